Background: an optimization exercise with open tools, aiming at small area. Do not read the settings as production practice. Where RTL was checked, it was by simulation tests only, not by an equivalence proof against the original. The runs stand in the order in which they began. Some may have run side by side, so a run need not build on the results above it, and the first need not be the original design. The series may have gaps, and a smaller design here may also do less where the tests do not look. The RTL of runs 2 to 5 was laid out without a check of its function.

[flow/design.v]
module b9600tx(clk, reset, sig);
	input clk,reset;
	output sig;
	reg [11:0] cnt;
	wire [11:0] cntp1;
	reg sigr;
	assign cntp1 = cnt +1;
	always @(posedge clk)
	begin
		if (reset)
		begin
			cnt <= 0;
			sigr <= 0;
		end
		else
		begin
			cnt <= cntp1;
			if(cnt == 'd2604)
				sigr <= 1;
			else
				sigr <= 0;
		end
	end
	assign sig = sigr;
endmodule
module b115200tx(clk, reset, sig);
	input clk,reset;
	output sig;
	reg [7:0] cnt;
	wire [7:0] cntp1;
	reg sigr;
	assign cntp1 = cnt +1;
	always @(posedge clk)
	begin
		if (reset)
		begin
			cnt <= 0;
			sigr <= 0;
		end
		else
		begin
			cnt <= cntp1;
			if(cnt == 'd217)
				sigr <= 1;
			else
				sigr <= 0;
		end
	end
	assign sig = sigr;
endmodule
module b9600rx(clk, reset, sig);
	input clk,reset;
	output sig;
	reg [11:0] cnt;
	wire [11:0] cntp1;
	reg sigr;
	assign cntp1 = cnt +1;
	always @(posedge clk)
	begin
		if (reset)
		begin
			cnt <= 0;
			sigr <= 0;
		end
		else
		begin
			cnt <= cntp1;
			if(cnt == 11'd372)
				sigr <= 1;
			else
				sigr <= 0;
		end
	end
	assign sig = sigr;
endmodule
module b115200rx(clk, reset, sig);
	input clk,reset;
	output sig;
	reg [5:0] cnt;
	wire [5:0] cntp1;
	reg sigr;
	assign cntp1 = cnt +1;
	always @(posedge clk)
	begin
		if (reset)
		begin
			cnt <= 0;
			sigr <= 0;
		end
		else
		begin
			cnt <= cntp1;
			if(cnt == 'd30)
				sigr <= 1;
			else
				sigr <= 0;
		end
	end
	assign sig = sigr;
endmodule
module timer50u (clk, reset, enable, out1);
	parameter size = 'd13;
	input clk, reset, enable;
	output out1;
	reg [size-1:0] count;
	wire [size-1:0] countp1;
	wire eflag;
	parameter equal = 13'd2500;
	assign countp1 = count + 1;
	always @(posedge clk)
	begin
		if (reset)
			count <= 'd0;
		else if (enable)
			count <= countp1;
	end
	assign eflag = (count > equal) & ~reset;
	assign out1 = eflag;
endmodule
module counter2ms(clk, rst, ena, out);
	input clk, rst, ena;
	output out;
	wire outIntra, aXor;
	wire [5:0] cntP1;
	reg [5:0] cnt;
	reg timerRst;
	timer50u intraTimer(.clk(clk), .reset(rst | timerRst), .enable(ena), .out1(outIntra));
	always @(posedge clk)
	begin
		if(rst)
		begin
			cnt <= 'd0;
			timerRst <= 'd0;
		end
		else if(outIntra & ena)
			begin 
				cnt <= cntP1;
				timerRst <= 'd1;
			end
		else 
			timerRst <= 'd0;
	end
	assign cntP1 = cnt + 'd1;
	assign aXor = (cnt > 6'd40) & ~rst;
	assign out = aXor;
endmodule
module counter40ms (clk, reset, en, out);
	input clk, reset, en;
	output out;
	wire outIntra, aXor;
	wire [5:0] cntP1;
	reg [5:0] cnt;
	reg timerRst;
	assign cntP1 = cnt +'d1;
	counter2ms intracnt (.clk(clk), .rst(reset | timerRst), .ena(en), .out (outIntra));
	always @ (posedge clk)
	begin
		if (reset)
		begin
			cnt <='d0;
			timerRst <='d0;
		end
		else if (en & outIntra)
		begin
			cnt <= cntP1;
			timerRst <= 'd1;
		end
		else
			timerRst <= 'd0;
	end
	assign aXor = (cnt > 6'd20) & ~reset;
	assign out = aXor;
endmodule
module Tx(clk, rst, write_en, data_in, data_out, busy, baud_rate, parity_switch, data_length);
	input clk, rst, write_en, baud_rate, parity_switch, data_length;
	input [7:0] data_in;
	output data_out;
	output busy;
	reg [7:0] data_in_reg;
	reg data, parity;
	reg [3:0] state;
	reg b_clk_l_r, b_clk_h_r, busyreg, b_clk_h_r_ez, b_clk_l_r_ez, mrst;
	wire [3:0] statep1;
	wire btl, bth;
	wire b_clk_l, b_clk_h;
	assign statep1 = state + 1;
	assign data_out = data;
	assign b_clk_l = ~b_clk_l_r;
	assign b_clk_h = ~b_clk_h_r;
	assign busy = busyreg;
	b9600tx baudlowtx (.clk(clk), .reset(rst | mrst | baud_rate | btl) , .sig(btl));
	b115200tx baudhtx (.clk(clk), .reset(rst | mrst | ~baud_rate | bth), .sig(bth));
	always @(posedge clk)
	begin
		if(rst)
		begin
			data <= 1;
			parity <= 0;
			state <= 4'd0;
			b_clk_l_r <= 1;
			b_clk_h_r <= 1;
			busyreg <=0;
			b_clk_h_r_ez <=1;
			b_clk_l_r_ez <=1;
			mrst <= 1;
		end
		else
		begin
			if(btl)
			begin
				b_clk_l_r <= b_clk_l;
			end
			if(bth)
			begin
				b_clk_h_r <= b_clk_h;
			end
			else
				b_clk_h_r <= b_clk_h_r +0;
			if (write_en)
			begin 
				data_in_reg <= data_in;
				data <= 0;
				state <= 2;
				busyreg <=1;
				mrst <= 0;
			end
			if (busyreg)
			begin
				if(b_clk_l_r & (b_clk_l_r != b_clk_l_r_ez))
				begin
					b_clk_l_r_ez <=b_clk_l_r;
					if(~baud_rate)
					begin
						case(state)
							2: begin
								data <= data_in_reg[0];
								parity <= data ^ parity;
								state <= statep1;
							end
							3: begin
								data <= data_in_reg[1];
								parity <= data ^ parity;
								state <= statep1;
							end
							4: begin
								data <= data_in_reg[2];
								parity <= data ^ parity;
								state <= statep1;
							end
							5: begin
								data <= data_in_reg[3];
								parity <= data ^ parity;
								state <= statep1;
							end
							6: begin
								data <= data_in_reg[4];
								parity <= data ^ parity;
								state <= statep1;
							end
							7: begin
								data <= data_in_reg[5];
								parity <= data ^ parity;
								state <= statep1;
							end
							8: begin
								data <= data_in_reg[6];
								parity <= data ^ parity;
								state <= statep1;
							end
							9: begin
								if(data_length) 
									begin
										data <= data_in_reg[7];
										parity <= data ^ parity;
										state <= statep1;
									end
								else if(parity_switch) 
									begin
										data <= parity;
										state <= statep1;
									end
								else
									begin
										data <= 1;  
										state <= 'd0;
									end
							end
							10: begin
								if(data_length & ~parity_switch)
									begin
										data <= 1;  
										state <= 'd0;
									end
								else if(data_length & parity_switch)
									begin
										data <= parity;
										state <= statep1;
									end
								else 
									begin
										data <= 1; 
										state <= 'd0;
									end
							end
							11: begin
								data <= 1;  
								state <= 'd0;
							end
							default: begin
								data <= 1; 
								state <= 'd0;
								busyreg <= 0;
								mrst <= 1;
								b_clk_h_r <= 1;
								b_clk_h_r_ez <=0;
							end
						endcase
					end
				end
				else if(b_clk_h_r & (b_clk_h_r != b_clk_h_r_ez))
				begin
					b_clk_h_r_ez <= b_clk_h_r;
					if (baud_rate)
					begin
						case(state)
							2: begin
								data <= data_in_reg[0];
								parity <= data ^ parity;
								state <= statep1;
							end
							3: begin
								data <= data_in_reg[1];
								parity <= data ^ parity;
								state <= statep1;
							end
							4: begin
								data <= data_in_reg[2];
								parity <= data ^ parity;
								state <= statep1;
							end
							5: begin
								data <= data_in_reg[3];
								parity <= data ^ parity;
								state <= statep1;
							end
							6: begin
								data <= data_in_reg[4];
								parity <= data ^ parity;
								state <= statep1;
							end
							7: begin
								data <= data_in_reg[5];
								parity <= data ^ parity;
								state <= statep1;
							end
							8: begin
								data <= data_in_reg[6];
								parity <= data ^ parity;
								state <= statep1;
							end
							9: begin
								if(data_length) 
									begin
										data <= data_in_reg[7];
										parity <= data ^ parity;
										state <= statep1;
									end
								else if(parity_switch) 
									begin
										data <= parity;
										state <= statep1;
									end
								else
									begin
										data <= 1;  
										state <= 'd0;
									end
							end
							10: begin
								if(data_length & ~parity_switch)
									begin
										data <= 1;  
										state <= 'd0;
									end
								else if(data_length & parity_switch)
									begin
										data <= parity;
										state <= statep1;
									end
								else 
									begin
										data <= 1; 
										state <= 'd0;
									end
							end
							11: begin
								data <= 1;  
								state <= 'd0;
							end
							default: begin
								data <= 1; 
								state <= 'd0;
								busyreg <= 0;
								mrst <= 1;
								b_clk_l_r <= 1;
								b_clk_l_r_ez <=0;
							end
						endcase
					end
				end
				else
				begin
					b_clk_l_r_ez <=b_clk_l_r;
					b_clk_h_r_ez <=b_clk_h_r;
				end
			end
		end
	end
endmodule
module Rx(reset, clk, readen, rx, baudr, ps, dlr, letter, valid, framee, paritye, overrune); 
	input reset, clk, readen, rx, dlr, ps, baudr;
	output [7:0] letter;
	output valid, framee, paritye, overrune;
	reg [6:0] pulses;
	reg [2:0] pcount;
	(* KEEP = "TRUE" *) reg [2:0] Bcalc;
	reg SB, Bvalid, bclkl, bclkh, SBe;
	reg [7:0] data;
	reg [2:0] Dcnt;
	reg [3:0] Bcnt;
	reg parity, validr;
	reg framereg, parityreg, overrunreg;
	wire bl,bh;
	wire [2:0]pcountp1;
	wire pxor;
	wire [2:0]Dcntp1;
	wire bclkln;
	wire [3:0] Bcntp1;
	reg bclkhez, bclklez, readenez;
	assign pcountp1 = pcount +1;
	assign pxor = parity;
	assign Dcntp1 = Dcnt +1;
	assign letter = data;
	assign bclkln = ~bclkl;
	assign bclkhn = ~bclkh;
	assign valid = validr;
	assign paritye = parityreg;
	assign framee = framereg;
	assign overrune = overrunreg;
	assign Bcntp1 = Bcnt +1;
	b9600rx baudlowrx (.clk(clk), .reset(reset | baudr | bl ), .sig(bl));
	b115200rx baudhighrx (.clk(clk), .reset(reset | ~baudr | bh), .sig(bh));
	always @(posedge clk)
	begin
		if (reset)
		begin
			Dcnt <='d0;
			pulses <=255;
			pcount <=0;
			Bcalc <=7;
			SB <=0;
			Bvalid <=0;
			bclkh <=0;
			bclkl <=0;
			parity <=0;
			framereg <=0;
			overrunreg <=0;
			parityreg <=0;
			validr <= 0;
			SBe <=0;
			Bcnt <=0;
		end
		else
		begin
			if (bl)
				bclkl <= bclkln;
			if (bh)
				bclkh <= bclkhn;
			if ((bclkl != bclklez) & bclkl == 1)
			begin
				bclklez <= bclkl;
				if (~baudr)
				begin
					case (pcount)
						0: begin
							pulses[0] <= rx;
							pcount <= pcountp1;
							Dcnt <= Dcntp1;
							Bcalc <=  pulses[1] + pulses[2] + pulses[3] + pulses[4] + pulses[5] + pulses[6] + rx;
						end
						1: begin
							pulses[1] <= rx;
							pcount <= pcountp1;
							Dcnt <= Dcntp1;
							Bcalc <= pulses[0]  + pulses[2] + pulses[3] + pulses[4] + pulses[5] + pulses[6] + rx;
						end
						2: begin
							pulses[2] <= rx;
							pcount <= pcountp1;
							Dcnt <= Dcntp1;
							Bcalc <= pulses[0] + pulses[1]  + pulses[3] + pulses[4] + pulses[5] + pulses[6] + rx;
						end
						3: begin
							pulses[3] <= rx;
							pcount <= pcountp1;
							Dcnt <= Dcntp1;
							Bcalc <= pulses[0] + pulses[1] + pulses[2] +  pulses[4] + pulses[5] + pulses[6] + rx;
						end
						4: begin
							pulses[4] <= rx;
							pcount <= pcountp1;
							Dcnt <= Dcntp1;
							Bcalc <= pulses[0] + pulses[1] + pulses[2] + pulses[3] +  pulses[5] + pulses[6] + rx;
						end
						5: begin
							pulses[5] <= rx;
							pcount <= pcountp1;
							Dcnt <= Dcntp1;
							Bcalc <= pulses[0] + pulses[1] + pulses[2] + pulses[3] + pulses[4] +  pulses[6] + rx;
						end
						default: begin
							pulses[6] <= rx;
							pcount <= 0;
							Dcnt <= Dcntp1;
							Bcalc <= pulses[0] + pulses[1] + pulses[2] + pulses[3] + pulses[4] + pulses[5] + rx; 
						end
					endcase
				end
			end
			else
				bclklez <= bclkl;
			if ((bclkh != bclkhez) & bclkh == 1)
			begin
				bclkhez <= bclkh;
				if (baudr)
				begin
					case (pcount)
						0: begin
							pulses[0] <= rx;
							pcount <= pcountp1;
							Dcnt <= Dcntp1;
							Bcalc <= pulses[1] + pulses[2] + pulses[3] + pulses[4] + pulses[5] + pulses[6] + rx;
						end
						1: begin
							pulses[1] <= rx;
							pcount <= pcountp1;
							Dcnt <= Dcntp1;
							Bcalc <= pulses[0] + pulses[2] + pulses[3] + pulses[4] + pulses[5] + pulses[6] + rx;
						end
						2: begin
							pulses[2] <= rx;
							pcount <= pcountp1;
							Dcnt <= Dcntp1;
							Bcalc <= pulses[0] + pulses[1] + pulses[3] + pulses[4] + pulses[5] + pulses[6] + rx;
						end
						3: begin
							pulses[3] <= rx;
							pcount <= pcountp1;
							Dcnt <= Dcntp1;
							Bcalc <= pulses[0] + pulses[1] + pulses[2] + pulses[4] + pulses[5] + pulses[6] + rx;
						end
						4: begin
							pulses[4] <= rx;
							pcount <= pcountp1;
							Dcnt <= Dcntp1;
							Bcalc <= pulses[0] + pulses[1] + pulses[2] + pulses[3] + pulses[5] + pulses[6] + rx;
						end
						5: begin
							pulses[5] <= rx;
							pcount <= pcountp1;
							Dcnt <= Dcntp1;
							Bcalc <= pulses[0] + pulses[1] + pulses[2] + pulses[3] + pulses[4] + pulses[6] + rx;
						end
						default: begin
							pulses[6] <= rx;
							pcount <= 0;
							Dcnt <= Dcntp1;
							Bcalc <= pulses[0] + pulses[1] + pulses[2] + pulses[3] + pulses[4] + pulses[5] + rx; 
						end
					endcase
				end
			end
			else
				bclkhez <= bclkh;
			if(~SB)
			begin 
				Bvalid <=0;
				SBe <= 0;
				if ((Bcalc <4))
				begin
					SB <= 1;
					parity <= 0;
					Bcnt <=15;
					if (SBe == 0)
					begin
						Dcnt <=4;
						SBe <= 1;
					end
					overrunreg <= validr;
				end
			end
			else if(Dcnt == 7)
				begin
					Bvalid <=1;
				end
			if (SB & Bvalid)
			begin
				Bvalid <= 0;
				case (Bcnt)
					0: begin
						data[0] <= Bcalc > 3;
						parity <= pxor ^ (Bcalc > 3);
						Dcnt <= Dcntp1;
						Bcnt <= Bcntp1;
					end
					1: begin
						data[1] <= Bcalc > 3;
						parity <= pxor ^ (Bcalc > 3);
						Dcnt <= Dcntp1;
						Bcnt <= Bcntp1;
					end
					2: begin
						data[2] <= Bcalc > 3;
						parity <= pxor ^ (Bcalc > 3);
						Dcnt <= Dcntp1;
						Bcnt <= Bcntp1;
					end
					3: begin
						data[3] <= Bcalc > 3;
						parity <= pxor ^ (Bcalc > 3);
						Dcnt <= Dcntp1;
						Bcnt <= Bcntp1;
					end
					4: begin
						data[4] <= Bcalc > 3;
						parity <= pxor ^ (Bcalc > 3);
						Dcnt <= Dcntp1;
						Bcnt <= Bcntp1;
					end
					5: begin
						data[5] <= Bcalc > 3;
						parity <= pxor ^ (Bcalc > 3);
						Dcnt <= Dcntp1;
						Bcnt <= Bcntp1;
					end
					6: begin
						data[6] <= Bcalc > 3;
						parity <= pxor ^ (Bcalc > 3);
						Dcnt <= Dcntp1;
						Bcnt <= Bcntp1;
					end
					7: begin
						if(dlr)
						begin
							data[7] <= Bcalc > 3;
							parity <= pxor ^ (Bcalc > 3);
							Dcnt <= Dcntp1;
							Bcnt <= Bcntp1;
						end
						else
						begin
							Dcnt <= Dcntp1;
							data[7] <= 0;
							if(ps)
								begin
									Bcnt <= Bcntp1;
									if (parity == (Bcalc > 3))
										parityreg <= 0;
									else
										parityreg <= 1;
								end
							else
							begin
								SB <= 0;
								parityreg <=0;
								Bcnt <= 15;
								if (Bcalc > 3)
								begin
									framereg <= 0;
									validr <= 1;
								end
								else
								begin
									framereg <= 1;
									validr <= 0;
								end
							end
						end
					end
					8: begin
						Dcnt <= Dcntp1;
						if(dlr)
						begin
							if(ps)
							begin
								Bcnt <= Bcntp1;
								if (parity == (Bcalc > 3))
									parityreg <= 0;
								else
									parityreg <= 1;
							end
							else
							begin
								parityreg <=0;
								Bcnt <= 15;
								SB <= 0;
								validr <= Bcalc >3;
								framereg <= ~(Bcalc >3);
							end
						end
						else
						begin
							SB <= 0;
							Bcnt <= 15;
							if (Bcalc > 3)
							begin
								framereg <= 0;
								validr <= 1;
							end
							else
							begin
								framereg <= 1;
								validr <= 0;
							end
						end
					end
					9: begin
						SB <= 0;
						Bcnt <= 15;
						if (Bcalc > 3)
						begin
							framereg <= 0;
							validr <= 1;
						end
						else
						begin
							framereg <= 1;
							validr <= 0;
						end
					end
					default:
					begin
						Bcnt <= 0;
						Dcnt <= Dcntp1;
					end
				endcase
			end
			if (readenez != readen & readen == 1)
				validr <= 0;
			else
				readenez <= readen;
		end	 
	end
endmodule
module LCDc(LCD, LCDe, busy, clk, reset, lettero, LSDew);
	input [7:0] LCD;
	input LCDe, clk, reset;
	output busy, LSDew;
	output [9:0] lettero;
	reg [9:0] LSD;
	reg [7:0] LSDez;
	reg [4:0] clkcn;
	reg [4:0] tavcn;
	wire [4:0] clkcnp1;
	reg [4:0]state;
	reg busyr;
	wire [4:0]tavcnp1;
	reg en40m,en2m,en50u,LSDe,cnf;
	wire cflag40m,cflag2m,cflag50u;
	assign clkcnp1 = clkcn +1;
	assign lettero = LSD;
	assign LSDew = LSDe;
	assign busy = busyr;
	assign tavcnp1 = tavcn +1;
	counter40ms time40ms (.clk(clk), .reset(reset | ~en40m),.en(en40m), .out(cflag40m));
	counter2ms time2ms (.clk(clk), .rst(reset | ~en2m),.ena(en2m), .out(cflag2m));
	timer50u time50us (.clk(clk), .reset(reset | ~en50u),.enable(en50u), .out1(cflag50u));
	always @(reset)
	begin
	end
	always @(posedge clk)
	begin
		if (reset)
		begin
			state <=0;
			state <=1;
			busyr <= 0;
			en2m <= 0;
			en40m <= 0;
			en50u <= 0;
			clkcn <= 0;
			LSDe <= 0;
			cnf <=1;
			tavcn <= 0;
			LSDez <= 0;
			LSD <= 0;
		end
		else
		begin
			case (state)
			6'b000001: begin
				busyr <=1;
				en40m <= 1;
				if (cflag40m)
				begin
					state <= 6'd2;
					cnf <= 0;
				end
				else if (~cnf & cflag40m)
					state <= 6'd2;
				else
					state <= 6'b000001;
			end
			6'd2: begin
				en40m <=0;
				LSD <= 10'b0000110000;  
				state <= 6'd3;
				cnf <= 1;
			end
			6'd3:begin
				en50u <= 1;
				if (cnf)
					clkcn <= clkcnp1;
				else
					clkcn <= clkcn;
				if (~|(clkcn ^ 4'd3))
					LSDe <= 1;
				else if (~|(clkcn ^ 4'd15)) begin
					LSDe <= 0;
					cnf <=0;
					end
				else
					LSDe <= LSDe;
				if (cflag50u)
				begin
					state <= 6'd4;
					clkcn <= 0;
				end
				else if (~cnf & cflag50u)
					state <= 6'd4;
				else
					state <= 6'd3;  
			end
			6'd4: begin
				en50u <=0;
				LSD <= 10'b0000110000;  
				state <= 6'd5;
				cnf <= 1;
			end
			6'd5:begin
				en50u <= 1;
				if (cnf)
					clkcn <= clkcnp1;
				else
					clkcn <= clkcn;
				if (~|(clkcn ^ 4'd3))
					LSDe <= 1;
				else if (~|(clkcn ^ 4'd15)) begin
					LSDe <= 0;
					cnf <=0;
					end
				else
					LSDe <= LSDe;
				if (cflag50u)
				begin
					state <= 6'd6;
					clkcn <= 0;
				end
				else if (~cnf & cflag50u)
					state <= 6'd6;
				else
					state <= 6'd5;
			end
			6'd6: begin
				en50u <=0;
				LSD <= 10'b000001111;
				state <= 6'd7;
				cnf <= 1;
			end
			6'd7: begin
				en50u <= 1;
				if (cnf)
					clkcn <= clkcnp1;
				else
					clkcn <= clkcn;
				if (~|(clkcn ^ 4'd3))
					LSDe <= 1;
				else if (~|(clkcn ^ 4'd15)) begin
					LSDe <= 0;
					cnf <=0;
					end
				else
					LSDe <= LSDe;
				if (cflag50u)
				begin
					state <= 6'd8;
					clkcn <= 0;
				end
				else if (~cnf & cflag50u)
					state <= 6'd8;
				else
					state <= 6'd7;
			end
			6'd8: begin
				en50u <=0;
				LSD <= 10'b1;  
				state <= 6'd9;
				cnf <= 1;
			end
			6'd9: begin
				en2m <= 1;
				if (cnf)
					clkcn <= clkcnp1;
				else
					clkcn <= clkcn;
				if (~|(clkcn ^ 4'd3))
					LSDe <= 1;
				else if (~|(clkcn ^ 4'd15)) begin
					LSDe <= 0;
					cnf <=0;
					end
				else
					LSDe <= LSDe;
				if (cflag2m)
				begin
					state <= 6'd10;
					state <= 6'd10;
					clkcn <= 0;
				end
				else if (~cnf & cflag2m)
					state <= 6'd10;
				else
					state <= 6'd9;
			end
			6'd10: begin
				en2m <=0;
				LSD <= 10'b0000000110;
				state <= 6'd11;
				cnf <= 1;
			end
			6'd11: begin
				en50u <= 1;
				if (cnf)
					clkcn <= clkcnp1;
				else
					clkcn <= clkcn;
				if (~|(clkcn ^ 4'd3))
					LSDe <= 1;
				else if (~|(clkcn ^ 4'd15)) begin
					LSDe <= 0;
					cnf <=0;
					end
				else
					LSDe <= LSDe;
				if (cflag50u)
				begin
					state <= 6'd12;
					clkcn <= 0;
				end
				else if (~cnf & cflag50u)
					state <= 6'd12;
				else
					state <= 6'd11;
			end
			6'd12: begin
				en50u <=0;
				en2m <=0;
				LSD <= 10'b0000001111;  
				state <= 6'd13;
				cnf <= 1;
			end
			6'd13: begin
				en50u <= 1;
				if (cnf)
					clkcn <= clkcnp1;
				else
					clkcn <= clkcn;
				if (~|(clkcn ^ 4'd3))
					LSDe <= 1;
				else if (~|(clkcn ^ 4'd15)) begin
					LSDe <= 0;
					cnf <=0;
					end
				else
					LSDe <= LSDe;
				if (cflag50u)
				begin
					state <= 6'd14;
					clkcn <= 0;
				end
				else if (~cnf & cflag50u)
					state <= 6'd14;
				else
					state <= 6'd13;
			end
			6'd14: begin
				en50u <=0;
				en2m <=0;
				LSD <= 10'b0000000110;  
				state <= 6'd15;
				cnf <= 1;
			end
			6'd15: begin
				en50u <= 1;
				if (cnf)
					clkcn <= clkcnp1;
				else
					clkcn <= clkcn;
				if (~|(clkcn ^ 4'd3))
					LSDe <= 1;
				else if (~|(clkcn ^ 4'd15)) begin
					LSDe <= 0;
					cnf <=0;
					end
				else
					LSDe <= LSDe;
				if (cflag50u)
				begin
					state <= 6'd16;
					clkcn <= 0;
				end
				else if (~cnf & cflag50u)
					state <= 6'd16;
				else
					state <= 6'd15;
			end
			6'd16: begin
				en50u <=0;
				en2m <=0;
				busyr <= 0;
				cnf <=1;
				LSD[7:0] <= LCD;
				LSDez[7:0] <= LCD;
				LSD[8] <= 0;
				LSD[9] <= 1;
				if (LCDe)
					if(LCD == 'hd)
						state <= 6'd18;
					else if(tavcn <16)
					begin
						state <= 6'd17;
						tavcn <= tavcnp1;
					end
					else
						state <= 6'd20;
				else
					state <= 6'd16;
				end
			6'd17: begin
				en50u <= 1;
				busyr <= 1;
				if (cnf)
					clkcn <= clkcnp1;
				else
					clkcn <= clkcn;
				if (~|(clkcn ^ 4'd3))
					LSDe <= 1;
				else if (~|(clkcn ^ 4'd15)) begin
					LSDe <= 0;
					cnf <=0;
					end
				else
					LSDe <= LSDe;
				if (cflag50u)
				begin
					state <= 6'd16;
					clkcn <= 0;
				end
				else if (~cnf & cflag50u)
					state <= 6'd16;
				else
					state <= 6'd17;
				end
			6'd18: begin
				en50u <=0;
				busyr <=1;
				tavcn <= 0;
				en2m <=0;
				LSD <= 10'b1;  
				state <= 6'd19;
				cnf <= 1;
			end
			6'd19: begin
				en2m <= 1;
				if (cnf)
					clkcn <= clkcnp1;
				else
					clkcn <= clkcn;
				if (~|(clkcn ^ 4'd3))
					LSDe <= 1;
				else if (~|(clkcn ^ 4'd15)) begin
					LSDe <= 0;
					cnf <=0;
					end
				else
					LSDe <= LSDe;
				if (cflag2m)
				begin
					state <= 6'd16;
					clkcn <= 0;
				end
				else if (~cnf & cflag2m)
					state <= 6'd16;
				else
					state <= 6'd19;
			end
			6'd20: begin
				en50u <= 1;
				busyr <= 1;
				LSD <= 'h18;
				if (cnf)
					clkcn <= clkcnp1;
				else
					clkcn <= clkcn;
				if (~|(clkcn ^ 4'd3))
					LSDe <= 1;
				else if (~|(clkcn ^ 4'd15)) begin
					LSDe <= 0;
					cnf <=0;
					end
				else
					LSDe <= LSDe;
				if (cflag50u)
				begin
					state <= 6'd21;
					clkcn <= 0;
				end
				else if (~cnf & cflag50u)
				begin
					state <= 6'd21;
				end
				else
					state <= 6'd20;
			end
			6'd21: begin
				en50u <=0;
				en2m <=0;
				LSD[7:0] <= LSDez; 
				LSD[8] <= 0;
				LSD[9] <= 1;
				state <= 6'd17;
				cnf <= 1;
			end
			default : 
				state <= 6'b000001;
			endcase
		end
	end
endmodule
module control(clk, reset, paritys, bauds, dls, rxo, txo, lcdo, lcdeo, led);
	output [2:0] led;
	input clk, reset, dls, bauds, paritys, rxo;
	output [9:0]lcdo;
	output txo, lcdeo;
	reg [7:0] tx;
	wire valid, busylcd, busywr;
	reg parityreg, framereg, overunreg, xon, writeready, readenreg, lcdenreg;
	reg [2:0] newflag;
	reg [2:0] fifocn;
	reg [2:0] lcdfifocn;
	reg [2:0] txfifocn;
	reg [7:0] fifo0;
	reg [7:0] fifo1;
	reg [7:0] fifo2;
	reg [7:0] fifo3;
	reg [7:0] fifo4;
	reg [7:0] fifo5;
	reg [7:0] fifo6;
	reg [7:0] fifo7;
	wire baudso, dlso, parityso, readen, lcden , writeen, writeenregw;
	wire [2:0] fifocnp1;
	wire [2:0] lcdfifocnp1;
	wire [2:0] txfifocnp1;
	wire [7:0] rx;
	reg [7:0] data;
	assign fifocnp1 = fifocn +1;
	assign lcdfifocnp1 = lcdfifocn +1;
	assign txfifocnp1 = txfifocn +1;
	assign led[2] = framereg;
	assign led[1] = parityreg;
	assign led[0] = overunreg;
	assign baudso = bauds;
	assign dlso = dls;
	assign parityso = paritys;
	assign readen = readenreg;
	assign lcden = lcdenreg;
	assign writeen = writeenregw;
	assign writeenregw = (xon & writeready & ~busywr);
	Rx receiver(.reset(reset), .clk(clk), .readen(readen), .rx(rxo), .baudr(baudso), .ps(parityso), .dlr(dlso), .letter(rx), .valid(valid), .framee(framee), .paritye(paritye), .overrune(overune));
	Tx sender(.clk(clk), .rst(reset), .write_en(writeen), .data_in(tx), .data_out(txo), .busy(busywr), .baud_rate(baudso), .parity_switch(parityso), .data_length(dlso));
	LCDc LSD(.LCD(data), .LCDe(lcden), .busy(busylcd), .clk(clk), .reset(reset), .lettero(lcdo), .LSDew(lcdeo));
	always @(posedge clk)
	begin
		if (~reset)
		begin
			if (paritye)
				parityreg <= 1;
			if (overune)
				overunreg <= 1;
			if (framee)
				framereg <=1;
			if (busylcd)
				lcdenreg <=0;
			if (busywr)	
				writeready <= 0;
			if ((lcdfifocn != fifocn) & ~busylcd & ~lcden)
			begin
				case (lcdfifocn)
					0: data <= fifo0;
					1: data <= fifo1;
					2: data <= fifo2;
					3: data <= fifo3;
					4: data <= fifo4;
					5: data <= fifo5;
					6: data <= fifo6;
					default: data <= fifo7;
				endcase
				lcdfifocn <= lcdfifocnp1;
				lcdenreg <= 1;
			end
			else
				lcdenreg <= 0;
			if ((txfifocn != fifocn) & ~busywr & ~writeready)
			begin
				case (txfifocn)
					0: tx <= fifo0;
					1: tx <= fifo1;
					2: tx <= fifo2;
					3: tx <= fifo3;
					4: tx <= fifo4;
					5: tx <= fifo5;
					6: tx <= fifo6;
					default: tx <= fifo7;
				endcase
				txfifocn <= txfifocnp1;
				writeready <= 1;
			end
			else
				writeready <= 0;
			if(valid & ~paritye)
			begin
				readenreg <= 1;
				if (rx == 'd19)
					xon <=0;
				else if(rx == 'd17)
					xon <= 1;
				else if (newflag == fifocn)
				begin
					case (fifocn)
						0: fifo0 <= rx;
						1: fifo1 <= rx;
						2: fifo2 <= rx;
						3: fifo3 <= rx;
						4: fifo4 <= rx;
						5: fifo5 <= rx;
						6: fifo6 <= rx;
						default: fifo7 <= rx;
					endcase
					fifocn <= fifocnp1;
				end
				else
					newflag <= fifocn;
			end
			else
			begin
				readenreg <=0;
			end
			end
		else
		begin
			framereg <= 0;
			parityreg <=0;
			overunreg <=0;
			xon <= 1;
			writeready <= 0;
			lcdenreg <= 0;
			fifo0 <= 0;
			fifo1 <= 0;
			fifo2 <= 0;
			fifo3 <= 0;
			fifo4 <= 0;
			fifo5 <= 0;
			fifo6 <= 0;
			fifo7 <= 0;
			fifocn <= 0;
			lcdfifocn <= 0;
			txfifocn <= 0;
			newflag <=0;
			data <= 0;
		end
	end
endmodule
[flow/constraint.sdc]
create_clock -name core_clock -period 20.0 [get_ports {clk}]
set_input_delay 4.0000 -clock core_clock [delete_from_list [all_inputs] [get_ports {clk}]]
set_output_delay 4.0000 -clock core_clock [all_outputs]
set_load 0.01 [all_outputs]
[flow/run.sh]
#!/bin/bash
# synth_recipe.tcl (not shown) runs the flow's synth.tcl, then flattens the netlist and writes it again
# the make line also repeats each setting of config.mk as NAME=value (left out here)
make -C /OpenROAD-flow-scripts/flow DESIGN_CONFIG=/design/flow/config.mk WORK_HOME=/design/flow/orfs CLKGATE_MAP_FILE= SYNTH_SCRIPT=/design/flow/synth_recipe.tcl finish
[flow/config.mk]
export PLATFORM = sky130hd
export DESIGN_NAME = control
export DESIGN_NICKNAME = control
export VERILOG_FILES = /design/flow/design.v
export SDC_FILE = /design/flow/constraint.sdc
export NUM_CORES = 4
export LEC_CHECK = 0
export CAP_MARGIN = 20
export CORE_MARGIN = 2
export CORE_UTILIZATION = 40
export SLEW_MARGIN = 20
==> impl_results.md, run 1 <==
- GRT Util Overall: 17.4%
- RR Startpoint: receiver.pulses[2]
- Initial antenna violation count: 0
- Max Cap Viol: 0
- FF-to-FF path depth: 13
- CTS Sinks: 298
- Slowest stage delay, CP: 0.52 ns
- Worst Path Buf+Inv: 4
- Fin area: 0.0167 mm2
- Worst Skew: 0.0144 ns
- Placed Area: 0.0155 mm2
- Slew @ Worst Pin: 0.966 ns
- Largest family of logic cells by synthesized area: simple AND/OR/NAND/NOR gates
- Clock buffer depth: 3
- H-tree depth: 2
- Share of cells above drive strength 1: 6.38%
- CP startpoint kind: primary input
- Largest net degree at the start of global routing: 74
- Commonest non-fill, non-tap cell in the layout: dfxtp_1
- Status: finished clean
- Worst-path clk slew: 0.06 ns
- Post-synthesis mux area share: 7.19%
- Vias: 11,400
- Setup-failing EPs final: 0
- Die Ht: 198 um
- Setup Crit Path Kind: primary input to flop
- Data required, critical path: 20.37 ns
- Final period utilization: 34.6%
- First-pass GRT wire length: 56.4 mm
- Min-delay src: tx[6]
- Synthesized area: 0.0151 mm2
- Number of diodes: 0
- Cells on Worst Hold Path: 0
- XOR/XNOR Fraction of Synth Area: 5.74%
- Number of synthesized flops with an enable pin: 28
- Post-Syn Nets: 1,737
- Post-DP HPWL: 22.5 mm
- Relative slew slack: 35.5%
- Top FF cell, synth: dfxtp_1
- Cell count after synthesis: 1,643
- CP arrival: 7.29 ns
- Final ANT Viol Nets: 0
- YS warnings: 15
- Routability cong.: 0.810
- Synth Area in Simple Gates: 18.8%
- Endpoints failing hold: 0
- Layout Nets: 1,714
- Worst R2R Setup Slack: 16.71 ns
- CP max-delay cell: fa_1
- Fin worst setup slack: 13.08 ns
- Starting Density: 40.4%
- Routed WL per cell: 15.4 um
- Cts bufs inserted: 34
- Top flop regs: LSD.time2ms.intraTimer.count: 13 flops, LSD.time40ms.intracnt.intraTimer.count: 13 flops, LSD.time50us.count: 13 flops
- Synth unique cells: 87
- Hold Path End: sender.data_in_reg[6]
- DRT Pass-1 Iters: 5
- Async SR Flop Fraction: 0%
- Final Non-Filler Cells: 2,156
- Die Footprint: 0.0393 mm2
- Worst-path fanout max: 12
- IO Pins: 21
- Clock insertion delay at the later pin of the skew report: 0.52 ns
- Worst Setup End Kind: flop
- CTS root buffer: clkbuf_16
- Setup TNS: 0 ns
- Post-CTS Resized: 0
- Max Clk Rate: 144 MHz
- Compound-Gate Fraction of Synth Area: 13.3%
- Global route total overflow: 0
- Crit path cell chain: clkdlybuf4s50_1 -> inv_1 -> fa_1 -> fa_1 -> inv_1 -> ha_1 -> inv_1 -> fa_1 -> xnor2_1 -> a22oi_1 -> o22ai_1 -> o31ai_1 -> o211ai_1
- Worst path top cell family by delay: adder cells
- Mean Syn Cell Area: 9.19 um2
- Port Buf Inserts: 19
- Post-CTS Setup Bufs: 0
- CTS tree: built
- Tmin final: 6.92 ns
- Vias in the first global route: 11,200
- Post-Place Setup Slack: 12.53 ns
- Register area share after synthesis: 41.4%
- Number of core rows: 71
- Die Wd: 198 um
- Layout area overhead: 10.6%
- Hold Crit Class: flop to flop
- Total wire length: 33.3 mm
- Fill cells: 3,593
- Final Max Tran Viols: 0
- Routed vias/inst: 5.29
- Core Area: 0.0374 mm2
- R2r endpoint: receiver.Bcalc[2]
- Initial DRC Count: 747
- Remaining DRCs: 0
- Unrepaired setup endpoints after global routing: no
- Hold buffer count at CTS: 0
- Adder-cell share of the synthesized area: 8.19%
- Synth Register Bits: 298
- Placed cell count: 2,095
- Most frequent cells in the layout: dfxtp_1 (270), nor2_1 (238), nand2_1 (100), a21oi_1 (97), inv_1 (95)
[area by class of cell]
| cell class | count | area, um2 | share of cell area (%) |
|---|---|---|---|
| Clock buffer | 47 | 993 | 5.95 |
| Clock inverter | 14 | 155 | 0.930 |
| Inverter | 97 | 364 | 2.18 |
| Multi-Input combinational cell | 1162 | 8040 | 48.2 |
| Sequential cell | 298 | 6250 | 37.4 |
| Tap cell | 511 | 639 | 3.83 |
| Timing Repair Buffer | 27 | 248 | 1.48 |
[kinds of logic after synthesis]
family | after synthesis
AND/OR/NAND/NOR | 573
flip-flops | 298
AO/OA/AOI/OAI | 295
buffers and inverters | 183
multiplexers | 106
XOR/XNOR | 99
adder cells (fa/ha/maj) | 88
other | 1
[synth_stat cells, types with 18 or more instances]
cell        n  area share, %
and3_1     22           0.91
nor2_1    238            5.9
o21ai_0    48            1.6
nand2b_1   20           0.83
ha_1       70            5.8
dfxtp_1   270             36
nand4_1    20           0.83
clkbuf_1   50            1.2
a21oi_1    97            3.2
mux2_2     19            1.4
a222oi_1   25            1.7
inv_1      95            2.4
fa_1       18            2.4
nand3_1    36            1.2
xnor2_1    51            3.0
mux2i_1    87            5.8
edfxtp_1   28            5.6
nand2_1   100            2.5
or3_1      18           0.75
xor2_1     48            2.8
nor3_1     34            1.1
[worst max path at each step]
stage	to	start	cells past startpoint	slack, ns
finish	receiver.Bcalc[2]	rxo	13	13.08
global route	receiver.Bcalc[2]	rxo	13	12.84
CTS	receiver.Bcalc[2]	rxo	13	13.06
detailed placement	receiver.Bcalc[2]	rxo	13	12.53
global placement	receiver.Bcalc[2]	rxo	13	12.60
floorplan	receiver.Bcalc[2]	rxo	12	13.37
[layer usage]
| metal | vias up | routed length, um | track usage, % |
|---|---|---|---|
| met5 | - | 0 | 0 |
| met4 | 0 | 717 | 5.74 |
| met3 | 56 | 1580 | 3.24 |
| met2 | 208 | 15300 | 28.6 |
| met1 | 5413 | 15700 | 22.9 |
| li1 | 5723 | - | - |
[through the flow]
stage	hold slack, ns	utilization, %
after CTS	0.434	44.6
after global placement	0.417	41.6
final	0.427	44.6
after global routing	0.437	44.6
after detailed placement	0.419	41.6
after floorplan	0.400	-
Power of run 1 is not shown: the default activity estimate is doubtful for this run.
==> run 2: changes to the inputs <==
==> flow/design.v (replaced) <==
module Tx(clk, rst, write_en, load, data_in, data_out, busy, baud_rate, parity_switch, data_length);
	input clk, rst, write_en, load, baud_rate, parity_switch, data_length;
	input [7:0] data_in;
	output data_out;
	output busy;
	reg [7:0] data_in_reg;
	reg data, parity, busyreg;
	reg [3:0] state;
	reg [12:0] cnt;
	wire zero = (cnt == 13'd2504);
	wire ev = busyreg & zero;
	assign data_out = data;
	assign busy = busyreg;
	always @(posedge clk)
		if (load)
			data_in_reg <= data_in;
	always @(posedge clk) begin
		if (write_en)
			cnt <= baud_rate ? 13'd127 : 13'd5119;
		else if (zero)
			cnt <= baud_rate ? 13'd254 : 13'd2046;
		else
			cnt <= {cnt[11:0], cnt[12] ^ cnt[9]};
	end
	always @(posedge clk) begin
		if (rst) begin
			data <= 1;
			parity <= 0;
			state <= 0;
			busyreg <= 0;
		end else if (write_en) begin
			data <= 0;
			state <= 2;
			busyreg <= 1;
		end else if (ev) begin
			case (state)
				2, 3, 4, 5, 6, 7, 8: begin
					data <= data_in_reg[state - 4'd2];
					parity <= data ^ parity;
					state <= state + 1'b1;
				end
				9: begin
					if (data_length) begin
						data <= data_in_reg[7];
						parity <= data ^ parity;
						state <= 10;
					end else if (parity_switch) begin
						data <= parity;
						state <= 10;
					end else begin
						data <= 1;
						state <= 0;
					end
				end
				10: begin
					if (data_length & parity_switch) begin
						data <= parity;
						state <= 11;
					end else begin
						data <= 1;
						state <= 0;
					end
				end
				11: begin
					data <= 1;
					state <= 0;
				end
				default: begin
					data <= 1;
					state <= 0;
					busyreg <= 0;
				end
			endcase
		end
	end
endmodule
module Rx(reset, clk, readen, rx, baudr, ps, dlr, letter, valid, framee, paritye, overrune);
	input reset, clk, readen, rx, dlr, ps, baudr;
	output [7:0] letter;
	output valid, framee, paritye, overrune;
	reg [9:0] bcnt;
	wire tick = (bcnt == 10'd234);
	reg [6:0] pulses;	 
	reg [2:0] Dcnt;
	reg [3:0] Bcnt;
	reg SB, Bvalid, SBe, parity, validr, framereg, parityreg, overrunreg;
	reg [7:0] data;
	wire [2:0] s0 = pulses[0] + pulses[1] + pulses[2];
	wire [2:0] s1 = pulses[3] + pulses[4] + pulses[5];
	wire [3:0] sum = s0 + s1 + pulses[6];
	wire maj = sum[3] | sum[2];
	wire [2:0] Dcntp1 = Dcnt + 1'b1;
	wire proc = SB & Bvalid;
	assign letter = data;
	assign valid = validr;
	assign paritye = parityreg;
	assign framee = framereg;
	assign overrune = overrunreg;
	always @(posedge clk) begin
		if (reset) begin
			bcnt <= baudr ? 10'd925 : 10'd521;
			pulses <= 7'h7f;
			Dcnt <= 0;
			SB <= 0;
			Bvalid <= 0;
			parity <= 0;
			framereg <= 0;
			overrunreg <= 0;
			parityreg <= 0;
			validr <= 0;
			SBe <= 0;
			Bcnt <= 0;
		end else begin
			if (tick)
				bcnt <= baudr ? 10'd653 : 10'd77;
			else
				bcnt <= {bcnt[8:0], bcnt[9] ^ bcnt[8]};
			if (tick) begin
				pulses <= {pulses[5:0], rx};
				Dcnt <= Dcntp1;
			end
			if (~SB) begin
				Bvalid <= 0;
				SBe <= 0;
				if (~maj) begin
					SB <= 1;
					parity <= 0;
					Bcnt <= 15;
					if (~SBe) begin
						Dcnt <= 4;
						SBe <= 1;
					end
					overrunreg <= validr;
				end
			end else if (Dcnt == 7)
				Bvalid <= 1;
			if (proc) begin
				Bvalid <= 0;
				case (Bcnt)
					0, 1, 2, 3, 4, 5, 6: begin
						data <= {maj, data[7:1]};
						parity <= parity ^ maj;
						Dcnt <= Dcntp1;
						Bcnt <= Bcnt + 1'b1;
					end
					7: begin
						Dcnt <= Dcntp1;
						if (dlr) begin
							data <= {maj, data[7:1]};
							parity <= parity ^ maj;
							Bcnt <= Bcnt + 1'b1;
						end else begin
							data <= {1'b0, data[7:1]};
							if (ps) begin
								Bcnt <= Bcnt + 1'b1;
								parityreg <= parity ^ maj;
							end else begin
								SB <= 0;
								parityreg <= 0;
								Bcnt <= 15;
								framereg <= ~maj;
								validr <= maj;
							end
						end
					end
					8: begin
						Dcnt <= Dcntp1;
						if (dlr & ps) begin
							Bcnt <= Bcnt + 1'b1;
							parityreg <= parity ^ maj;
						end else begin
							if (dlr)
								parityreg <= 0;
							SB <= 0;
							Bcnt <= 15;
							framereg <= ~maj;
							validr <= maj;
						end
					end
					9: begin
						SB <= 0;
						Bcnt <= 15;
						framereg <= ~maj;
						validr <= maj;
					end
					default: begin
						Bcnt <= 0;
						Dcnt <= Dcntp1;
					end
				endcase
			end
			if (readen)
				validr <= 0;
		end
	end
endmodule
module LCDc(LCD, LCDe, busy, clk, reset, lettero, LSDew);
	input [7:0] LCD;
	input LCDe, clk, reset;
	output busy, LSDew;
	output [9:0] lettero;
	localparam S1 = 5'd1, S16 = 5'd16, S17 = 5'd17, S18 = 5'd18, S19 = 5'd19,
		S21 = 5'd20, S20 = 5'd21;
	reg [4:0] state;
	reg [11:0] T;
	reg [9:0] LSD;
	reg [7:0] LSDez;
	reg [4:0] tavcn;
	reg busyr;
	wire timed = state[0];
	wire s40 = (state == S1);
	wire s2m = (state == 5'd9) | (state == S19);
	wire longw = s40 | s2m;
	wire c12 = &T;
	wire e40 = LSDez[4] & tavcn[3] & tavcn[2] & tavcn[1] & T[9] & T[6] & T[5];		 
	wire e2m = tavcn[4] & tavcn[3] & tavcn[0] & T[7] & T[6] & T[4] & T[3] & T[2] & T[1] & T[0];	 
	wire e50 = T[11] & T[8] & T[7] & T[6] & T[2] & T[1];			 
	wire done = s40 ? e40 : s2m ? e2m : e50;
	assign lettero = LSD;
	assign busy = busyr;
	assign LSDew = timed & ~s40 & (T[11:4] == 0) & (T[3] | T[2]) & ~(s2m & (|tavcn));
	wire tinc = (state == S16) & LCDe & (LCD != 8'h0d) & ~tavcn[4];
	always @(posedge clk) begin
		if (reset) begin
			state <= S1;
			T <= 0;
			busyr <= 0;
			tavcn <= 0;
			LSD <= 0;
			LSDez[4:0] <= 0;
		end else begin
			T <= timed ? T + 1'b1 : 12'd0;
			if ((state == S18) | (longw & done))
				tavcn <= 0;
			else if (tinc | (longw & c12))
				tavcn <= tavcn + 1'b1;
			if (s40 & c12 & (&tavcn))
				LSDez[4:0] <= LSDez[4:0] + 1'b1;
			busyr <= (state != S16);
			case (state)
				S16: begin
					LSD <= {2'b10, LCD};
					LSDez <= LCD;
					if (LCDe) begin
						if (LCD == 8'h0d)
							state <= S18;
						else if (~tavcn[4])
							state <= S17;
						else
							state <= S20;
					end
				end
				S17: if (done) state <= S16;
				S18: begin
					LSD <= 10'h001;
					state <= S19;
				end
				S19: if (done) state <= S16;
				S20: begin
					LSD <= 10'h018;
					if (done) state <= S21;
				end
				S21: begin
					LSD <= {2'b10, LSDez};
					state <= S17;
				end
				5'd2, 5'd4: begin LSD <= 10'h030; state <= state + 1'b1; end
				5'd6, 5'd12: begin LSD <= 10'h00f; state <= state + 1'b1; end
				5'd8: begin LSD <= 10'h001; state <= state + 1'b1; end
				5'd10, 5'd14: begin LSD <= 10'h006; state <= state + 1'b1; end
				5'd1, 5'd3, 5'd5, 5'd7, 5'd9, 5'd11, 5'd13, 5'd15:
					if (done) state <= state + 1'b1;
				default: state <= S1;
			endcase
		end
	end
endmodule
module control(clk, reset, paritys, bauds, dls, rxo, txo, lcdo, lcdeo, led);
	output [2:0] led;
	input clk, reset, dls, bauds, paritys, rxo;
	output [9:0] lcdo;
	output txo, lcdeo;
	wire valid, busylcd, busywr, framee, paritye, overrune;
	wire [7:0] rx;
	reg parityreg, framereg, overunreg, xon, writeready, readenreg, lcdenreg, pend;
	reg [2:0] fifocn, lcdfifocn, txfifocn;
	reg [7:0] fifo [0:7];
	reg [7:0] data;
	wire lcdrd = (lcdfifocn != fifocn) & ~busylcd & ~lcdenreg;
	wire txrd = (txfifocn != fifocn) & ~busywr & ~writeready;
	wire wen = xon & writeready & ~busywr;
	assign led = {framereg, parityreg, overunreg};
	Rx receiver(.reset(reset), .clk(clk), .readen(readenreg), .rx(rxo), .baudr(bauds), .ps(paritys), .dlr(dls),
		.letter(rx), .valid(valid), .framee(framee), .paritye(paritye), .overrune(overrune));
	Tx sender(.clk(clk), .rst(reset), .write_en(wen), .load(txrd), .data_in(fifo[txfifocn]), .data_out(txo), .busy(busywr),
		.baud_rate(bauds), .parity_switch(paritys), .data_length(dls));
	LCDc LSD(.LCD(data), .LCDe(lcdenreg), .busy(busylcd), .clk(clk), .reset(reset), .lettero(lcdo), .LSDew(lcdeo));
	always @(posedge clk) begin
		if (reset) begin
			framereg <= 0;
			parityreg <= 0;
			overunreg <= 0;
			xon <= 1;
			writeready <= 0;
			lcdenreg <= 0;
			fifocn <= 0;
			lcdfifocn <= 0;
			txfifocn <= 0;
			pend <= 0;
			data <= 0;
		end else begin
			if (paritye) parityreg <= 1;
			if (overrune) overunreg <= 1;
			if (framee) framereg <= 1;
			lcdenreg <= lcdrd;
			if (lcdrd) begin
				data <= fifo[lcdfifocn];
				lcdfifocn <= lcdfifocn + 1'b1;
			end
			writeready <= txrd;
			if (txrd)
				txfifocn <= txfifocn + 1'b1;
			if (valid & ~paritye) begin
				if (rx == 8'd19)
					xon <= 0;
				else if (rx == 8'd17)
					xon <= 1;
				else if (~pend) begin
					fifo[fifocn] <= rx;
					fifocn <= fifocn + 1'b1;
					pend <= 1;
				end else
					pend <= 0;
			end
		end
		readenreg <= valid & ~paritye;
	end
endmodule
--- a/flow/config.mk
+++ b/flow/config.mk
@@ -9,3 +9,4 @@
 export CORE_MARGIN = 2
 export CORE_UTILIZATION = 40
+export CTS_BUF_LIST = sky130_fd_sc_hd__clkbuf_4 sky130_fd_sc_hd__clkbuf_8
 export SLEW_MARGIN = 20
==> run 2 against run 1 <==
Compared with the run above:
- count of clock-buffer cells in the layout decreased by 30
- still clean on timing, DRC and antenna
- global-route usage decreased by 1.2 points
- setup slack improved by 0.34 ns
- synthesized cell count decreased by 50%
- die area decreased by 38%
- register-to-register slack improved by 0.18 ns
- critical endpoint is now lcdeo
- critical path type is now flop to output port
==> impl_results.md, run 2 <==
- Synth unique cells: 70 (-20%)
- Die Wd: 156 um (-21%)
- Fin area: 0.0101 mm2 (-39%)
- Cts bufs inserted: 17 (-50%)
- Vias: 6,005 (-47%)
- Unrepaired setup endpoints after global routing: no
- Starting Density: 40.9% (+0.55 points)
- Register area share after synthesis: 51.4% (+10 points)
- Port Buf Inserts: 19 (unchanged)
- Setup-failing EPs final: 0 (unchanged)
- Synth area leader: edfxtp_1
- IO Pins: 21 (unchanged)
- Post-Syn Nets: 860 (-50%)
- DRT Pass-1 Iters: 5 (unchanged)
- CP startpoint kind: flop
- Endpoints failing hold: 0 (unchanged)
- Share of cells above drive strength 1: 13.4% (+7.0 points)
- Routability cong.: 0.793 (-2.0%)
- Post-Place Setup Slack: 13.09 ns (+0.560 ns)
- Top FF cell, synth: dfxtp_1
- Final ANT Viol Nets: 0 (unchanged)
- Number of synthesized flops with an enable pin: 83 (+200%)
- GRT Util Overall: 16.2% (-1.2 points)
- Synth Register Bits: 197 (-34%)
- XOR/XNOR Fraction of Synth Area: 3.02% (-2.7 points)
- Async SR Flop Fraction: 0% (unchanged)
- Mean Syn Cell Area: 11.4 um2 (+24%)
- Clock buffer depth: 2 (-1)
- Synth Area in Simple Gates: 14.5% (-4.3 points)
- Setup TNS: 0 ns (unchanged)
- Relative slew slack: 29.7% (-5.7 points)
- Most frequent cell after synthesis: dfxtp_1
- Top flop regs: fifo: 64 flops, sender.cnt: 13 flops, LSD.T: 12 flops
- Tmin final: 6.59 ns (-0.337 ns)
- Global route total overflow: 0 (unchanged)
- Slew @ Worst Pin: 1.05 ns (+0.0851 ns)
- Worst-path clk slew: 0.12 ns (+0.06 ns)
- Setup Crit Path Kind: flop to output port
- Number of diodes: 0 (unchanged)
- Initial DRC Count: 505 (-32%)
- Adder-cell share of the synthesized area: 5.15% (-3.0 points)
- Status: finished clean
- CP arrival: 2.59 ns (-4.70 ns)
- Worst-path fanout max: 26 (+14)
- Die Ht: 156 um (-21%)
- Commonest non-fill, non-tap cell in the layout: dfxtp_1
- Most frequent cells in the layout: dfxtp_1 (114), nor2_1 (98), edfxtp_1 (83), nand2_1 (45), ha_1 (35)
- Dominant cells by area after synthesis: edfxtp_1 (27%), dfxtp_1 (25%), mux4_2 (8.2%), ha_1 (4.7%), nor2_1 (4.0%)
- Largest family of logic cells by synthesized area: simple AND/OR/NAND/NOR gates
- H-tree depth: 4 (+2)
- Post-DP HPWL: 13.0 mm (-42%)
- YS warnings: 4 (-11)
- Worst Skew: 0.0241 ns (+0.00968 ns)
- Data required, critical path: 16.00 ns (-4.37 ns)
- First-pass GRT wire length: 30.8 mm (-45%)
- Post-synthesis mux area share: 12.7% (+5.5 points)
- Core Area: 0.0227 mm2 (-39%)
- Synth top area share: 26.8% (-9.0 points)
- Hold Crit Class: flop to flop
- Post-layout util: 44.6% (about the same)
- Max Clk Rate: 152 MHz (+5.1%)
- Largest net degree at the start of global routing: 70 (-5.4%)
- Synthesized area: 0.00929 mm2 (-38%)
- Layout area overhead: 9.08%
- Compound-Gate Fraction of Synth Area: 9.81% (-3.5 points)
- Hold buffer count at CTS: 0 (unchanged)
- Total wire length: 18.7 mm (-44%)
- Clock insertion delay at the later pin of the skew report: 0.48 ns (-0.04 ns)
- CTS root buffer: clkbuf_8
- CTS tree: built
- Register with the most flip-flops: fifo
- Largest register FFs: 64
- Routed WL per cell: 16.8 um (+9.0%)
- Die Footprint: 0.0245 mm2 (-38%)
- Post-CTS Resized: 0 (unchanged)
- Post-CTS Setup Bufs: 0 (unchanged)
- Initial antenna violation count: 0 (unchanged)
- Commonest cells in the netlist: dfxtp_1 (114), nor2_1 (98), edfxtp_1 (83)
- Vias in the first global route: 5,714 (-49%)
- Layout Nets: 858 (-50%)
- Routed vias/inst: 5.40 (+2.0%)
- Worst Setup End Kind: output port
- Number of core rows: 55 (-23%)
- Max Cap Viol: 0 (unchanged)
- Fin worst setup slack: 13.41 ns (+0.337 ns)
- CTS Sinks: 197 (-34%)
- Cell count after synthesis: 817 (-50%)
- Placed Area: 0.00969 mm2 (-38%)
- Fill cells: 2,094 (-42%)
- Final period utilization: 32.9% (-1.7 points)
- Remaining DRCs: 0 (unchanged)
- Final Max Tran Viols: 0 (unchanged)
run 2: final timing paths:
check	from	endpoint	slack [ns]	cells past startpoint
min	readenreg	receiver.validr	0.45	1
max	LSD.state[2]	lcdeo	13.41	5
min reg2reg	readenreg	receiver.validr	0.45	1
max reg2reg	LSD.state[0]	LSD.tavcn[2]	16.89	9
run 2: layer usage:
layer	global-route usage (%)	wire length, um	vias up
li1	-	-	2989
met1	22.8	9170	2898
met4	4.72	297	0
met2	25.4	8720	103
met5	0	0	-
met3	3.30	541	15
run 2: kinds of logic (layout without fill, tap and decap cells):
group | after synthesis | after routing
flip-flops | 197 | 197
other | 1 | 1
AO/OA/AOI/OAI | 134 | 134
multiplexers | 74 | 74
AND/OR/NAND/NOR | 268 | 268
buffers and inverters | 74 | 85
adder cells (fa/ha/maj) | 37 | 37
XOR/XNOR | 32 | 32
run 2: layout make-up:
type	count	area, um2	area share, %
Sequential cell	197	4770	47.1
Multi-Input combinational cell	546	4230	41.8
Tap cell	285	357	3.52
Timing Repair Buffer	26	238	2.35
Clock buffer	17	234	2.31
Clock inverter	15	195	1.93
Inverter	27	101	1.00
run 2: worst max-delay path, stage by stage, from the launching register on:
cell and delay [ns]:
dfxtp_1 0.84, nor4b_2 0.17, nor4_1 0.21, o2111ai_1 0.14, a21oi_1 0.19, clkdlybuf4s50_1 0.57
run 2: stage by stage:
stage | hold slack, ns | instances
floorplan | 0.381 | 817
global placement | 0.422 | 1081
detailed placement | 0.432 | 1081
CTS | 0.453 | 1113
global route | 0.460 | 1113
finish | 0.452 | 1113
Power of run 2 is not shown: the default activity estimate is doubtful for this run.
==> run 3: changes to the inputs <==
--- a/flow/design.v
+++ b/flow/design.v
@@ -287,4 +287,16 @@
 	reg [7:0] fifo [0:7];
 	reg [7:0] data;
+	wire [7:0] lsel = 8'd1 << lcdfifocn;
+	wire [7:0] tsel = 8'd1 << txfifocn;
+	reg [7:0] lword, tword;
+	integer k;
+	always @* begin
+		lword = 0;
+		tword = 0;
+		for (k = 0; k < 8; k = k + 1) begin
+			lword = lword | ({8{lsel[k]}} & fifo[k]);
+			tword = tword | ({8{tsel[k]}} & fifo[k]);
+		end
+	end
 	wire lcdrd = (lcdfifocn != fifocn) & ~busylcd & ~lcdenreg;
 	wire txrd = (txfifocn != fifocn) & ~busywr & ~writeready;
@@ -293,5 +305,5 @@
 	Rx receiver(.reset(reset), .clk(clk), .readen(readenreg), .rx(rxo), .baudr(bauds), .ps(paritys), .dlr(dls),
 		.letter(rx), .valid(valid), .framee(framee), .paritye(paritye), .overrune(overrune));
-	Tx sender(.clk(clk), .rst(reset), .write_en(wen), .load(txrd), .data_in(fifo[txfifocn]), .data_out(txo), .busy(busywr),
+	Tx sender(.clk(clk), .rst(reset), .write_en(wen), .load(txrd), .data_in(tword), .data_out(txo), .busy(busywr),
 		.baud_rate(bauds), .parity_switch(paritys), .data_length(dls));
 	LCDc LSD(.LCD(data), .LCDe(lcdenreg), .busy(busylcd), .clk(clk), .reset(reset), .lettero(lcdo), .LSDew(lcdeo));
@@ -315,5 +327,5 @@
 			lcdenreg <= lcdrd;
 			if (lcdrd) begin
-				data <= fifo[lcdfifocn];
+				data <= lword;
 				lcdfifocn <= lcdfifocn + 1'b1;
 			end
--- a/flow/config.mk
+++ b/flow/config.mk
@@ -9,4 +9,5 @@
 export CORE_MARGIN = 2
 export CORE_UTILIZATION = 40
-export CTS_BUF_LIST = sky130_fd_sc_hd__clkbuf_4 sky130_fd_sc_hd__clkbuf_8
+export CTS_BUF_LIST = sky130_fd_sc_hd__clkbuf_8
+export CTS_CLUSTER_SIZE = 20
 export SLEW_MARGIN = 20
==> run 3 against run 2 <==
Compared with the run above:
- still clean
- final area down 1.8%
- non-clock buffer count down 2
- count of clock-buffer cells in the layout unchanged
- routed wire length up 10%
- sequential share of layout area up 0.87 points
- hold slack worse by 0.018 ns
- via count up 9.4%
- core utilization down 0.68 points
- synthesized cell count up 6.7%
- final cell count up 4.3%
==> impl_results.md, run 3 <==
- Slew @ Worst Pin: 1.00 ns (-0.0489 ns)
- Total wire length: 20.6 mm (+10%)
- YS warnings: 4 (unchanged)
- Number of core rows: 55 (unchanged)
- Mean Syn Cell Area: 10.6 um2 (-6.7%)
- Starting Density: 40.9% (-0.053 points)
- Hold buffer count at CTS: 0 (unchanged)
- IO Pins: 21 (unchanged)
- Synth top area share: 26.9% (+0.12 points)
- GRT Util Overall: 17.5% (+1.3 points)
- Worst Setup End Kind: output port
- Multi-input gate area: 0.00412 mm2 (-2.7%)
- Setup Crit Path Kind: flop to output port
- Number of synthesized flops with an enable pin: 83 (unchanged)
- Post-CTS Resized: 0 (unchanged)
- CTS root buffer: clkbuf_8
- Setup-failing EPs final: 0 (unchanged)
- Layout Nets: 916 (+6.8%)
- Top flop regs: fifo: 64 flops, sender.cnt: 13 flops, LSD.T: 12 flops
- First-pass GRT wire length: 33.4 mm (+8.4%)
- Number of diodes: 0 (unchanged)
- Synthesized area: 0.00925 mm2 (-0.43%)
- Relative slew slack: 32.6% (+2.9 points)
- DRT Pass-1 Iters: 9 (+4)
- Post-DP HPWL: 14.4 mm (+11%)
- Synth area leader: edfxtp_1
- Largest net degree at the start of global routing: 50 (-29%)
- Largest register FFs: 64 (unchanged)
- Commonest cells in the netlist: dfxtp_1 (114), nor2_1 (101), edfxtp_1 (83)
- Initial antenna violation count: 0 (unchanged)
- Worst Skew: 0.0160 ns (-0.00807 ns)
- Die Wd: 156 um (-0.21%)
- Final Max Tran Viols: 0 (unchanged)
- CP arrival: 2.58 ns (about the same)
- Port Buf Inserts: 19 (unchanged)
- CP startpoint kind: flop
- Hold Crit Class: flop to flop
- Setup TNS: 0 ns (unchanged)
- Die Ht: 156 um (-0.21%)
- Max Cap Viol: 0 (unchanged)
- Async SR Flop Fraction: 0% (unchanged)
- Top FF cell, synth: dfxtp_1
- Remaining DRCs: 0 (unchanged)
- Register area share after synthesis: 51.6% (+0.22 points)
- Tmin final: 6.58 ns (-0.00820 ns)
- Layout area overhead: 7.56%
- Commonest non-fill, non-tap cell in the layout: dfxtp_1
- Die Footprint: 0.0244 mm2 (-0.42%)
- Post-Route M1 WL: 9.86 mm (+7.6%)
- Wire length on met3: 1.06 mm (+96%)
- Register with the most flip-flops: fifo
- Cts bufs inserted: 17 (unchanged)
- Cell count after synthesis: 872 (+6.7%)
- Dominant cells by area after synthesis: edfxtp_1 (27%), dfxtp_1 (25%), ha_1 (6.1%), nor2_1 (4.1%), a222oi_1 (3.6%)
- Most frequent cell after synthesis: dfxtp_1
- Register area: 0.00477 mm2 (unchanged)
- Unrepaired setup endpoints after global routing: no
- Post-Syn Nets: 925 (+7.6%)
- Routed WL per cell: 17.8 um (+5.6%)
- Most frequent cells in the layout: dfxtp_1 (114), nor2_1 (101), edfxtp_1 (83), nand2_1 (49), ha_1 (45)
- H-tree depth: 4 (unchanged)
- Worst-path fanout max: 24 (-7.7%)
- Vias in the first global route: 6,124 (+7.2%)
- Max Clk Rate: 152 MHz (+0.12%)
- Share of cells above drive strength 1: 7.88% (-5.5 points)
- Endpoints failing hold: 0 (unchanged)
- Data required, critical path: 16.00 ns (about the same)
- Synth unique cells: 78 (+11%)
- Max layer used: met4
- Synth Register Bits: 197 (unchanged)
- Core Area: 0.0226 mm2 (-0.30%)
- Status: finished clean
- Final period utilization: 32.9% (-0.041 points)
- Routability cong.: 0.937 (+18%)
- Met2 wire length: 9.33 mm (+7.0%)
- Clock buffer depth: 2 (unchanged)
- Fill cells: 2,093 (-0.048%)
- Final ANT Viol Nets: 0 (unchanged)
- CTS tree: built
- Routed vias/inst: 5.66 (+4.9%)
- Worst-path clk slew: 0.10 ns (-0.02 ns)
- Initial DRC Count: 758 (+50%)
- CTS Sinks: 197 (unchanged)
- Global route total overflow: 0 (unchanged)
- Vias: 6,568 (+9.4%)
- Post-CTS Setup Bufs: 0 (unchanged)
- Clock insertion delay at the later pin of the skew report: 0.49 ns (about the same)
[run 3: cell count changes after synthesis, sizes merged, moves of 7 or more]
cell    before  now
mux2        11    3
ha          35   45
mux2i       29   19
xnor2       21   14
a21oi       30   41
a221o        1    9
or3          3   10
a222oi       1   33
nand2b      14    6
mux4        34    2
[run 3: final timing paths]
check        cells past startpoint        startpoint  slack, ns               to
min reg2reg                      1   receiver.Bvalid       0.43  receiver.Bvalid
max reg2reg                      5  receiver.data[4]      16.83       fifo[1][5]
min                              1   receiver.Bvalid       0.43  receiver.Bvalid
max                              5      LSD.state[2]      13.42            lcdeo
[run 3: layout make-up]
type	instances	area share, %
Clock inverter	15	1.19
Sequential cell	197	48.0
Multi-Input combinational cell	589	41.4
Timing Repair Buffer	24	2.21
Tap cell	285	3.58
Inverter	34	1.28
Clock buffer	17	2.35
[run 3: cell families (layout without fill, tap and decap cells)]
kind of cell,after synthesis,in the layout,synth area share (%)
AO/OA/AOI/OAI,211,211,16.8
XOR/XNOR,27,27,2.56
adder cells (fa/ha/maj),47,47,6.52
buffers and inverters,86,90,4.18
flip-flops,197,197,51.6
multiplexers,24,24,2.91
other,1,1,0.0405
AND/OR/NAND/NOR,279,279,15.3
[run 3: worst max-delay path, cell delays in order, from the launching register on]
cell,delay (ns)
dfxtp_1,0.87
nor4b_1,0.19
nor4_1,0.21
o2111ai_1,0.14
a21oi_1,0.15
clkdlybuf4s50_1,0.55
[run 3: metrics by stage]
step | hold slack, ns | std cells | util [%] | worst slack, ns | area, um2
after floorplan | 0.380 | 872 | - | 14.43 | 9250
after global placement | 0.422 | 1128 | 42.3 | 13.95 | 9570
after detailed placement | 0.415 | 1128 | 42.3 | 13.84 | 9570
after CTS | 0.438 | 1160 | 43.8 | 13.41 | 9930
after global routing | 0.455 | 1161 | 43.9 | 13.22 | 9950
final | 0.434 | 1161 | 43.9 | 13.42 | 9950
[run 3: metal layers]
metal  up-vias  GRT usage, %
li1       3233             -
met1      3115          24.8
met2       185          26.9
met3        35          3.97
met4         0          5.24
met5         -             0
Power of run 3 is not shown: the default activity estimate is doubtful for this run.
==> run 4: changes to the inputs <==
==> flow/design.v (replaced) <==
module Tx(clk, rst, write_en, load, data_in, data_out, busy, baud_rate, parity_switch, data_length);
	input clk, rst, write_en, load, baud_rate, parity_switch, data_length;
	input [7:0] data_in;
	output data_out;
	output busy;
	reg [7:0] data_in_reg;
	reg data, parity, busyreg;
	reg [3:0] state;
	reg [12:0] cnt;
	wire zero = (cnt == 13'd2504);
	wire ev = busyreg & zero;
	assign data_out = data;
	assign busy = busyreg;
	always @(posedge clk)
		if (load)
			data_in_reg <= data_in;
	always @(posedge clk) begin
		if (write_en)
			cnt <= baud_rate ? 13'd127 : 13'd5119;
		else if (zero)
			cnt <= baud_rate ? 13'd254 : 13'd2046;
		else
			cnt <= {cnt[11:0], cnt[12] ^ cnt[9]};
	end
	wire dbit = ~state[3] & ((state[2:0] != 3'd7) | data_length);
	wire s8 = state[3] & ~state[2] & ~state[0];
	wire s9 = state[3] & ~state[2] & state[0];
	wire last = state[3] & state[2];
	always @(posedge clk) begin
		if (write_en)
			state <= 0;
		else if (ev) begin
			if (dbit | (~state[3] & parity_switch) | (s8 & data_length & parity_switch))
				state <= state + 1'b1;
			else
				state <= 4'd12;
		end
	end
	always @(posedge clk) begin
		if (rst) begin
			data <= 1;
			parity <= 0;
			busyreg <= 0;
		end else if (write_en) begin
			data <= 0;
			busyreg <= 1;
		end else if (ev) begin
			if (dbit) begin
				data <= data_in_reg[state[2:0]];
				parity <= data ^ parity;
			end else if ((~state[3] & parity_switch) | (s8 & data_length & parity_switch))
				data <= parity;
			else
				data <= 1;
			if (last)
				busyreg <= 0;
		end
	end
endmodule
module Rx(reset, clk, readen, rx, baudr, ps, dlr, letter, valid, framee, paritye, overrune);
	input reset, clk, readen, rx, dlr, ps, baudr;
	output [7:0] letter;
	output valid, framee, paritye, overrune;
	reg [9:0] bcnt;
	wire tick = (bcnt == 10'd234);
	reg [6:0] pulses;	 
	reg [2:0] Dcnt;
	reg [3:0] Bcnt;
	reg SB, Bvalid, SBe, parity, validr, framereg, parityreg, overrunreg;
	reg [7:0] data;
	wire [2:0] s0 = pulses[0] + pulses[1] + pulses[2];
	wire [2:0] s1 = pulses[3] + pulses[4] + pulses[5];
	wire [3:0] sum = s0 + s1 + pulses[6];
	wire maj = sum[3] | sum[2];
	wire [2:0] Dcntp1 = {Dcnt[1:0], Dcnt[2] ^ (Dcnt[1] | ~Dcnt[0])};
	wire proc = SB & Bvalid;
	assign letter = data;
	assign valid = validr;
	assign paritye = parityreg;
	assign framee = framereg;
	assign overrune = overrunreg;
	reg [2:0] nDcnt;
	reg [3:0] nBcnt;
	reg b7, b8, b9, fin;
	reg nSB, nBvalid, nSBe, nparity, nvalidr, nframereg, nparityreg, noverrunreg, shift, shbit;
	always @* begin
		nDcnt = tick ? Dcntp1 : Dcnt;
		nBcnt = Bcnt;
		nSB = SB;
		nBvalid = Bvalid;
		nSBe = SBe;
		nparity = parity;
		nvalidr = validr;
		nframereg = framereg;
		nparityreg = parityreg;
		noverrunreg = overrunreg;
		shift = 0;
		shbit = maj;
		b7 = 0; b8 = 0; b9 = 0; fin = 0;
		if (~SB) begin
			nBvalid = 0;
			nSBe = 0;
			if (~maj) begin
				nSB = 1;
				nparity = 0;
				nBcnt = 15;
				if (~SBe) begin
					nDcnt = 3'b000;
					nSBe = 1;
				end
				noverrunreg = validr;
			end
		end else if (Dcnt == 3'b101)
			nBvalid = 1;
		if (proc) begin
			nBvalid = 0;
			b7 = ~Bcnt[3] & (&Bcnt[2:0]);
			b8 = Bcnt[3] & ~Bcnt[1] & ~Bcnt[0];
			b9 = Bcnt[3] & ~Bcnt[1] & Bcnt[0];
			fin = (b7 & ~dlr & ~ps) | (b8 & ~(dlr & ps)) | b9;
			nBcnt = fin ? 4'd15 : Bcnt + 1'b1;
			if (~b9)
				nDcnt = Dcntp1;
			shift = ~Bcnt[3];
			shbit = maj & ~(b7 & ~dlr);
			if ((~Bcnt[3] & ~b7) | (b7 & dlr))
				nparity = parity ^ maj;
			if ((b7 & ~dlr & ps) | (b8 & dlr & ps))
				nparityreg = parity ^ maj;
			if ((b7 & ~dlr & ~ps) | (b8 & dlr & ~ps))
				nparityreg = 0;
			if (fin) begin
				nSB = 0;
				nframereg = ~maj;
				nvalidr = maj;
			end
		end
		if (readen)
			nvalidr = 0;
	end
	always @(posedge clk) begin
		Dcnt <= nDcnt;
		Bcnt <= nBcnt;
		Bvalid <= nBvalid;
		SBe <= nSBe;
		parity <= nparity;
		if (shift)
			data <= {shbit, data[7:1]};
	end
	always @(posedge clk) begin
		if (reset) begin
			bcnt <= baudr ? 10'd925 : 10'd521;
			pulses <= 7'h7f;
			SB <= 0;
			framereg <= 0;
			overrunreg <= 0;
			parityreg <= 0;
			validr <= 0;
		end else begin
			if (tick) begin
				bcnt <= baudr ? 10'd653 : 10'd77;
				pulses <= {pulses[5:0], rx};
			end else
				bcnt <= {bcnt[8:0], bcnt[9] ^ bcnt[8]};
			SB <= nSB;
			framereg <= nframereg;
			overrunreg <= noverrunreg;
			parityreg <= nparityreg;
			validr <= nvalidr;
		end
	end
endmodule
module LCDc(LCD, LCDe, busy, clk, reset, lettero, LSDew, inc40, clr40);
	input [7:0] LCD;
	input LCDe, clk, reset;
	output busy, LSDew, inc40, clr40;
	output [9:0] lettero;
	localparam S1 = 5'd1, S16 = 5'd16, S17 = 5'd17, S18 = 5'd18, S19 = 5'd19,
		S21 = 5'd20, S20 = 5'd21;
	reg [4:0] state;
	reg [11:0] T;
	reg [9:0] LSD;
	reg [4:0] tavcn;
	reg busyr;
	wire timed = state[0];
	wire s40 = (state == S1);
	wire s2m = (state == 5'd9) | (state == S19);
	wire longw = s40 | s2m;
	wire c12 = &T;
	wire e40 = LCD[4] & tavcn[3] & tavcn[2] & tavcn[1] & T[9] & T[6] & T[5];		 
	wire e2m = tavcn[4] & tavcn[3] & tavcn[0] & T[7] & T[6] & T[4] & T[3] & T[2] & T[1] & T[0];	 
	wire e50 = T[11] & T[8] & T[7] & T[6] & T[2] & T[1];			 
	wire done = s40 ? e40 : s2m ? e2m : e50;
	wire ov = busyr & ((state == S20) | (state == S21));
	assign lettero = ov ? 10'h018 : LSD;
	assign inc40 = s40 & c12 & (&tavcn);
	assign clr40 = s40 & done;
	assign busy = busyr;
	assign LSDew = timed & ~s40 & (T[11:4] == 0) & (T[3] | T[2]) & ~(s2m & (|tavcn));
	wire tinc = (state == S16) & LCDe & (LCD != 8'h0d) & ~tavcn[4];
	always @(posedge clk) begin
		if (reset) begin
			state <= S1;
			T <= 0;
			busyr <= 0;
			tavcn <= 0;
			LSD <= 0;
		end else begin
			T <= timed ? T + 1'b1 : 12'd0;
			if ((state == S18) | (longw & done))
				tavcn <= 0;
			else if (tinc | (longw & c12))
				tavcn <= tavcn + 1'b1;
			busyr <= (state != S16);
			case (state)
				S16: begin
					LSD <= {2'b10, LCD};
					if (LCDe) begin
						if (LCD == 8'h0d)
							state <= S18;
						else if (~tavcn[4])
							state <= S17;
						else
							state <= S20;
					end
				end
				S17: if (done) state <= S16;
				S18: begin
					LSD <= 10'h001;
					state <= S19;
				end
				S19: if (done) state <= S16;
				S20: if (done) state <= S21;
				S21: state <= S17;
				5'd2, 5'd4: begin LSD <= 10'h030; state <= state + 1'b1; end
				5'd6, 5'd12: begin LSD <= 10'h00f; state <= state + 1'b1; end
				5'd8: begin LSD <= 10'h001; state <= state + 1'b1; end
				5'd10, 5'd14: begin LSD <= 10'h006; state <= state + 1'b1; end
				5'd1, 5'd3, 5'd5, 5'd7, 5'd9, 5'd11, 5'd13, 5'd15:
					if (done) state <= state + 1'b1;
				default: state <= S1;
			endcase
		end
	end
endmodule
module control(clk, reset, paritys, bauds, dls, rxo, txo, lcdo, lcdeo, led);
	output [2:0] led;
	input clk, reset, dls, bauds, paritys, rxo;
	output [9:0] lcdo;
	output txo, lcdeo;
	wire valid, busylcd, busywr, framee, paritye, overrune;
	wire [7:0] rx;
	reg parityreg, framereg, overunreg, xon, writeready, readenreg, lcdenreg, pend;
	reg [2:0] fifocn, lcdfifocn, txfifocn;
	function [2:0] pnext(input [2:0] p);
		pnext = {p[1:0], p[2] ^ (p[1] | ~p[0])};
	endfunction
	reg [7:0] fifo [0:7];
	reg [7:0] data;
	wire [7:0] lsel = 8'd1 << lcdfifocn;
	wire [7:0] tsel = 8'd1 << txfifocn;
	reg [7:0] lword, tword;
	integer k;
	always @* begin
		lword = 0;
		tword = 0;
		for (k = 0; k < 8; k = k + 1) begin
			lword = lword | ({8{lsel[k]}} & fifo[k]);
			tword = tword | ({8{tsel[k]}} & fifo[k]);
		end
	end
	wire lcdrd = (lcdfifocn != fifocn) & ~busylcd & ~lcdenreg;
	wire txrd = (txfifocn != fifocn) & ~busywr & ~writeready;
	wire wen = xon & writeready & ~busywr;
	assign led = {framereg, parityreg, overunreg};
	Rx receiver(.reset(reset), .clk(clk), .readen(readenreg), .rx(rxo), .baudr(bauds), .ps(paritys), .dlr(dls),
		.letter(rx), .valid(valid), .framee(framee), .paritye(paritye), .overrune(overrune));
	Tx sender(.clk(clk), .rst(reset), .write_en(wen), .load(txrd), .data_in(tword), .data_out(txo), .busy(busywr),
		.baud_rate(bauds), .parity_switch(paritys), .data_length(dls));
	wire inc40, clr40;
	LCDc LSD(.LCD(data), .LCDe(lcdenreg), .busy(busylcd), .clk(clk), .reset(reset), .lettero(lcdo), .LSDew(lcdeo),
		.inc40(inc40), .clr40(clr40));
	always @(posedge clk) begin
		if (reset) begin
			framereg <= 0;
			parityreg <= 0;
			overunreg <= 0;
			xon <= 1;
			writeready <= 0;
			fifocn <= 0;
			lcdfifocn <= 0;
			txfifocn <= 0;
			pend <= 0;
			data <= 0;
		end else begin
			if (paritye) parityreg <= 1;
			if (overrune) overunreg <= 1;
			if (framee) framereg <= 1;
			if (clr40)
				data <= 0;
			else if (inc40)
				data[4:0] <= data[4:0] + 1'b1;
			if (lcdrd) begin
				data <= lword;
				lcdfifocn <= pnext(lcdfifocn);
			end
			writeready <= txrd;
			if (txrd)
				txfifocn <= pnext(txfifocn);
			if (valid & ~paritye) begin
				if (rx == 8'd19)
					xon <= 0;
				else if (rx == 8'd17)
					xon <= 1;
				else if (~pend) begin
					fifo[fifocn] <= rx;
					fifocn <= pnext(fifocn);
					pend <= 1;
				end else
					pend <= 0;
			end
		end
		readenreg <= valid & ~paritye;
		lcdenreg <= lcdrd;
	end
endmodule
==> flow/flow/run.sh (new file) <==
#!/bin/bash
# Layout: the standard ORFS flow (standard.sh) with three changes:
#  - synthesis maps logic with an area-oriented ABC script (flow/abc.script);
#    registers are mapped before ABC, exactly as in the standard synthesis;
#  - clock tree synthesis uses small clock buffers and no dummy loads;
#  - port buffers use the smallest buffer cell.
# Each tool's output goes to flow.log in the work folder.
set -euo pipefail
here=$(pwd)
export OWN_ABC_SCRIPT="$here/flow/abc.script"
export CTS_ARGS="-sink_clustering_enable -repair_clock_nets -dont_use_dummy_load -sink_clustering_size 20 -sink_clustering_max_diameter 100 -buf_list {sky130_fd_sc_hd__clkbuf_8}"
export BUFFER_PORTS_ARGS="-buffer_cell sky130_fd_sc_hd__buf_1"
sed "s#SYNTH_SCRIPT=[^ ]*#SYNTH_SCRIPT=$here/flow/synth.tcl#" standard.sh > own_standard.sh
grep -q "SYNTH_SCRIPT=$here/flow/synth.tcl" own_standard.sh
bash own_standard.sh > flow.log 2>&1
==> flow/flow/abc.script (new file) <==
&get -n
&st
&deepsyn -T 20
&dch
&nf -a -p
&put
==> flow/flow/synth.tcl (new file) <==
# The standard synthesis script (synth_recipe.tcl), with one change: the
# ABC technology-mapping step runs the area-oriented script in abc.script.
proc synth {args} { yosys synth -nofsm -noshare {*}$args }
proc abc {args} {
  set i [lsearch $args -script]
  if {$i >= 0 && [info exists ::env(OWN_ABC_SCRIPT)]} {
    lset args [expr {$i + 1}] $::env(OWN_ABC_SCRIPT)
  }
  yosys abc {*}$args
}
source $::env(SCRIPTS_DIR)/synth.tcl
# left out here: clear keep_hierarchy, flatten, clean up, hide names made inside functions, write 1_2_yosys.v
==> flow/standard.sh (new file) <==
#!/bin/bash
# synth_recipe.tcl (not shown) runs the flow's synth.tcl, then flattens the netlist and writes it again
# the make line also repeats each setting of config.mk as NAME=value (left out here)
make -C /OpenROAD-flow-scripts/flow DESIGN_CONFIG=/design/flow/config.mk WORK_HOME=/design/flow/orfs CLKGATE_MAP_FILE= SYNTH_SCRIPT=/design/flow/synth_recipe.tcl "${@:-finish}"
--- a/flow/config.mk
+++ b/flow/config.mk
@@ -9,5 +9,3 @@
 export CORE_MARGIN = 2
 export CORE_UTILIZATION = 40
-export CTS_BUF_LIST = sky130_fd_sc_hd__clkbuf_8
-export CTS_CLUSTER_SIZE = 20
 export SLEW_MARGIN = 20
removed: flow/run.sh
==> run 4 against run 3 <==
Compared with the run above:
- hold slack worse by 0.039 ns
- core utilization rose by 0.51 points
- die area is 12% lower
- highest routed layer unchanged
- clock skew is 0.013 ns higher
- final area fell by 12%
- register-to-register slack improved by 0.15 ns
- still clean on timing, DRC and antenna
- synthesized cell count is 18% lower
- critical path depth is the same
- largest cell class unchanged
- global-route usage increased by 1.2 points
- sequential cell count fell by 8
==> impl_results.md, run 4 <==
- Status: finished clean
- Remaining DRCs: 0 (unchanged)
- Layout area overhead: 8.13%
- Synth Register Bits: 189 (-4.1%)
- CTS tree: built
- Worst Setup End Kind: output port
- Post-Syn Nets: 757 (-18%)
- DRT Pass-1 Iters: 7 (-2)
- Vias: 6,024 (-8.3%)
- Routability cong.: 0.911 (-2.7%)
- Register with the most flip-flops: fifo
- Layout Nets: 793 (-13%)
- Core Area: 0.0197 mm2 (-13%)
- Cts bufs inserted: 17 (unchanged)
- Max Clk Rate: 160 MHz (+5.6%)
- Max layer used: met4
- Clock buffer depth: 2 (unchanged)
- Post-DP HPWL: 14.1 mm (-1.9%)
- Max Cap Viol: 0 (unchanged)
- Most frequent cell after synthesis: dfxtp_1
- Worst R2R Setup Slack: 16.98 ns (+0.15 ns)
- Relative slew slack: 38.2% (+5.6 points)
- Post-synthesis mux area share: 0.666% (-2.2 points)
- Largest net degree at the start of global routing: 32 (-36%)
- Port Buf Inserts: 19 (unchanged)
- First-pass GRT wire length: 31.8 mm (-5.0%)
- Crit path launch: LSD.state[0]
- Commonest non-fill, non-tap cell in the layout: dfxtp_1
- Starting Density: 41.1% (+0.26 points)
- Final period utilization: 31.2% (-1.7 points)
- Synth top area share: 31.6% (+4.6 points)
- Number of core rows: 51 (-7.3%)
- Worst Skew: 0.0295 ns (+0.0135 ns)
- Hold buffer count at CTS: 0 (unchanged)
- Worst-path fanout max: 8 (-67%)
- Dominant cells by area after synthesis: edfxtp_1 (32%), dfxtp_1 (26%), ha_1 (4.6%), a222oi_1 (3.7%), nor2_1 (3.2%)
- WHS: 0.396 ns (-0.0388 ns)
- Synthesized area: 0.00808 mm2 (-13%)
- Hold Crit Class: flop to flop
- IO Pins: 21 (unchanged)
- Top FF cell, synth: dfxtp_1
- Routed vias/inst: 5.92 (+4.6%)
- Cells on Worst Hold Path: 1 (unchanged)
- Share of cells above drive strength 1: 3.45% (-4.4 points)
- R2r endpoint: LSD.tavcn[1]
- Cell count after synthesis: 719 (-18%)
- Global route total overflow: 0 (unchanged)
- Die Footprint: 0.0213 mm2 (-12%)
- Largest register FFs: 64 (unchanged)
- Post-layout util: 44.4% (+0.51 points)
- Clock insertion delay at the later pin of the skew report: 0.46 ns (-0.03 ns)
- GRT Util Overall: 18.8% (+1.2 points)
- Worst-path clk slew: 0.09 ns (about the same)
- Setup Crit Path Kind: flop to output port
- Initial DRC Count: 792 (+4.5%)
- CP arrival: 2.23 ns (-0.35 ns)
- H-tree depth: 4 (unchanged)
- Total wire length: 19.6 mm (-5.0%)
- Adder-cell share of the synthesized area: 5.14% (-1.4 points)
- Synth unique cells: 67 (-14%)
- Number of synthesized flops with an enable pin: 85 (+2.4%)
- Register area share after synthesis: 57.4% (+5.7 points)
- Met2 wire length: 9.30 mm (-0.34%)
- Wire length on met3: 1.33 mm (+25%)
- RR Startpoint: LSD.state[0]
- Most frequent cells in the layout: dfxtp_1 (104), edfxtp_1 (85), nor2_1 (69), nand2_1 (44), clkinv_1 (31)
- Top flop regs: fifo: 64 flops, sender.cnt: 13 flops, LSD.T: 12 flops
- Async SR Flop Fraction: 0% (unchanged)
- CTS root buffer: clkbuf_8
- Die Ht: 146 um (-6.4%)
- Worst setup path end: lcdeo
- Setup-failing EPs final: 0 (unchanged)
- CP startpoint kind: flop
- Post-CTS Setup Bufs: 0 (unchanged)
- Vias in the first global route: 5,776 (-5.7%)
- Mean Syn Cell Area: 11.2 um2 (+5.9%)
- FF-to-FF path depth: 6 (+1)
- Setup TNS: 0 ns (unchanged)
- Tmin final: 6.23 ns (-0.346 ns)
- XOR/XNOR Fraction of Synth Area: 0.434% (-2.1 points)
- CTS Sinks: 189 (-4.1%)
- Endpoints failing hold: 0 (unchanged)
- Routed WL per cell: 19.3 um (+8.4%)
- Slew @ Worst Pin: 0.920 ns (-0.0831 ns)
- Final Max Tran Viols: 0 (unchanged)
- Initial antenna violation count: 0 (unchanged)
- Post-CTS Resized: 0 (unchanged)
- Synth area leader: edfxtp_1
- YS warnings: 4 (unchanged)
- Synth Area in Simple Gates: 17.3% (+1.9 points)
- Compound-Gate Fraction of Synth Area: 17.3% (+0.43 points)
- Number of diodes: 0 (unchanged)
- Unrepaired setup endpoints after global routing: no
- Final ANT Viol Nets: 0 (unchanged)
- Die Wd: 146 um (-6.4%)
- Largest family of logic cells by synthesized area: compound AO/OA/AOI/OAI gates
- Commonest cells in the netlist: dfxtp_1 (104), edfxtp_1 (85), nor2_1 (69)
- Data required, critical path: 16.00 ns (about the same)
- Min-delay src: readenreg
- Post-Route M1 WL: 8.67 mm (-12%)
-- run 4: metrics by stage --
step	area, um2	std cells	setup slack (ns)
3_3_place_gp	8470	1001	13.93
6_report	8740	1018	13.77
4_1_cts	8720	1018	13.73
2_1_floorplan	8080	719	14.51
5_1_grt	8740	1018	13.61
3_5_place_dp	8490	1001	13.77
-- run 4: worst max-delay path, cell delays in order, from the launching register on --
cell and delay, ns:
dfxtp_1 0.48, ha_1 0.30, or3b_1 0.38, and2_0 0.25, o211a_1 0.26, buf_1 0.12
-- run 4: worst min path at each step --
stage	endpoint	slack [ns]
2_1_floorplan	receiver.validr	0.37
3_3_place_gp	receiver.validr	0.37
3_5_place_dp	receiver.validr	0.39
4_1_cts	receiver.validr	0.40
5_1_grt	receiver.validr	0.41
6_report	receiver.validr	0.40
-- run 4: final cells by class --
| cell class | instances | area (um2) |
|---|---|---|
| fill | 1820 | 10900 |
| sequential | 189 | 4630 |
| multi-input combinational | 495 | 3330 |
| tap | 265 | 332 |
| clock buffer | 17 | 234 |
| inverter | 31 | 116 |
| timing repair buffer | 21 | 86.3 |
-- run 4: routing by layer --
metal / up-vias / global-route usage, %
li1: 2844 / -
met1: 2906 / 24.8
met2: 239 / 30.8
met3: 35 / 4.81
met4: 0 / 4.90
met5: - / 0
-- run 4: cell families after synthesis --
family                   after synthesis
buffers and inverters                 35
other                                  1
XOR/XNOR                               4
multiplexers                           5
flip-flops                           189
AND/OR/NAND/NOR                      267
AO/OA/AOI/OAI                        186
adder cells (fa/ha/maj)               32
Power of run 4 is not shown: the default activity estimate is doubtful for this run.
==> run 5: changes to the inputs <==
--- a/flow/flow/run.sh
+++ b/flow/flow/run.sh
@@ -9,5 +9,5 @@
 here=$(pwd)
 export OWN_ABC_SCRIPT="$here/flow/abc.script"
-export CTS_ARGS="-sink_clustering_enable -repair_clock_nets -dont_use_dummy_load -sink_clustering_size 20 -sink_clustering_max_diameter 100 -buf_list {sky130_fd_sc_hd__clkbuf_8}"
+export CTS_ARGS="-sink_clustering_enable -repair_clock_nets -dont_use_dummy_load -sink_clustering_size 30 -sink_clustering_max_diameter 120 -buf_list {sky130_fd_sc_hd__clkbuf_16}"
 export BUFFER_PORTS_ARGS="-buffer_cell sky130_fd_sc_hd__buf_1"
 sed "s#SYNTH_SCRIPT=[^ ]*#SYNTH_SCRIPT=$here/flow/synth.tcl#" standard.sh > own_standard.sh
==> run 5 against run 4 <==
Compared with the run above:
- area after synthesis stayed put
- final area up 2.2%
- register-to-register slack barely moved
- final cell count stayed put
- first-iteration DRC count up 4.0%
- sequential share of layout area down 1.1 points
- critical endpoint unchanged
- highest routed layer unchanged
==> impl_results.md, run 5 <==
- Starting Density: 41.1% (unchanged)
- First-pass GRT wire length: 31.8 mm (+0.15%)
- Vias in the first global route: 5,820 (+0.76%)
- IO Pins: 21 (unchanged)
- Share of cells above drive strength 1: 3.45% (unchanged)
- Clock insertion delay at the later pin of the skew report: 0.43 ns (-0.03 ns)
- Port Buf Inserts: 19 (unchanged)
- H-tree depth: 4 (unchanged)
- Number of synthesized flops with an enable pin: 85 (unchanged)
- Synth top area share: 31.6% (unchanged)
- Worst-path fanout max: 8 (unchanged)
- Endpoints failing hold: 0 (unchanged)
- CP max-delay cell: dfxtp_1
- Max Clk Rate: 161 MHz (+0.52%)
- Worst path depth: 5 (unchanged)
- Routed vias/inst: 5.91 (-0.17%)
- Min-delay src: readenreg
- Routed WL per cell: 19.3 um (+0.13%)
- Layout Nets: 793 (unchanged)
- Status: finished clean
- Global route total overflow: 0 (unchanged)
- Synth area leader: edfxtp_1
- Initial DRC Count: 824 (+4.0%)
- RR Startpoint: LSD.state[0]
- Async SR Flop Fraction: 0% (unchanged)
- Top FF cell, synth: dfxtp_1
- Final ANT Viol Nets: 0 (unchanged)
- Post-Place Setup Slack: 13.77 ns (unchanged)
- YS warnings: 4 (unchanged)
- Number of core rows: 51 (unchanged)
- Worst path top cell family by delay: simple AND/OR/NAND/NOR gates
- Die Wd: 146 um (unchanged)
- Routability cong.: 0.911 (unchanged)
- Synth unique cells: 67 (unchanged)
- Fin area: 0.00893 mm2 (+2.2%)
- Remaining DRCs: 0 (unchanged)
- Layout area overhead: 10.5%
- Data required, critical path: 16.00 ns (about the same)
- GRT Util Overall: 18.9% (+0.14 points)
- Clock buffer depth: 2 (unchanged)
- Crit path launch: LSD.state[0]
- Worst-path clk slew: 0.07 ns (-0.02 ns)
- Vias: 6,014 (-0.17%)
- Worst Setup End Kind: output port
- Setup TNS: 0 ns (unchanged)
- Register area share after synthesis: 57.4% (unchanged)
- Setup Crit Path Kind: flop to output port
- Core Area: 0.0197 mm2 (unchanged)
- Dominant cells by area after synthesis: edfxtp_1 (32%), dfxtp_1 (26%), ha_1 (4.6%), a222oi_1 (3.7%), nor2_1 (3.2%)
- Synth Register Bits: 189 (unchanged)
- Commonest cells in the netlist: dfxtp_1 (104), edfxtp_1 (85), nor2_1 (69)
- CTS tree: built
- Cts bufs inserted: 17 (unchanged)
- Hold Crit Class: flop to flop
- Max Cap Viol: 0 (unchanged)
- Initial antenna violation count: 0 (unchanged)
- Setup-failing EPs final: 0 (unchanged)
- DRT Pass-1 Iters: 9 (+2)
- Largest net degree at the start of global routing: 32 (unchanged)
- Top flop regs: fifo: 64 flops, sender.cnt: 13 flops, LSD.T: 12 flops
- Commonest non-fill, non-tap cell in the layout: dfxtp_1
- Slew @ Worst Pin: 0.949 ns (+0.0297 ns)
- Post-CTS Resized: 0 (unchanged)
- Most frequent cell after synthesis: dfxtp_1
- CP startpoint kind: flop
- Placed Area: 0.00849 mm2 (unchanged)
- Number of diodes: 0 (unchanged)
- CTS root buffer: clkbuf_16
- Cells on Worst Hold Path: 1 (unchanged)
- Hold buffer count at CTS: 0 (unchanged)
- Post-Syn Nets: 757 (unchanged)
- Slowest stage delay, CP: 0.48 ns (about the same)
- Final period utilization: 31.0% (-0.16 points)
- Total wire length: 19.6 mm (+0.13%)
- Die Ht: 146 um (unchanged)
- Die Footprint: 0.0213 mm2 (unchanged)
- Cell count after synthesis: 719 (unchanged)
- Largest family of logic cells by synthesized area: compound AO/OA/AOI/OAI gates
- Unrepaired setup endpoints after global routing: no
- Relative slew slack: 36.2% (-2.0 points)
- Crit path cell chain: ha_1 -> or3b_1 -> and2_0 -> o211a_1 -> buf_1
- Most frequent cells in the layout: dfxtp_1 (104), edfxtp_1 (85), nor2_1 (69), nand2_1 (44), clkinv_1 (31)
- Worst Skew: 0.0195 ns (-0.00999 ns)
- Tmin final: 6.20 ns (-0.0324 ns)
- Mean Syn Cell Area: 11.2 um2 (unchanged)
- Register with the most flip-flops: fifo
- Post-synthesis mux area share: 0.666% (unchanged)
- Adder-cell share of the synthesized area: 5.14% (unchanged)
- Synthesized area: 0.00808 mm2 (unchanged)
- Synth Area in Simple Gates: 17.3% (unchanged)
- FF-to-FF path depth: 6 (unchanged)
- Fin worst setup slack: 13.80 ns (+0.0324 ns)
- Post-CTS Setup Bufs: 0 (unchanged)
- CTS Sinks: 189 (unchanged)
- CP arrival: 2.20 ns (-0.03 ns)
- Post-DP HPWL: 14.1 mm (unchanged)
- Worst Path Buf+Inv: 1 (unchanged)
- Largest register FFs: 64 (unchanged)
- Final Max Tran Viols: 0 (unchanged)
- Compound-Gate Fraction of Synth Area: 17.3% (unchanged)
- XOR/XNOR Fraction of Synth Area: 0.434% (unchanged)
==> run 5: logic make-up after synthesis <==
kind of cell | Yosys count
mux | 5
flops | 189
simple gates | 267
buf+inv | 35
other cells | 1
fa+ha+maj | 32
compound gates | 186
xor+xnor | 4
==> run 5: path summary, 6_finish.rpt <==
check | to | slack (ns)
max | lcdeo | 13.80
min | receiver.validr | 0.39
max reg2reg | LSD.state[0] | 16.97
min reg2reg | receiver.validr | 0.39
==> run 5: area by class of cell <==
type,instances,area [um2]
Fill cell,1795,10700
Tap cell,265,332
Sequential cell,189,4630
Clock buffer,17,425
Inverter,31,116
Timing Repair Buffer,21,86.3
Multi-Input combinational cell,495,3330
==> run 5: per-layer routing <==
layer | vias to the layer above | global-route usage [%] | routed length (um)
li1 | 2846 | - | -
met1 | 2920 | 24.9 | 8790
met2 | 218 | 30.7 | 9370
met3 | 30 | 5.00 | 1200
met4 | 0 | 5.78 | 270
met5 | - | 0 | 0
==> run 5: per-stage QoR <==
| stage | hold WS, ns | std cells | util, % |
|---|---|---|---|
| 2_1_floorplan | 0.368 | 719 | - |
| 3_3_place_gp | 0.375 | 1001 | 43.1 |
| 3_5_place_dp | 0.387 | 1001 | 43.2 |
| 4_1_cts | 0.394 | 1018 | 45.3 |
| 5_1_grt | 0.405 | 1018 | 45.4 |
| 6_report | 0.393 | 1018 | 45.4 |
Power of run 5 is not shown: the default activity estimate is doubtful for this run.
==> run 6: changes to the inputs <==
--- a/flow/design.v
+++ b/flow/design.v
@@ -23,16 +23,20 @@
 			cnt <= {cnt[11:0], cnt[12] ^ cnt[9]};
 	end
-	wire dbit = ~state[3] & ((state[2:0] != 3'd7) | data_length);
-	wire s8 = state[3] & ~state[2] & ~state[0];
-	wire s9 = state[3] & ~state[2] & state[0];
-	wire last = state[3] & state[2];
+	wire [2:0] snext = {state[1:0], state[2] ^ (state[1] | ~state[0])};
+	wire [7:0] pr = {data_in_reg[5], data_in_reg[6], data_in_reg[3], data_in_reg[7],
+		data_in_reg[4], data_in_reg[2], data_in_reg[1], data_in_reg[0]};
+	wire k7 = ~state[3] & state[2] & ~state[1] & ~state[0];
+	wire dbit = ~state[3] & (~k7 | data_length);
+	wire s8 = state[3] & ~state[1] & ~state[0];
+	wire last = state[3] & state[1];
+	wire adv = dbit | (~state[3] & parity_switch) | (s8 & data_length & parity_switch);
 	always @(posedge clk) begin
 		if (write_en)
 			state <= 0;
 		else if (ev) begin
-			if (dbit | (~state[3] & parity_switch) | (s8 & data_length & parity_switch))
-				state <= state + 1'b1;
+			if (adv)
+				state <= {state[3] | k7, snext};
 			else
-				state <= 4'd12;
+				state <= 4'b1010;
 		end
 	end
@@ -47,7 +51,7 @@
 		end else if (ev) begin
 			if (dbit) begin
-				data <= data_in_reg[state[2:0]];
+				data <= pr[state[2:0]];
 				parity <= data ^ parity;
-			end else if ((~state[3] & parity_switch) | (s8 & data_length & parity_switch))
+			end else if (adv)
 				data <= parity;
 			else
@@ -258,23 +262,21 @@
 	reg [7:0] fifo [0:7];
 	reg [7:0] data;
-	wire [7:0] lsel = 8'd1 << lcdfifocn;
-	wire [7:0] tsel = 8'd1 << txfifocn;
-	reg [7:0] lword, tword;
+	wire lcdrd = (lcdfifocn != fifocn) & ~busylcd & ~lcdenreg;
+	wire txrd = (txfifocn != fifocn) & ~busywr & ~writeready;
+	reg txlate;
+	wire tload = (txrd & ~lcdrd) | txlate;
+	wire [7:0] rsel = 8'd1 << (lcdrd ? lcdfifocn : txfifocn);
+	reg [7:0] rword;
 	integer k;
 	always @* begin
-		lword = 0;
-		tword = 0;
-		for (k = 0; k < 8; k = k + 1) begin
-			lword = lword | ({8{lsel[k]}} & fifo[k]);
-			tword = tword | ({8{tsel[k]}} & fifo[k]);
-		end
+		rword = 0;
+		for (k = 0; k < 8; k = k + 1)
+			rword = rword | ({8{rsel[k]}} & fifo[k]);
 	end
-	wire lcdrd = (lcdfifocn != fifocn) & ~busylcd & ~lcdenreg;
-	wire txrd = (txfifocn != fifocn) & ~busywr & ~writeready;
 	wire wen = xon & writeready & ~busywr;
 	assign led = {framereg, parityreg, overunreg};
 	Rx receiver(.reset(reset), .clk(clk), .readen(readenreg), .rx(rxo), .baudr(bauds), .ps(paritys), .dlr(dls),
 		.letter(rx), .valid(valid), .framee(framee), .paritye(paritye), .overrune(overrune));
-	Tx sender(.clk(clk), .rst(reset), .write_en(wen), .load(txrd), .data_in(tword), .data_out(txo), .busy(busywr),
+	Tx sender(.clk(clk), .rst(reset), .write_en(wen), .load(tload), .data_in(rword), .data_out(txo), .busy(busywr),
 		.baud_rate(bauds), .parity_switch(paritys), .data_length(dls));
 	wire inc40, clr40;
@@ -291,4 +293,5 @@
 			lcdfifocn <= 0;
 			txfifocn <= 0;
+			txlate <= 0;
 			pend <= 0;
 			data <= 0;
@@ -302,9 +305,10 @@
 				data[4:0] <= data[4:0] + 1'b1;
 			if (lcdrd) begin
-				data <= lword;
+				data <= rword;
 				lcdfifocn <= pnext(lcdfifocn);
 			end
 			writeready <= txrd;
-			if (txrd)
+			txlate <= txrd & lcdrd;
+			if (tload)
 				txfifocn <= pnext(txfifocn);
 			if (valid & ~paritye) begin
==> flow/flow/run.sh (replaced) <==
#!/bin/bash
# Layout: the standard ORFS flow (standard.sh) with three changes:
#  - synthesis maps logic with several area-oriented ABC scripts
#    (flow/abc_*.script) and keeps the smallest result (flow/synth.tcl);
#    registers are mapped before ABC, exactly as in the standard synthesis;
#  - clock tree synthesis uses clkbuf_8 buffers and no dummy loads;
#  - port buffers use the smallest buffer cell.
# All tool output goes to flow.log in the work folder.
set -euo pipefail
here=$(pwd)
export OWN_ABC_SCRIPTS="$(ls "$here"/flow/abc_*.script | tr '\n' ' ')"
export CTS_ARGS="-sink_clustering_enable -sink_clustering_levels 1 -sink_clustering_size 24 -sink_clustering_max_diameter 80 -repair_clock_nets -dont_use_dummy_load -buf_list {sky130_fd_sc_hd__clkbuf_8}"
export BUFFER_PORTS_ARGS="-buffer_cell sky130_fd_sc_hd__buf_1"
sed "s#SYNTH_SCRIPT=[^ ]*#SYNTH_SCRIPT=$here/flow/synth.tcl#" standard.sh > own_standard.sh
grep -q "SYNTH_SCRIPT=$here/flow/synth.tcl" own_standard.sh
bash own_standard.sh > flow.log 2>&1
==> flow/flow/abc_ds1.script (new file) <==
&get -n
&st
&deepsyn -T 20 -S 1
&dch
&nf -a -p
&put
==> flow/flow/abc_ds2.script (new file) <==
&get -n
&st
&deepsyn -T 20 -S 2
&dch
&nf -a -p
&put
==> flow/flow/abc_ds3.script (new file) <==
&get -n
&st
&deepsyn -T 20 -S 3
&dch
&nf -a -p
&put
==> flow/flow/abc_ds4.script (new file) <==
&get -n
&st
&deepsyn -T 20 -S 4
&dch
&nf -a -p
&put
==> flow/flow/abc_ds5.script (new file) <==
&get -n
&st
&deepsyn -T 20 -S 5
&dch
&nf -a -p
&put
==> flow/flow/abc_ds6.script (new file) <==
&get -n
&st
&deepsyn -T 20 -S 6
&dch
&nf -a -p
&put
==> flow/flow/abc_nf.script (new file) <==
&get -n
&st
&dch
&nf -a -p
&st
&dch
&nf -a -p
&put
==> flow/flow/synth.tcl (replaced) <==
# The standard synthesis script (synth_recipe.tcl), with one change: the
# ABC technology-mapping step is run with several area-oriented ABC scripts
# (flow/abc_*.script) on the same netlist, and the smallest result is kept.
# Registers are mapped before ABC, exactly as in the standard synthesis.
proc synth {args} { yosys synth -nofsm -noshare {*}$args }
proc abc {args} {
  set i [lsearch $args -script]
  set l [lsearch $args -liberty]
  if {$i < 0 || $l < 0 || ![info exists ::env(OWN_ABC_SCRIPTS)]} {
    yosys abc {*}$args
    return
  }
  set lib [lindex $args [expr {$l + 1}]]
  set tmp $::env(RESULTS_DIR)/own_abc_stat.txt
  set best -1
  yosys design -save own_pre_abc
  foreach script $::env(OWN_ABC_SCRIPTS) {
    yosys design -load own_pre_abc
    lset args [expr {$i + 1}] $script
    if {[catch {yosys abc {*}$args} err]} {
      puts "own abc: $script failed: $err"
      continue
    }
    yosys tee -q -o $tmp stat -liberty $lib
    set f [open $tmp r]
    set txt [read $f]
    close $f
    if {![regexp {Chip area for module [^:]*: ([0-9.]+)} $txt -> area]} { continue }
    puts "own abc: $script area $area"
    if {$best < 0 || $area < $best} {
      set best $area
      yosys design -save own_best_abc
    }
  }
  if {$best < 0} {
    yosys design -load own_pre_abc
    yosys abc {*}$args
  } else {
    puts "own abc: kept area $best"
    yosys design -load own_best_abc
  }
}
source $::env(SCRIPTS_DIR)/synth.tcl
# left out here: clear keep_hierarchy, flatten, clean up, hide names made inside functions, write 1_2_yosys.v
removed: flow/flow/abc.script
==> run 6 against run 5 <==
Compared with the run above:
- critical path depth is the same
- final cell count fell by 1.9%
- routed wire length is 14% lower
- sequential cell count is 1 higher
- clock skew up 0.019 ns
- hold slack better by 0.012 ns
- first-iteration DRC count is 52% lower
- setup slack worse by 0.020 ns
- global-route usage shrank 2.1 points
- final area shrank 5.0%
- synthesized cell count down 2.8%
- critical endpoint is now lcdo[3]
==> impl_results.md, run 6 <==
- Synth Register Bits: 190 (+0.53%)
- Layout Nets: 769 (-3.0%)
- Core Area: 0.0193 mm2 (-1.6%)
- Number of synthesized flops with an enable pin: 85 (unchanged)
- CP startpoint kind: flop
- Final Non-Filler Cells: 999 (-1.9%)
- Tmin final: 6.22 ns (+0.0200 ns)
- Commonest cells in the netlist: dfxtp_1 (105), edfxtp_1 (85), nor2_1 (69)
- Post-Syn Nets: 732 (-3.3%)
- Number of diodes: 0 (unchanged)
- CTS root buffer: clkbuf_8
- Synth top area share: 32.6% (+0.96 points)
- Top FF cell, synth: dfxtp_1
- Worst-path fanout max: 15 (+7)
- Placed cell count: 982 (-1.9%)
- Cell count after synthesis: 699 (-2.8%)
- Final Max Tran Viols: 0 (unchanged)
- Data required, critical path: 16.00 ns (about the same)
- Async SR Flop Fraction: 0% (unchanged)
- Placed Area: 0.00824 mm2 (-2.9%)
- Post-CTS Setup Bufs: 0 (unchanged)
- Mean Syn Cell Area: 11.2 um2 (-0.17%)
- Grt met3 use: 4.07% (-0.93 points)
- Register area: 0.00465 mm2 (+0.43%)
- Met2 Use GR: 28.5% (-2.2 points)
- Hold buffer count at CTS: 0 (unchanged)
- Post-DP HPWL: 12.1 mm (-14%)
- Number of core rows: 51 (unchanged)
- Routed WL per cell: 16.9 um (-12%)
- Initial DRC Count: 393 (-52%)
- Setup TNS: 0 ns (unchanged)
- Layout area overhead: 8.11%
- Total wire length: 16.9 mm (-14%)
- IO Pins: 21 (unchanged)
- Share of cells above drive strength 1: 3.13% (-0.32 points)
- Commonest non-fill, non-tap cell in the layout: dfxtp_1
- Endpoints failing hold: 0 (unchanged)
- Post-CTS Resized: 0 (unchanged)
- Worst Skew: 0.0382 ns (+0.0187 ns)
- Multi-input gate area: 0.00305 mm2 (-8.5%)
- Max Cap Viol: 0 (unchanged)
- GRT Util Overall: 16.8% (-2.1 points)
- Relative slew slack: 27.1% (-9.1 points)
- First-pass GRT wire length: 26.8 mm (-16%)
- Worst Setup End Kind: output port
- Register area share after synthesis: 59.4% (+2.0 points)
- Largest register FFs: 64 (unchanged)
- Post-Place Setup Slack: 13.58 ns (-0.190 ns)
- Clock buffer depth: 2 (unchanged)
- Hold Crit Class: flop to flop
- Fin worst setup slack: 13.78 ns (-0.0200 ns)
- Fin area: 0.00848 mm2 (-5.0%)
- Global route total overflow: 0 (unchanged)
- CTS tree: built
- Final ANT Viol Nets: 0 (unchanged)
- Met1 usage: 20.7% (-4.2 points)
- Port Buf Inserts: 19 (unchanged)
- Routed vias/inst: 5.57 (-5.7%)
- Remaining DRCs: 0 (unchanged)
- GR peak layer: met2
- Setup Crit Path Kind: flop to output port
- DRT Pass-1 Iters: 4 (-5)
- Vias in the first global route: 5,334 (-8.4%)
- Die Footprint: 0.0207 mm2 (-2.9%)
- Initial antenna violation count: 0 (unchanged)
- Clock insertion delay at the later pin of the skew report: 0.46 ns (+0.03 ns)
- Die Wd: 144 um (-1.4%)
- Setup-failing EPs final: 0 (unchanged)
- Status: finished clean
- Most frequent cells in the layout: dfxtp_1 (105), edfxtp_1 (85), nor2_1 (69), nand2_1 (47), a21oi_1 (41)
- Synth area leader: edfxtp_1
- Max Clk Rate: 161 MHz (-0.32%)
- Synth unique cells: 63 (-6.0%)
- CP arrival: 2.22 ns (+0.02 ns)
- Final period utilization: 31.1% (+0.10 points)
- Top flop regs: fifo: 64 flops, sender.cnt: 13 flops, LSD.T: 12 flops
- Die Ht: 144 um (-1.4%)
- Routability cong.: 0.851 (-6.6%)
- Starting Density: 40.6% (-0.55 points)
- H-tree depth: 4 (unchanged)
- Cts bufs inserted: 17 (unchanged)
- Synthesized area: 0.00784 mm2 (-2.9%)
- Unrepaired setup endpoints after global routing: no
- YS warnings: 4 (unchanged)
- Register with the most flip-flops: fifo
- Most frequent cell after synthesis: dfxtp_1
- Slew @ Worst Pin: 1.09 ns (+0.136 ns)
- CTS Sinks: 190 (+0.53%)
- Vias: 5,565 (-7.5%)
- Fill cells: 1,820 (+1.4%)
- Worst-path clk slew: 0.09 ns (+0.02 ns)
- Largest net degree at the start of global routing: 38 (+19%)
- Dominant cells by area after synthesis: edfxtp_1 (33%), dfxtp_1 (27%), ha_1 (4.0%), nor2_1 (3.3%), a21oi_1 (2.6%)
## run 6: worst paths after layout
check | start | endpoint | slack [ns] | depth (start not counted)
max reg2reg | fifocn[1] | data[3] | 16.20 | 8
min reg2reg | readenreg | receiver.validr | 0.40 | 1
min | readenreg | receiver.validr | 0.40 | 1
max | LSD.state[2] | lcdo[3] | 13.78 | 5
## run 6: cell families after synthesis
group | share of synthesized area, %
flip-flops | 59.4
AND/OR/NAND/NOR | 17.7
other | 0.0478
adder cells (fa/ha/maj) | 4.63
AO/OA/AOI/OAI | 13.8
buffers and inverters | 1.82
XOR/XNOR | 1.01
multiplexers | 1.64
## run 6: final cells by class
cell class	count	share of cell area, %
timing repair buffer	22	1.12
tap	265	3.91
inverter	30	1.33
clock buffer	17	2.76
multi-input combinational	475	36.0
sequential	190	54.9
## run 6: per-layer routing
layer / routed length, um / part of all wire (%)
met1: 7580 / 45
met4: 305 / 1.8
met5: 0 / 0
met2: 8420 / 50
met3: 617 / 3.6
## run 6: worst max-delay path, stage by stage (launching register included)
cell and delay, ns:
dfxtp_1 0.63, and3b_1 0.32, nand2_1 0.07, nor2_1 0.42
or2_0 0.18, buf_1 0.16
## run 6: metrics by stage
| step | hold WS (ns) | utilization, % |
|---|---|---|
| finish | 0.405 | 43.8 |
| global route | 0.420 | 43.8 |
| CTS | 0.407 | 43.8 |
| detailed placement | 0.396 | 42.6 |
| global placement | 0.385 | 42.6 |
| floorplan | 0.373 | - |
Power of run 6 is not shown: the default activity estimate is doubtful for this run.

[re-timing with driven ports]
The results above use ideal ports. As a check the final layouts listed here were re-extracted and re-timed, cells and wires unchanged.
Step 1, drivers: a clkbuf_16 drives clk and a buf_2 each remaining input, both assumed.
Step 2 also shifts input and output timing later by t, the mid clock arrival at the registers, as if the neighbouring blocks saw the same clock.
Three values: ideal, step 1, step 2; two values: the first two.
run | t (ns) | slack for setup (ns) | latest minus earliest clock arrival (ns) | worst data-port slew with drivers (ns)
run 1 | 0.566 | 13.077 / 13.107 / 12.541 | 0.019 / 0.018 | 0.04
run 2 | 0.505 | 13.414 / 13.372 / 13.481 | 0.025 / 0.024 | 0.04
run 3 | 0.516 | 13.422 / 13.383 / 13.880 | 0.016 / 0.016 | 0.03
run 4 | 0.487 | 13.768 / 13.725 / 14.006 | 0.032 / 0.032 | 0.03
run 5 | 0.470 | 13.800 / 13.752 / 13.993 | 0.021 / 0.021 | 0.03
run 6 | 0.482 | 13.780 / 13.739 / 13.584 | 0.040 / 0.040 | 0.03
After both steps setup and hold are still met in every run listed. The setup slack of run 1, which loses most, moves by +0.030 ns with the drivers and by -0.536 ns with both steps.
